Context: an optimization exercise on an open-source flow, tuned for small area, a short achievable clock period and few clock cycles per item. The choices shown serve that exercise and are no tape-out recipe.
In this exercise RTL edits were held to simulation tests only and were not proved equivalent to the original.
Runs are listed by start time; runs that overlapped did not see each other's results, and the first one shown may already differ from the original design.
Some runs may be left out. An edit can pass the tests and still lose a function that they never use.
Power is estimated from default activity; no workload was simulated.

==> flow/design.v <==
`timescale 1ns / 1ps
module Flopr
#(parameter WIDTH = 8)
(	
	input 			  clk,reset,
	input [WIDTH-1:0] d,
	output reg [WIDTH-1:0] q
);
always@(posedge clk or posedge reset)
begin
	if (reset)
		q <= 0;
	else
		q <= d;
end	
endmodule
`timescale 1ns / 1ps
module Floprc 
#(parameter WIDTH = 8)
(
	input                  clk, reset, clear,
	input      [WIDTH-1:0] d, 
	output reg [WIDTH-1:0] q
);
always @(posedge clk, posedge reset)
    if (reset)      q <= 0;
    else if (clear) q <= 0;
    else            q <= d;
endmodule
`timescale 1ns / 1ps
module Flopenr
#(parameter WIDTH = 8)
(	
	input 			  clk,reset,en,
	input 	   [WIDTH-1:0] d,
	output reg [WIDTH-1:0] q
);
always@(posedge clk or posedge reset)
begin
	if (reset)
		q <= 0;
	else if(en)
		q <= d;
end	
endmodule
`timescale 1ns / 1ps
module Flopenrc 
#(parameter WIDTH = 8)
(
	input                  clk, reset,
	input                  en, clear,
	input      [WIDTH-1:0] d, 
	output reg [WIDTH-1:0] q
);
always @(posedge clk, posedge reset)
    if      (reset) q <= 0;
    else if (clear) q <= 0;
    else if (en)    q <= d;
endmodule
`timescale 1ns / 1ps
module Mux2
#(parameter WIDTH = 8)
(
	input [WIDTH-1:0] d0,d1,
	input 			  sel,
	output[WIDTH-1:0] out
);
assign out = sel ? d1 : d0;
endmodule
`timescale 1ns / 1ps
module Mux3
#(parameter WIDTH = 8)
(
	input [WIDTH-1:0] d0,d1,d2,
	input [1:0]		  sel,
	output[WIDTH-1:0] out
);
assign out = sel[1] ? d2 : (sel[0] ? d1 : d0);
endmodule
`timescale 1ns / 1ps
module Adder(
	input [31:0] a,b,
	output[31:0] out
);
assign out = a + b;
endmodule
`timescale 1ns / 1ps
module ALU(
	input [31:0] A,B,
	input [2:0]  ALUControl,
	output		 Zero,
	output reg [31:0] Result
);
wire [31:0] temp1,Sum;
wire		V,slt;  
assign temp1 = ALUControl[0] ? ~B:B;
assign Sum   = A + temp1 + ALUControl[0];
assign V	 = ((~ALUControl[1]) & (A[31]^Sum[31]) & (~ALUControl[0]^A[31]^B[31]));
assign slt	 = V^Sum[31];
always@(*)
  case(ALUControl)
	3'b000: Result = Sum;  
	3'b001: Result = Sum;  
	3'b010: Result = A&B;  
	3'b011: Result = A|B;  
	3'b101: Result = {31'b0,slt};  
	default:Result = Sum;
  endcase
assign Zero = (Result == 32'b0)? 1'b1:1'b0;
endmodule
`timescale 1ns / 1ps
module Extend(
	input [31:7] instr,
	input [2:0]  immsrc,
	output reg [31:0] immext
);
always@(*)
	case(immsrc)		
		3'b000: immext = {{20{instr[31]}},instr[31:20]}; 
		3'b001: immext = {{20{instr[31]}},instr[31:25],instr[11:7]}; 
		3'b010: immext = {{20{instr[31]}},instr[7],instr[30:25],instr[11:8],1'b0}; 
		3'b011: immext = {{12{instr[31]}},instr[19:12],instr[20],instr[30:21],1'b0}; 
		3'b100: immext = {instr[31:12],12'd0};  
		default: immext = 32'd0;  
	endcase
endmodule
`timescale 1ns / 1ps
module Regfile(
	input 		 clk,reset,
	input 		 we3,
	input [4:0]  ra1,ra2,wa3,
	input [31:0] wd3,
	output[31:0] rd1,rd2
);
reg [31:0] rf[31:0];
integer i;
always@(posedge clk)
begin
	if (reset) begin
        for (i = 0; i < 32; i = i + 1) begin
            rf[i] <= 32'b0;
        end
	end
	else if(we3)
		rf[wa3] <= wd3;
end
assign rd1 = (ra1 == 0) ? 32'b0 : (we3 && (wa3 == ra1)) ? wd3 : rf[ra1];
assign rd2 = (ra2 == 0) ? 32'b0 : (we3 && (wa3 == ra2)) ? wd3 : rf[ra2];
endmodule
`timescale 1ns / 1ps
module Maindec(
	input [6:0] op,
	output[1:0] ResultSrc,
	output		MemWrite,
	output		Branch,ALUSrc,
	output		RegWrite,Jump,
	output[2:0] ImmSrc,
	output[1:0] ALUop
);
reg [11:0] controls;
always@(*)
	case(op)
	  7'b0000000: controls = 12'b0_000_0_0_00_0_00_0;
	  7'b0000011: controls = 12'b1_000_1_0_01_0_00_0; 
	  7'b0100011: controls = 12'b0_001_1_1_00_0_00_0; 
	  7'b0110011: controls = 12'b1_000_0_0_00_0_10_0; 
	  7'b1100011: controls = 12'b0_010_0_0_00_1_01_0; 
	  7'b0010011: controls = 12'b1_000_1_0_00_0_10_0; 
	  7'b1101111: controls = 12'b1_011_0_0_10_0_00_1; 
	  7'b0110111: controls = 12'b1_100_1_0_00_0_00_0; 
	  default:    controls = 12'b0_000_0_0_00_0_00_0; 
    endcase
assign {RegWrite,ImmSrc,ALUSrc,MemWrite,
		ResultSrc,Branch,ALUop,Jump} = controls;	
endmodule
`timescale 1ns / 1ps
module ALUdec(
	input 		opb5,
	input [2:0] funct3,
	input 		funct7b5,
	input [1:0] ALUOp,
	output reg [2:0] ALUControl
);
wire RtypeSub;
assign RtypeSub = funct7b5 & opb5;  
always@(*)
begin
	case(ALUOp)
	  2'b00:			  ALUControl = 3'b000;  
	  2'b01:			  ALUControl = 3'b001;  
	  default:case(funct3) 
				3'b000: if(RtypeSub)
						  ALUControl = 3'b001;  
						else
						  ALUControl = 3'b000;  
				3'b010:   ALUControl = 3'b101;  
				3'b110:   ALUControl = 3'b011;  
				3'b111:   ALUControl = 3'b010;  
				default:  ALUControl = 3'b000;  
			endcase
	endcase
end
endmodule
`timescale 1ns / 1ps
module Hazard
(
	input  	   [4:0] Rs1D, Rs2D, Rs1E, Rs2E, RdM, RdW, RdE, 
	input  	         RegwriteM, RegwriteW,PCSrcE,
	input  	   [1:0] ResultSrcE,
	output reg [1:0] forwardAE, forwardBE,
	output       	 stallF, stallD, flushD, flushE
);
  wire lwstallD;
  always @(*)
    begin
      forwardAE = 2'b00; forwardBE = 2'b00;
      if (Rs1E != 0)
        if ((Rs1E == RdM) & RegwriteM) 
			forwardAE = 2'b10;
        else if ((Rs1E == RdW) & RegwriteW) 
			forwardAE = 2'b01;
		else
			forwardAE = 2'b00;
      if (Rs2E != 0)
        if ((Rs2E == RdM) & RegwriteM) 
			forwardBE = 2'b10;
        else if ((Rs2E == RdW) & RegwriteW) 
			forwardBE = 2'b01;
		else
			forwardBE = 2'b00;
    end
  assign lwstallD = ResultSrcE[0] & ((Rs1D == RdE) | (Rs2D == RdE));
  assign stallD = lwstallD;
  assign stallF = lwstallD;  
  assign flushD = PCSrcE;
  assign flushE = lwstallD | PCSrcE;  
endmodule
`timescale 1ns / 1ps
module IFU(
input 		 clk,reset,
input 		 PCSrcE,
input  [31:0] PCtargetE,
input stallF,
output [31:0] PCF,
output [31:0] PCplus4F
);
wire [31:0] PCnextF;
Mux2 #(32) PCmux(
	.d0(PCplus4F),
	.d1(PCtargetE),
	.sel(PCSrcE),
	.out(PCnextF)
);
Flopenr #(32) PCreg(
	.clk(clk),
	.reset(reset),
	.en(~stallF),
	.d(PCnextF),
	.q(PCF)
);
Adder PCadd4(
	.a(PCF),
	.b(32'd4),
	.out(PCplus4F)
);
endmodule
`timescale 1ns / 1ps
module IDU(
input 		 clk,reset,
input [31:0] PCplus4F,PCF,InstrF,
input 		 flushD,stallD,
input [2:0]  ImmSrcD,
input        RegWriteW,
input [31:0] ResultW,
input [4:0]  RdW,
output [31:0] InstrD,PCplus4D,ImmExtD,
output [31:0] PCD,RD1D,RD2D
);
Flopenr #(32) r1D(
	.clk(clk), 
	.reset(reset), 
	.en(~stallD), 
	.d(PCplus4F), 
	.q(PCplus4D)
);
Flopenrc #(32) r2D(
	.clk(clk), 
	.reset(reset), 
	.en(~stallD), 
	.clear(flushD), 
	.d(InstrF),
	.q(InstrD)
);
Flopenrc #(32) r3D(
	.clk(clk), 
	.reset(reset), 
	.en(~stallD), 
	.clear(flushD), 
	.d(PCF),
	.q(PCD)
);
Regfile rf(
	.clk(clk),
	.reset(reset),
	.we3(RegWriteW),
    .ra1((InstrD[6:0] == 7'b0110111) ? 5'd0 : InstrD[19:15]),  
	.ra2(InstrD[24:20]),
	.wa3(RdW),
    .wd3(ResultW),
    .rd1(RD1D),
    .rd2(RD2D)
);
Extend ext(
	.instr(InstrD[31:7]),
	.immsrc(ImmSrcD),
    .immext(ImmExtD)
);
endmodule
`timescale 1ns / 1ps
module EXU(
input 		 clk,reset,
input [4:0]  Rs1D,Rs2D,RdD,
input [31:0] RD1D,RD2D,
input [31:0] PCD,PCplus4D,ImmExtD,
input		 flushE,ALUSrcE,
input [1:0]  forwardAE, forwardBE,
input [2:0]  ALUControlE,
input [31:0] ResultW,ALUResultM,
output 		  ZeroE,
output [4:0] RdE,Rs1E,Rs2E,
output [31:0]PCplus4E,
output [31:0]PCtargetE,ALUResultE,WriteDataE
);
wire [31:0] ImmExtE;
wire [31:0] RD1E,RD2E;
wire [31:0] PCE;
wire [31:0] SrcAE,SrcBE;
Floprc #(32) r1E(
	.clk(clk), 
	.reset(reset),  
	.clear(flushE), 
	.d(RD1D),
	.q(RD1E)
);
Floprc #(32) r2E(
	.clk(clk), 
	.reset(reset),  
	.clear(flushE), 
	.d(RD2D),
	.q(RD2E)
);
Floprc #(32) r3E(
	.clk(clk), 
	.reset(reset),  
	.clear(flushE), 
	.d(PCD),
	.q(PCE)
);
Floprc #(5) r4E(
	.clk(clk), 
	.reset(reset),  
	.clear(flushE), 
	.d(Rs1D),
	.q(Rs1E)
);
Floprc #(5) r5E(
	.clk(clk), 
	.reset(reset),  
	.clear(flushE), 
	.d(Rs2D),
	.q(Rs2E)
);
Floprc #(5) r6E(
	.clk(clk), 
	.reset(reset),  
	.clear(flushE), 
	.d(RdD),
	.q(RdE)
);
Floprc #(32) r7E(
	.clk(clk), 
	.reset(reset),  
	.clear(flushE), 
	.d(ImmExtD),
	.q(ImmExtE)
);
Floprc #(32) r8E(
	.clk(clk), 
	.reset(reset),  
	.clear(flushE), 
	.d(PCplus4D),
	.q(PCplus4E)
);
Mux3 #(32) SrcAmux(
	.d0(RD1E),
	.d1(ResultW),
	.d2(ALUResultM),
    .sel(forwardAE),
    .out(SrcAE)
);
Mux3 #(32) SrcBmux(
	.d0(RD2E),
	.d1(ResultW),
	.d2(ALUResultM),
    .sel(forwardBE),
    .out(WriteDataE)
);
Adder PCaddBranch(
	.a(PCE),
	.b(ImmExtE),
	.out(PCtargetE)
);
Mux2 #(32) Srcmux(
	.d0(WriteDataE),
	.d1(ImmExtE),
	.sel(ALUSrcE),
	.out(SrcBE)
);
ALU alu(
	.A(SrcAE),
	.B(SrcBE),
    .ALUControl(ALUControlE),
    .Zero(ZeroE),
    .Result(ALUResultE)
);
endmodule
`timescale 1ns / 1ps
module MEMS(
input 		 clk,reset,
input [31:0] ALUResultE,WriteDataE,PCplus4E,
input [4:0] RdE,
output [31:0] ALUResultM,WriteDataM,PCplus4M,
output [4:0] RdM
);
Flopr #(32) r1M(
	.clk(clk), 
	.reset(reset), 
	.d(ALUResultE), 
	.q(ALUResultM)
);
Flopr #(32) r2M(
	.clk(clk), 
	.reset(reset), 
	.d(WriteDataE), 
	.q(WriteDataM)
);
Flopr #(5) r3M(
	.clk(clk), 
	.reset(reset), 
	.d(RdE), 
	.q(RdM)
);
Flopr #(32) r4M(
	.clk(clk), 
	.reset(reset), 
	.d(PCplus4E), 
	.q(PCplus4M)
);
endmodule
`timescale 1ns / 1ps
module WBU(
input 		 clk,reset,
input [4:0]  RdM,
input [31:0] ALUResultM,
input [31:0] ReadDataM,PCplus4M,
input [1:0]  ResultSrcW,
output [4:0] RdW,
output [31:0] ResultW
);
wire [31:0] ALUResultW,ReadDataW,PCplus4W;	
Flopr #(32) r1W(
	.clk(clk), 
	.reset(reset), 
	.d(ALUResultM), 
	.q(ALUResultW)
);
Flopr #(32) r2W(
	.clk(clk), 
	.reset(reset), 
	.d(ReadDataM), 
	.q(ReadDataW)
);
Flopr #(5) r3W(
	.clk(clk), 
	.reset(reset), 
	.d(RdM), 
	.q(RdW)
);
Flopr #(32) r4W(
	.clk(clk), 
	.reset(reset), 
	.d(PCplus4M), 
	.q(PCplus4W)
);
Mux3 #(32) resultmux(
	.d0(ALUResultW),
	.d1(ReadDataW),
	.d2(PCplus4W),
    .sel(ResultSrcW),
    .out(ResultW)
);	
endmodule
`timescale 1ns / 1ps
module Datapath(
	input 		 clk,reset,
	input [1:0]  ResultSrcW,
	input 		 PCSrcE,ALUSrcE,
	input 		 RegWriteM,RegWriteW,
	input [2:0]  ImmSrcD,
	input [2:0]  ALUControlE,
	input [31:0] InstrF,
	input [31:0] ReadDataM,
	input [1:0]  ResultSrcE,
	output 		  ZeroE,
	output [31:0] InstrD,
	output		  flushE,
	output [31:0] PCF,
	output [31:0] ALUResultM,WriteDataM
);
wire [1:0]  forwardAE, forwardBE;
wire 		stallD,stallF;
wire [4:0]  Rs1D, Rs2D, Rs1E, Rs2E, RdM, RdW, RdE,RdD;
wire 		flushD;
wire [31:0] PCplus4F,PCplus4D,PCplus4E,PCplus4M,PCplus4W;
wire [31:0] PCD,PCE;
wire [31:0] PCtargetE;
wire [31:0] RD1D,RD2D,RD1E,RD2E;
wire [31:0] ImmExtD,ImmExtE;
wire [31:0] SrcAE,SrcBE;
wire [31:0] ALUResultE,ALUResultW,WriteDataE,ReadDataW;
wire [31:0] ResultW;
IFU u_IFU(
	.clk(clk),
	.reset(reset),
	.PCSrcE(PCSrcE),
	.PCtargetE(PCtargetE),
	.stallF(stallF),
	.PCF(PCF),
	.PCplus4F(PCplus4F)
);
IDU u_IDU(
	.clk(clk),
	.reset(reset),
	.PCF(PCF),
	.PCplus4F(PCplus4F),
	.InstrF(InstrF),
	.flushD(flushD),
	.ImmSrcD(ImmSrcD),
	.RdW(RdW),
	.stallD(stallD),
	.RegWriteW(RegWriteW),
	.ResultW(ResultW),
	.InstrD(InstrD),
	.PCplus4D(PCplus4D),
	.ImmExtD(ImmExtD),
	.PCD(PCD),
	.RD1D(RD1D),
	.RD2D(RD2D)
);
assign Rs1D = (InstrD[6:0] == 7'b0110111) ? 5'd0 : InstrD[19:15];  
assign Rs2D = InstrD[24:20];
assign RdD = InstrD[11:7];
EXU u_EXU(
	.clk(clk),
	.reset(reset),
	.Rs1D(Rs1D),
	.Rs2D(Rs2D),
	.RdD(RdD),
	.RD1D(RD1D),
	.RD2D(RD2D),
	.PCD(PCD),
	.PCplus4D(PCplus4D),
	.ImmExtD(ImmExtD),
	.flushE(flushE),
	.ALUSrcE(ALUSrcE),
	.forwardAE(forwardAE),
	.forwardBE(forwardBE),
	.ALUControlE(ALUControlE),
	.ResultW(ResultW),
	.ALUResultM(ALUResultM),
	.ZeroE(ZeroE),
	.RdE(RdE),
	.Rs1E(Rs1E),
	.Rs2E(Rs2E),
	.PCplus4E(PCplus4E),
	.PCtargetE(PCtargetE),
	.WriteDataE(WriteDataE),
	.ALUResultE(ALUResultE)
);
MEMS u_MEMS(
	.clk(clk),
	.reset(reset),
	.ALUResultE(ALUResultE),
	.WriteDataE(WriteDataE),
	.PCplus4E(PCplus4E),
	.RdE(RdE),
	.ALUResultM(ALUResultM),
	.WriteDataM(WriteDataM),
	.PCplus4M(PCplus4M),
	.RdM(RdM)
);
WBU u_WBU(
	.clk(clk),
	.reset(reset),
	.RdM(RdM),
	.ALUResultM(ALUResultM),
	.ReadDataM(ReadDataM),
	.PCplus4M(PCplus4M),
	.ResultSrcW(ResultSrcW),
	.RdW(RdW),
	.ResultW(ResultW)
);
Hazard H(
	.Rs1D(Rs1D), 
	.Rs2D(Rs2D), 
	.Rs1E(Rs1E), 
	.Rs2E(Rs2E), 
	.RdM(RdM), 
	.RdW(RdW), 
	.RdE(RdE),
	.RegwriteM(RegWriteM), 
	.RegwriteW(RegWriteW),
	.ResultSrcE(ResultSrcE),
	.PCSrcE(PCSrcE),
	.forwardAE(forwardAE), 
	.forwardBE(forwardBE),
	.stallF(stallF), 
	.stallD(stallD), 
	.flushD(flushD), 
	.flushE(flushE)	
);
endmodule
`timescale 1ns / 1ps
module Controller(
	input		clk,reset,
	input [6:0] opD,
	input [2:0] funct3D,
	input  		funct7b5D,
	input  		ZeroE,
	input		flushE,
	output[1:0] ResultSrcE,ResultSrcW,
	output 		MemWriteM,
	output 		PCSrcE,ALUSrcE,
	output 		RegWriteM,RegWriteW,JumpE,
	output[2:0] ImmSrcD,
	output[2:0] ALUControlE
);
  wire [1:0] ALUopD;
  wire		 MemWriteD,BranchD,ALUSrcD,RegWriteD,JumpD;
  wire 		 BranchE;
  wire 		 RegWriteE,MemWriteE;
  wire [1:0] ResultSrcD,ResultSrcM;
  wire [2:0] ALUControlD;
Maindec u_decode(
  	.op(opD),
    .ResultSrc(ResultSrcD),
    .MemWrite(MemWriteD),
    .Branch(BranchD),
  	.ALUSrc(ALUSrcD),
    .RegWrite(RegWriteD),
  	.Jump(JumpD),
    .ImmSrc(ImmSrcD),
    .ALUop(ALUopD)
  );
  ALUdec u_ALUdecode(
  	.opb5(opD[5]),
    .funct3(funct3D),
    .funct7b5(funct7b5D),
    .ALUOp(ALUopD),
    .ALUControl(ALUControlD)
  );
  assign PCSrcE = (BranchE & ZeroE )|JumpE;
Floprc #(10) regE(
	.clk(clk), 
	.reset(reset), 
	.clear(flushE),
	.d({RegWriteD,ResultSrcD,MemWriteD,JumpD,BranchD,ALUControlD,ALUSrcD}), 
	.q({RegWriteE,ResultSrcE,MemWriteE,JumpE,BranchE,ALUControlE,ALUSrcE})
);
Flopr #(4) regM(
	.clk(clk), 
	.reset(reset), 
	.d({RegWriteE,ResultSrcE,MemWriteE}), 
	.q({RegWriteM,ResultSrcM,MemWriteM})
);
Flopr #(3) regW(
	.clk(clk), 
	.reset(reset), 
	.d({RegWriteM,ResultSrcM}), 
	.q({RegWriteW,ResultSrcW})
);
endmodule
`timescale 1ns / 1ps
module miniRISCVpipe(
	input 		 clk,reset,
	input [31:0] InstrF,
	input [31:0] ReadDataM,
	output[31:0] PCF,
	output		 MemWriteM,
	output[31:0] ALUResultM,WriteDataM
);
wire 	   ALUSrcE,RegWriteW,JumpE,ZeroE,PCSrcE;
wire   	   flushE,RegWriteM;
wire [1:0] ResultSrcE,ResultSrcW;
wire [2:0] ALUControlE,ImmSrcD;
wire [31:0]InstrD;
Controller u_control(
	.clk(clk),
	.reset(reset),
	.opD(InstrD[6:0]),
    .funct3D(InstrD[14:12]),
    .funct7b5D(InstrD[30]),
    .ZeroE(ZeroE),
	.flushE(flushE),
    .ResultSrcE(ResultSrcE),
	.ResultSrcW(ResultSrcW),
    .MemWriteM(MemWriteM),
    .PCSrcE(PCSrcE),
	.ALUSrcE(ALUSrcE),
	.RegWriteM(RegWriteM),
    .RegWriteW(RegWriteW),
	.JumpE(JumpE),
    .ImmSrcD(ImmSrcD),
    .ALUControlE(ALUControlE)
);
Datapath u_dp(
	.clk(clk),
	.reset(reset),
    .ResultSrcW(ResultSrcW),
    .PCSrcE(PCSrcE),
	.ALUSrcE(ALUSrcE),
	.RegWriteM(RegWriteM),
    .RegWriteW(RegWriteW),
    .ImmSrcD(ImmSrcD),
    .ALUControlE(ALUControlE),
    .InstrF(InstrF),
    .ReadDataM(ReadDataM),
	.ResultSrcE(ResultSrcE),
	.ZeroE(ZeroE),
	.InstrD(InstrD),
	.flushE(flushE),
	.PCF(PCF),
	.ALUResultM(ALUResultM),
	.WriteDataM(WriteDataM)
);	
endmodule
==> flow/run.sh <==
#!/bin/bash
# synth_recipe.tcl (not shown) runs the flow's synth.tcl, then flattens the netlist and writes it again
# the make line also repeats each setting of config.mk as NAME=value (left out here)
make -C /OpenROAD-flow-scripts/flow DESIGN_CONFIG=/design/flow/config.mk WORK_HOME=/design/flow/orfs CLKGATE_MAP_FILE= SYNTH_SCRIPT=/design/flow/synth_recipe.tcl finish
==> flow/config.mk <==
export PLATFORM = sky130hd
export DESIGN_NAME = miniRISCVpipe
export DESIGN_NICKNAME = miniRISCVpipe
export VERILOG_FILES = /design/flow/design.v
export SDC_FILE = /design/flow/constraint.sdc
export NUM_CORES = 4
export LEC_CHECK = 0
export CAP_MARGIN = 20
export CORE_MARGIN = 2
export CORE_UTILIZATION = 40
export SLEW_MARGIN = 20
==> flow/constraint.sdc <==
create_clock -name core_clock -period 10.0 [get_ports {clk}]
set_input_delay 2.0000 -clock core_clock [delete_from_list [all_inputs] [get_ports {clk}]]
set_output_delay 2.0000 -clock core_clock [all_outputs]
set_load 0.01 [all_outputs]
==> flow_summary.ini, run 1 <==
[run_status]
status = finished clean

[cts]
cts_tree = built
cts_root_buf = clkbuf_16
cts_sinks = 1545
worstSkewPairLatency_ns = 0.85
cts_buffers = 170
post_cts_buffers = 0
hold_buffers = 0
path_clk_slew_ns = 0.06
clk_path_buf_depth = 3
cts_resized = 0
htree_levels = 4

[detailed_routing]
antenna_left = 0
routedWlPerCell_um = 32.84
vias = 58930
drtPass1Iterations = 6
vias_per_cell = 6.369
drtIter0Drc = 8741
drc = 0
wl_mm = 303.8

[timing]
slew_headroom_pct = 6.410
tightest_slew_ns = 1.395
setup_ws_ns = 1.714
clock.fmax_ghz = 0.1207
skew_ns = 0.05469
tns_ns = 0
slew_viol_final = 0
period_minus_slack_ns = 8.286
rsz0062_at_grt = false
period_share_pct = 82.86
setup_viol = 0
hold_viol = 0

[layout]
final_area_mm2 = 0.08827
area_growth_pct = 12.91
drive_above_1_share_pct = 15.62
fin_nets = 6690

[floorplanning]
die_w_um = 446.1
die_h_um = 446.1
die_area_mm2 = 0.1990
core_mm2 = 0.1946
start_util_pct = 40.18
pin_count = 163
core.rowCount = 162

[worst_setup_path]
setup.worst_path.class = reg2reg
cp_cell_sequence = mux2i_1 -> o21a_2 -> a22o_1 -> o21ai_0 -> mux2i_1 -> fa_1 -> nor2b_1 -> o31ai_1 -> a21oi_1 -> a21oi_1 -> a31oi_1 -> nand4b_1 -> nand4b_1 -> nand2_1 -> a221oi_1 -> nor4_2 -> and3_1 -> nand4_1 -> buf_12 -> o2111ai_4 -> a211oi_1
cp_max_fo = 83
required_ns = 10.67
critPathBufInv = 1
crit_arrival_ns = 8.96
cp_slowest_cell = dfrtp_2
cp_top_family = compound AO/OA/AOI/OAI gates
start_kind = register
crit_path_end_kind = register
slowest_delay_ns = 1.06

[logic_synthesis]
synth_edf_count = 1024
synth_fp_nets = 6811
ys_ff_latch = 1545
synth_flop_cell = edfxtp_1
netlist-cell-type-count = 92
ys_seq_area_share_pct = 56.01
synthTopCellsByArea = edfxtp_1 39%, dfrtp_1 17%, mux4_2 11%
yosys_warnings = 15
yosysTopAreaCell = edfxtp_1
synth_async_sr_flop_share_pct = 33.72
syn_avg_cell_area_um2 = 11.70
syn_area_mm2 = 0.07818
synth_top_area_share_pct = 39.33
synth_cells = 6681

[grt]
gr-usage-all-layers_pct = 30.12
grt_pass1_vias = 56220
antenna_found_initial = 12
gr-total-overflow = 0
grt_max_degree = 171
grt_first_pass_wirelength_mm = 426.5

[placed_design]
hpwl_mm = 191.2
globalplace.congestion = 1.001
io_buffer_count = 162
dpl_cell_area_mm2 = 0.08265
place_ws_ns = 1.922

[min_path]
hp-class = reg2reg

[power]
powerDensity_mw_per_mm2 = 209.9
p_leak_nw = 33.09
vdd_drop_max_mv = 0.1808

[flow_run]
cap_violations = 0
[per-stage QoR]
| step | power, mW | utilization [%] | instances | hold WS (ns) |
|---|---|---|---|---|
| 6_report | 18.53 | 45.36 | 9253 | 0.3445 |
| 5_1_grt | 19.03 | 45.36 | 9252 | 0.3540 |
| 4_1_cts | 18.44 | 45.32 | 9242 | 0.3418 |
| 3_5_place_dp | 12.16 | 42.47 | 8928 | 0.3347 |
| 3_3_place_gp | 12.12 | 42.44 | 8926 | 0.3328 |
| 2_1_floorplan | 10.09 | - | 6681 | 0.3312 |
[where the power goes]
group / total, mW / switching (mW) / internal [mW]
Sequential: 8.03 / 0.624 / 7.41
Combinational: 4.16 / 2.88 / 1.29
Clock: 6.33 / 2.75 / 3.58
[worst paths after layout]
path                                  startpoint                    to  slack (ns)  cells after the start
max                          u_control.regW.q[0]   u_dp.u_EXU.r1E.q[3]        1.71                     21
max in group asynchronous                  reset   u_control.regW.q[1]        5.97                      4
min                        u_dp.u_MEMS.r4M.q[30]  u_dp.u_WBU.r4W.q[30]        0.34                      0
min in group asynchronous                  reset   u_dp.u_EXU.r4E.q[0]        1.84                      2
max reg2reg                  u_control.regW.q[0]   u_dp.u_EXU.r1E.q[3]        1.71                     21
min reg2reg                u_dp.u_MEMS.r4M.q[30]  u_dp.u_WBU.r4W.q[30]        0.34                      0
[synthesized netlist by cell type (38+ instances only)]
| library cell | number |
|---|---|
| nor2_1 | 1209 |
| edfxtp_1 | 1024 |
| nand2_1 | 651 |
| clkbuf_1 | 531 |
| dfrtp_1 | 521 |
| mux4_2 | 378 |
| a211oi_1 | 358 |
| a21oi_1 | 355 |
| mux2i_1 | 134 |
| o21ai_0 | 127 |
| and2_1 | 112 |
| and3_1 | 104 |
| xnor2_1 | 97 |
| a311oi_1 | 96 |
| mux2_2 | 87 |
| nor3_1 | 77 |
| buf_1 | 67 |
| ha_1 | 62 |
| inv_1 | 62 |
| nor2b_1 | 62 |
| nand3_1 | 48 |
| o221ai_1 | 39 |
| nand2b_1 | 38 |
[final cells by class]
class | instances | area, µm²
Inverter | 64 | 247.7
Clock buffer | 225 | 4661
Antenna cell | 9 | 22.52
Sequential cell | 1545 | 43820
Tap cell | 2542 | 3181
Timing Repair Buffer | 334 | 3138
Fill cell | 17700 | 106300
Clock inverter | 89 | 868.3
Multi-Input combinational cell | 4445 | 32340
[routing by layer]
layer / vias to the layer above / track usage, % / part of all wire, %
met2: 3837 / 44.72 / 44
met3: 684 / 8.262 / 12
met4: 6 / 17.97 / 6.8
li1: 24390 / - / -
met5: - / 0 / 0.013
met1: 30020 / 39.43 / 37
[sequential cells by signal, summed over array words and instances, names as in the netlist, 32 cells and up]
signal,flops
u_dp.u_EXU.r2E.q,32
u_dp.u_WBU.r4W.q,32
u_dp.u_MEMS.r2M.q,32
u_dp.u_EXU.r7E.q,32
u_dp.u_MEMS.r1M.q,32
u_dp.u_EXU.r3E.q,32
u_dp.u_WBU.r2W.q,32
u_dp.u_EXU.r8E.q,32
u_dp.u_MEMS.r4M.q,32
u_dp.u_IDU.r1D.q,32
u_dp.u_IFU.PCreg.q,32
u_dp.u_IDU.r2D.q,32
u_dp.u_IDU.r3D.q,32
u_dp.u_IDU.rf.rf,1024
u_dp.u_WBU.r1W.q,32
u_dp.u_EXU.r1E.q,32
[cells in the final DEF, fill, tap and decap left out, types with 36 or more instances in the layout]
master              n
nor2_1           1207
edfxtp_1         1024
nand2_1           613
dfrtp_1           512
mux4_2            378
a211oi_1          347
a21oi_1           325
clkbuf_16         175
clkdlybuf4s50_1   162
buf_4             153
mux2i_1           134
o21ai_0           127
and2_1            109
and3_1            102
xnor2_1            97
a311oi_1           96
mux2_2             87
nor3_1             77
ha_1               62
inv_1              61
nor2b_1            61
nand3_1            48
clkbuf_1           40
o221ai_1           39
nand2b_1           38
xor2_1             36
[kinds of logic after synthesis]
kind of cell / after synthesis / synth area share, %
simple gates: 2416 / 13.29
flops: 1545 / 56.01
compound gates: 1218 / 10.74
buf+inv: 691 / 3.374
mux: 599 / 13.86
xor+xnor: 133 / 1.490
fa+ha+maj: 79 / 1.237
Testbench counts, summed over its fixed seeds: cycles 34,966, instret 23,956.
==> inputs of run 2 (changes only) <==
==> flow/design.v (replaced) <==
`timescale 1ns / 1ps
module miniRISCVpipe(
	input 		 clk,reset,
	input [31:0] InstrF,
	input [31:0] ReadDataM,
	output[31:0] PCF,
	output		 MemWriteM,
	output[31:0] ALUResultM,WriteDataM
);
reg [31:0] pc;
reg [31:0] aluM, wdM;
reg        memwM, regwM, loadM;
reg [4:0]  rdM;
reg [31:0] rf [1:31];
assign PCF        = pc;
assign ALUResultM = aluM;
assign WriteDataM = wdM;
assign MemWriteM  = memwM;
wire [31:0] I  = InstrF;
wire [6:0]  op = I[6:0];
wire [2:0]  f3 = I[14:12];
wire [4:0]  rs1 = I[19:15];
wire [4:0]  rs2 = I[24:20];
wire [4:0]  rd  = I[11:7];
wire isR   = (op == 7'b0110011);
wire isI   = (op == 7'b0010011);
wire isLW  = (op == 7'b0000011);
wire isSW  = (op == 7'b0100011);
wire isBEQ = (op == 7'b1100011);
wire isJAL = (op == 7'b1101111);
wire isLUI = (op == 7'b0110111);
wire isOp   = isR | isI;
wire opLog  = isOp & f3[2];                  
wire opSlt  = isOp & ~f3[2] & f3[1];         
wire opSub  = opSlt | (isR & ~f3[2] & ~f3[1] & I[30]);
wire selSum = ~(opLog | opSlt | isLUI | isJAL);
wire [31:0] immI = {{20{I[31]}}, I[31:20]};
wire [31:0] immS = {{20{I[31]}}, I[31:25], I[11:7]};
wire [31:0] immB = {{20{I[31]}}, I[7], I[30:25], I[11:8], 1'b0};
wire [31:0] immJ = {{12{I[31]}}, I[19:12], I[20], I[30:21], 1'b0};
wire [31:0] immU = {I[31:12], 12'd0};
wire [31:0] resM = loadM ? ReadDataM : aluM;
reg [31:0] rd1, rd2;
integer k;
always @(*) begin
	rd1 = 32'd0;
	rd2 = 32'd0;
	for (k = 1; k < 32; k = k + 1) begin
		rd1 = rd1 | ({32{rs1 == k}} & rf[k]);
		rd2 = rd2 | ({32{rs2 == k}} & rf[k]);
	end
end
wire fwdA = regwM & (rdM == rs1);
wire fwdB = regwM & (rdM == rs2);
wire [31:0] A   = fwdA ? resM : rd1;
wire [31:0] R2  = fwdB ? resM : rd2;
wire [31:0] B    = isR ? R2 : (isSW ? immS : immI);
wire [31:0] sum  = A + (opSub ? ~B : B) + {31'd0, opSub};
wire        slt  = (A[31] ^ B[31]) ? A[31] : sum[31];
wire [31:0] pc4  = pc + 32'd4;
wire [31:0] logv = f3[0] ? (A & B) : (A | B);
wire [31:0] res = ({32{selSum}} & sum)
                | ({32{opLog}}  & logv)
                | ({32{opSlt}}  & {31'd0, slt})
                | ({32{isLUI}}  & immU)
                | ({32{isJAL}}  & pc4);
wire [31:0] target = pc + (op[2] ? immJ : immB);
wire        taken  = isJAL | (isBEQ & (A == R2));
wire [31:0] pcnext = taken ? target : pc4;
wire regw = (isOp | isLW | isJAL | isLUI) & (rd != 5'd0);
always @(posedge clk or posedge reset) begin
	if (reset) begin
		pc    <= 32'd0;
		memwM <= 1'b0;
		regwM <= 1'b0;
	end else begin
		pc    <= pcnext;
		memwM <= isSW;
		regwM <= regw;
	end
end
always @(posedge clk) begin
	aluM  <= res;
	wdM   <= R2;
	rdM   <= rd;
	loadM <= isLW;
end
genvar g;
generate
	for (g = 1; g < 32; g = g + 1) begin : regs
		always @(posedge clk) begin
			if (reset)
				rf[g] <= 32'd0;
			else if (regwM && rdM == g)
				rf[g] <= resM;
		end
	end
endgenerate
endmodule
==> run 2 against run 1 <==
Against the previous run: global-route usage increased by 12 points; register-to-register slack improved by 2.0 ns; total power decreased by 42%; design area decreased by 29%; utilization increased by 1.1 points; critical path depth increased by 7; non-clock buffer count increased by 76; area after synthesis decreased by 30%; sequential power decreased by 43%; worst hold slack improved by 0.17 ns; critical endpoint is now aluM[28]; largest cell class is now multi-input gates; largest power group is now clock.
==> flow_summary.ini, run 2 <==
[logic_synthesis]
ys_seq_area_share_pct = 40.63
synth_edf_count = 0
syn_area_mm2 = 0.05436
synth_fp_nets = 6568
synthAdderAreaFrac_pct = 2.058
synth_xor_area_share_pct = 2.417
synth_cells = 6437
synth-simple-area-share_pct = 15.96
netlist-cell-type-count = 93
synth_top_area_share_pct = 39.11
synth_flop_cell = dfxtp_1
ys_ff_latch = 1095
yosys_warnings = 2
synth_async_sr_flop_share_pct = 3.014
yosysTopAreaCell = dfxtp_1
syn_avg_cell_area_um2 = 8.445
synth_most_common_cell = nor2_1
synthMuxAreaShare_pct = 2.419
netlist_top_cells_count = 1185 x nor2_1, 1062 x dfxtp_1, 998 x a211oi_1, 761 x a22oi_1, 525 x clkbuf_1
synth_top_family_by_area = compound AO/OA/AOI/OAI gates
synthTopCellsByArea = dfxtp_1 39%, a211oi_1 14%, a22oi_1 11%
synth_compound_area_share_pct = 31.04

[flow_run]
cap_violations = 0

[worst_setup_path]
cp_slowest_cell = clkdlybuf4s50_1
required_ns = 10.68
slowest_delay_ns = 0.88
cp_max_fo = 31
crit_path_end_kind = register
crit_arrival_ns = 9.25
start_kind = primary input
worstReg2RegStart = rdM[4]
r2r_slack_ns = 3.76
r2r-end = aluM[29]
setup.worst_path.class = in2reg
r2r_cells = 18

[placed_design]
hpwl_mm = 192.8
io_buffer_count = 161
globalplace.congestion = 1.034

[timing]
hold_viol = 0
slew_viol_final = 0
rsz0062_at_grt = false
setup_viol = 0
tightest_slew_ns = 1.256
period_minus_slack_ns = 8.566
skew_ns = 0.03874
tns_ns = 0
clock.fmax_ghz = 0.1167
slew_headroom_pct = 15.50
period_share_pct = 85.66

[grt]
antenna_found_initial = 25
grt-busiest-layer = met2
grt_pass1_vias = 52410
gr-usage-met1_pct = 53.90
gr-total-overflow = 0
grt_use_met2_pct = 59.86
grt_first_pass_wirelength_mm = 418.8
use_met3_pct = 14.30
gr-usage-all-layers_pct = 41.78
grt_max_degree = 214

[layout]
register_area_mm2 = 0.02209
largest_reg_flops = 992
nFillCells = 13190
regMostFlops = rf
area_growth_pct = 15.37
top_regs = rf (992), aluM (32), wdM (32)
final_common_cell = nor2_1
fin_nets = 6424
final_cell_mix = 1097 x nor2_1, 1061 x dfxtp_1, 998 x a211oi_1, 761 x a22oi_1, 255 x nand2_1
fin_util_pct = 46.41
multiInputGateArea_mm2 = 0.03041
drive_above_1_share_pct = 9.887

[cts]
cts_buffers = 118
worstSkewPairLatency_ns = 0.78
cts_sinks = 1095
post_cts_buffers = 0
path_clk_slew_ns = 0.07
hold_buffers = 0
cts_root_buf = clkbuf_16
htree_levels = 3
cts_resized = 0
cts_tree = built
clk_path_buf_depth = 3

[power]
switching_share_pct = 28.61
switchingPower_mw = 3.063
clockPowerShare_pct = 43.9
pwr-share-comb_pct = 13.4
p_leak_nw = 20.24
intPower_mw = 7.642
vdd_drop_max_mv = 0.1336
power_frac_seq_pct = 42.7
powerDensity_mw_per_mm2 = 170.7

[detailed_routing]
drtPass1Iterations = 14
routedWlPerCell_um = 37.12
antenna_left = 0
wl_mm = 303.8
vias_per_cell = 7.086
drtIter0Drc = 11490
vias = 58000
drc = 0

[floorplanning]
pin_count = 163
core_mm2 = 0.1351
start_util_pct = 40.23
die_area_mm2 = 0.1389
core.rowCount = 135
die_h_um = 372.7
die_w_um = 372.7

[min_path]
hold_start = rf[8][22]
hold_end = rf[8][22]
hold_path_depth = 2
hp-class = reg2reg

[run_status]
status = finished clean
## run 2: worst max path at each step
stage	from	to	slack (ns)	cells past startpoint
after floorplan	InstrF[24]	aluM[28]	3.21	28
after global placement	InstrF[20]	aluM[28]	1.0	28
after detailed placement	InstrF[20]	aluM[28]	0.98	28
after CTS	InstrF[20]	aluM[28]	1.79	28
after global routing	InstrF[20]	aluM[28]	1.11	28
final	InstrF[20]	aluM[28]	1.43	28
## run 2: kinds of logic after synthesis
kind of cell    count (synthesis)
compound gates               2247
xor+xnor                      150
fa+ha+maj                      94
buf+inv                       736
flops                        1095
mux                           128
other cells                     1
simple gates                 1986
## run 2: power groups by stage
stage	Combinational, mW	Sequential, mW	Clock [mW]
2_1_floorplan	0.807	4.65	0
3_3_place_gp	1.37	4.67	0
3_5_place_dp	1.38	4.67	0
4_1_cts	1.39	4.57	4.69
5_1_grt	1.50	4.58	4.87
6_report	1.44	4.57	4.69
## run 2: per-stage QoR
stage | cells | setup slack (ns) | hold WS [ns] | total power [mW] | area (µm²)
finish | 8185 | 1.434 | 0.5163 | 10.70 | 62720
global route | 8174 | 1.110 | 0.5343 | 10.95 | 62690
CTS | 8169 | 1.788 | 0.5138 | 10.65 | 62580
detailed placement | 7950 | 0.9850 | 0.5054 | 6.050 | 58500
global placement | 7949 | 0.9973 | 0.4978 | 6.035 | 58480
floorplan | 6437 | 3.215 | 0.4814 | 5.458 | 54360
## run 2: layout make-up
class                           instances  share of cell area (%)
Multi-Input combinational cell       4606                   48.48
Tap cell                             1781                   3.553
Timing Repair Buffer                  410                   5.825
Sequential cell                      1095                   35.22
Clock inverter                         48                  0.9735
Antenna cell                           12                 0.04788
Clock buffer                          171                   5.524
Inverter                               62                  0.3711
## run 2: critical path: cells and delay by family
kind	cells	cell delay (ns)
xor gates and xnor gates	1	0.11
adders and majority gates	1	0.37
and+or+nand+nor	7	1.46
AOI/OAI and AO/OA	14	3.04
buffers and inverters	5	2.16
## run 2: routing by layer
layer  vias to the layer above  wire length (µm)
met5                         -               132
met3                      1445             43320
met2                      5175            122100
li1                      24010                 -
met1                     27350            115600
met4                        20             22670
Testbench counts for the RTL of run 2, summed over its fixed seeds: cycles 23,964, instret 23,956.
==> inputs of run 3 (changes only) <==
==> flow/design.v (replaced) <==
`timescale 1ns / 1ps
module miniRISCVpipe(
	input 		 clk,reset,
	input [31:0] InstrF,
	input [31:0] ReadDataM,
	output[31:0] PCF,
	output		 MemWriteM,
	output[31:0] ALUResultM,WriteDataM
);
reg [31:0] pc;
reg [31:0] aE, bE, sE;         
reg        regwE, memwE, loadE, beqE;
reg        subE, sltE, logE, andE;
reg        fAE, fBE, fSE;       
reg [4:0]  rdE;
reg [31:0] aluM, wdM;
reg        memwM, regwM, loadM;
reg [4:0]  rdM;
reg [31:0] rf [1:31];
assign PCF        = pc;
assign ALUResultM = aluM;
assign WriteDataM = wdM;
assign MemWriteM  = memwM;
wire [31:0] I  = InstrF;
wire [6:0]  op = I[6:0];
wire [2:0]  f3 = I[14:12];
wire [4:0]  rs1 = I[19:15];
wire [4:0]  rs2 = I[24:20];
wire [4:0]  rd  = I[11:7];
wire isR   = (op == 7'b0110011);
wire isI   = (op == 7'b0010011);
wire isLW  = (op == 7'b0000011);
wire isSW  = (op == 7'b0100011);
wire isBEQ = (op == 7'b1100011);
wire isJAL = (op == 7'b1101111);
wire isLUI = (op == 7'b0110111);
wire isOp  = isR | isI;
wire opLog = isOp & f3[2];                   
wire opSlt = isOp & ~f3[2] & f3[1];          
wire opSub = opSlt | (isR & ~f3[2] & ~f3[1] & I[30]);
wire useA  = isOp | isLW | isSW | isBEQ;
wire useS  = isR | isSW | isBEQ;
wire [31:0] immI = {{20{I[31]}}, I[31:20]};
wire [31:0] immS = {{20{I[31]}}, I[31:25], I[11:7]};
wire [31:0] immB = {{20{I[31]}}, I[7], I[30:25], I[11:8], 1'b0};
wire [31:0] immJ = {{12{I[31]}}, I[19:12], I[20], I[30:21], 1'b0};
wire [31:0] immU = {I[31:12], 12'd0};
wire [31:0] resM = loadM ? ReadDataM : aluM;
reg [31:0] rd1, rd2;
integer k;
always @(*) begin
	rd1 = 32'd0;
	rd2 = 32'd0;
	for (k = 1; k < 32; k = k + 1) begin
		rd1 = rd1 | ({32{rs1 == k}} & rf[k]);
		rd2 = rd2 | ({32{rs2 == k}} & rf[k]);
	end
end
wire [31:0] r1 = (regwM & (rdM == rs1)) ? resM : rd1;
wire [31:0] r2 = (regwM & (rdM == rs2)) ? resM : rd2;
wire [31:0] pc4    = pc + 32'd4;
wire [31:0] target = pc + (op[2] ? immJ : immB);
wire hitA  = regwE & (rdE == rs1) & useA;
wire hitS  = regwE & (rdE == rs2) & useS;
wire stall = loadE & (hitA | hitS);
wire [31:0] A = fAE ? aluM : aE;
wire [31:0] B = fBE ? aluM : bE;
wire [31:0] S = fSE ? aluM : sE;
wire [31:0] sum  = A + (subE ? ~B : B) + {31'd0, subE};
wire        slt  = (A[31] ^ B[31]) ? A[31] : sum[31];
wire [31:0] logv = andE ? (A & B) : (A | B);
wire [31:0] res  = logE ? logv : sltE ? {31'd0, slt} : sum;
wire taken = beqE & (A == S);      
wire kill = taken | stall;         
always @(posedge clk or posedge reset) begin
	if (reset) begin
		pc    <= 32'd0;
		regwE <= 1'b0;
		memwE <= 1'b0;
		loadE <= 1'b0;
		beqE  <= 1'b0;
		memwM <= 1'b0;
		regwM <= 1'b0;
	end else begin
		pc    <= taken ? bE : stall ? pc : isJAL ? target : pc4;
		regwE <= ~kill & (isOp | isLW | isJAL | isLUI) & (rd != 5'd0);
		memwE <= ~kill & isSW;
		loadE <= ~kill & isLW;
		beqE  <= ~kill & isBEQ;
		memwM <= memwE;
		regwM <= regwE;
	end
end
always @(posedge clk) begin
	aE   <= isJAL ? pc4 : isLUI ? 32'd0 : r1;
	bE   <= isR ? r2 : isSW ? immS : isLUI ? immU : isJAL ? 32'd0 : isBEQ ? target : immI;
	sE   <= r2;
	subE <= opSub;
	sltE <= opSlt;
	logE <= opLog;
	andE <= f3[0];
	fAE  <= hitA;
	fBE  <= hitS & isR;
	fSE  <= hitS;
	rdE  <= rd;
	aluM  <= res;
	wdM   <= S;
	rdM   <= rdE;
	loadM <= loadE;
end
genvar g;
generate
	for (g = 1; g < 32; g = g + 1) begin : regs
		always @(posedge clk) begin
			if (reset | (regwM && rdM == g))
				rf[g] <= reset ? 32'd0 : resM;
		end
	end
endgenerate
endmodule
==> run 3 against run 2 <==
Against the previous run: still clean on timing, DRC and antenna; register-to-register slack better by 1.0 ns; synthesized cell count down 25%; worst setup slack better by 2.1 ns; utilization up 0.26 points; count of clock-buffer cells in the layout down 13; critical endpoint is now bE[13]; largest power group is now sequential cells; highest routed layer unchanged.
==> flow_summary.ini, run 3 <==
[min_path]
hold_end = memwM
hp-class = reg2reg
hold_start = memwE
hold_path_depth = 0

[cts]
clk_path_buf_depth = 3
cts_root_buf = clkbuf_16
htree_levels = 4
cts_resized = 0
post_cts_buffers = 0
cts_buffers = 132
cts_tree = built
cts_sinks = 1208
worstSkewPairLatency_ns = 0.83
path_clk_slew_ns = 0.06
hold_buffers = 0

[floorplanning]
core_mm2 = 0.1414
pin_count = 163
die_area_mm2 = 0.1454
core.rowCount = 138
start_util_pct = 40.28
die_w_um = 381.4
die_h_um = 381.4

[timing]
slew_headroom_pct = 11.75
rsz0062_at_grt = false
hold_viol = 0
tns_ns = 0
period_minus_slack_ns = 6.509
skew_ns = 0.03848
slew_viol_final = 0
setup_viol = 0
tightest_slew_ns = 1.310
period_share_pct = 65.09
clock.fmax_ghz = 0.1536

[worst_setup_path]
r2r_cells = 13
cp_max_fo = 20
r2r_slack_ns = 4.76
required_ns = 10.71
worstReg2RegStart = fAE
r2r-end = aluM[29]
start_kind = primary input
setup.worst_path.class = in2reg
crit_path_end_kind = register
crit_arrival_ns = 7.22

[grt]
antenna_found_initial = 13
grt_pass1_vias = 47750
grt_first_pass_wirelength_mm = 395.3
gr-usage-all-layers_pct = 39.48
gr-total-overflow = 0
grt_max_degree = 61

[run_status]
status = finished clean

[logic_synthesis]
netlist-cell-type-count = 94
synthTopCellsByArea = edfxtp_1 52%, a22oi_1 11%, dfxtp_1 6.3%
ys_seq_area_share_pct = 60.22
synth_top_area_share_pct = 52.30
synth_async_sr_flop_share_pct = 3.146
synth_most_common_cell = edfxtp_1
yosys_warnings = 2
synth_edf_count = 992
synth_flop_cell = edfxtp_1
synth_fp_nets = 4951
netlist_top_cells_count = 992 x edfxtp_1, 838 x a22oi_1, 503 x nand2_1, 253 x clkbuf_1, 249 x nor2_1
ys_ff_latch = 1208
syn_area_mm2 = 0.05696
syn_avg_cell_area_um2 = 11.82
yosysTopAreaCell = edfxtp_1
synth_cells = 4820

[layout]
regMostFlops = rf
fin_nets = 5090
final_area_mm2 = 0.06600
largest_reg_flops = 992
multiInputGateArea_mm2 = 0.02152
final_common_cell = edfxtp_1
final_cell_mix = 992 x edfxtp_1, 838 x a22oi_1, 494 x nand2_1, 206 x nor2_1, 176 x buf_4
nFillCells = 12430
instances_no_fill = 6967
register_area_mm2 = 0.03431
drive_above_1_share_pct = 11.21
area_growth_pct = 15.87

[power]
power_frac_seq_pct = 47.6
p_leak_nw = 24.20
p_total_mw = 16.18
powerDensity_mw_per_mm2 = 245.1
clockPowerShare_pct = 31.4
switchingPower_mw = 5.386
vdd_drop_max_mv = 0.2282
pwr-share-comb_pct = 21.0
switching_share_pct = 33.29
intPower_mw = 10.79

[placed_design]
hpwl_mm = 172.5
globalplace.congestion = 1.015
dpl_cell_area_mm2 = 0.06149
dp_cells = 6713
io_buffer_count = 162

[detailed_routing]
drtPass1Iterations = 17
vias = 51360
vias_per_cell = 7.371
routedWlPerCell_um = 42.75
antenna_left = 0
drtIter0Drc = 12770
drc = 0
wl_mm = 297.9

[flow_run]
cap_violations = 0
[run 3: changes by cell type after synthesis, moves of 36 or more]
cell | before | now
a22oi_1 | 761 | 838
nor2_1 | 1185 | 249
edfxtp_1 | 0 | 992
nand2_1 | 255 | 503
buf_2 | 104 | 52
a211oi_1 | 998 | 20
o21ai_0 | 53 | 145
nand3_1 | 139 | 90
clkbuf_1 | 525 | 253
dfxtp_1 | 1062 | 178
a21oi_1 | 112 | 166
xnor2_1 | 72 | 108
[run 3: logic make-up (layout without fill, tap and decap cells)]
kind of cell | Yosys count | after routing | share of synthesized area (%)
AO/OA/AOI/OAI | 1549 | 1549 | 19.59
XOR/XNOR | 161 | 161 | 2.476
adder cells (fa/ha/maj) | 82 | 82 | 1.753
AND/OR/NAND/NOR | 1240 | 1240 | 10.20
multiplexers | 148 | 148 | 2.693
flip-flops | 1208 | 1208 | 60.22
buffers and inverters | 432 | 678 | 3.069
other | 0 | 11 | 0
[run 3: how the worst max path moves through the flow]
| stage | from | endpoint | cells past startpoint |
|---|---|---|---|
| 2_1_floorplan | reset | rf[10][0] | 4 |
| 3_3_place_gp | InstrF[2] | pc[25] | 12 |
| 3_5_place_dp | InstrF[2] | pc[25] | 12 |
| 4_1_cts | InstrF[2] | pc[25] | 12 |
| 5_1_grt | InstrF[22] | bE[13] | 10 |
| 6_report | InstrF[22] | bE[13] | 10 |
[run 3: critical path, cell delays in order]
cell and delay [ns]:
clkdlybuf4s50_1 1.10, nor3b_2 0.70, and2_2 0.66, buf_4 0.65, a22oi_1 0.14, nand4_1 0.13, nor3_1 0.06, a31oi_1 0.89
nor2_1 0.57, a21oi_1 0.26
[run 3: power groups by stage]
stage,clock [mW],sequential (mW),combinational [mW]
floorplan,0,7.35,1.63
global placement,0,7.73,3.18
detailed placement,0,7.71,3.19
CTS,5.05,7.62,3.21
global route,5.25,7.72,3.49
finish,5.09,7.69,3.40
[run 3: cell type report]
cell class | count | share of cell area [%]
multi-input combinational | 3180 | 32.61
timing repair buffer | 340 | 4.504
antenna | 11 | 0.04171
clock buffer | 158 | 5.312
tap | 1890 | 3.583
clock inverter | 83 | 1.403
inverter | 97 | 0.5555
sequential | 1208 | 51.99
[run 3: layer usage]
layer | routed length [µm] | part of all wire, % | track usage (%) | up-vias
met2 | 120300 | 40 | 56.38 | 5675
met5 | 279 | 0.094 | 0.9590 | -
li1 | - | - | - | 19300
met1 | 94950 | 32 | 45.77 | 24530
met3 | 51060 | 17 | 18.06 | 1832
met4 | 31330 | 11 | 30.73 | 22
[run 3: through the flow]
step	hold WS (ns)	util, %	worst slack (ns)
3_5_place_dp	0.3458	43.48	3.147
6_report	0.3577	46.67	3.491
2_1_floorplan	0.3312	-	4.769
3_3_place_gp	0.3384	43.48	3.105
5_1_grt	0.3592	46.65	3.622
4_1_cts	0.3602	46.62	3.912
Testbench counts for the RTL of run 3, summed over its fixed seeds: cycles 27,749, instret 23,956.
==> inputs of run 4 (changes only) <==
--- a/flow/design.v
+++ b/flow/design.v
@@ -1 +1,32 @@
+`timescale 1ns / 1ps
+module Adder #(parameter W = 32, parameter L = 5)    
+(
+	input  [W-1:0] a, b,
+	input          cin,
+	output [W-1:0] s,
+	output         cout
+);
+wire [W-1:0] p0 = a ^ b;
+wire [W-1:0] g  [0:L];
+wire [W-1:0] p  [0:L];
+assign g[0] = (a & b) | {{(W-1){1'b0}}, p0[0] & cin};
+assign p[0] = p0;
+genvar k, i;
+generate
+	for (k = 0; k < L; k = k + 1) begin : lvl
+		for (i = 0; i < W; i = i + 1) begin : bit_
+			if (i >= (1 << k)) begin : comb
+				assign g[k+1][i] = g[k][i] | (p[k][i] & g[k][i - (1 << k)]);
+				assign p[k+1][i] = p[k][i] & p[k][i - (1 << k)];
+			end else begin : pass
+				assign g[k+1][i] = g[k][i];
+				assign p[k+1][i] = p[k][i];
+			end
+		end
+	end
+endgenerate
+wire [W:0] c = {g[L], cin};
+assign s    = p0 ^ c[W-1:0];
+assign cout = c[W];
+endmodule
 `timescale 1ns / 1ps
@@ -60,4 +91,19 @@
 wire [31:0] r2 = (regwM & (rdM == rs2)) ? resM : rd2;
-wire [31:0] pc4    = pc + 32'd4;
-wire [31:0] target = pc + (op[2] ? immJ : immB);
+wire [19:0] hi  = pc[31:12];
+wire [19:0] hiP = hi + 20'd1;
+wire [19:0] hiM = hi - 20'd1;
+wire [12:0] lo4 = {1'b0, pc[11:0]} + 13'd4;
+wire [31:0] pc4 = {lo4[12] ? hiP : hi, lo4[11:0]};
+wire [12:0] loB = {1'b0, pc[11:0]} + {1'b0, immB[11:0]};
+wire [19:0] hiB = (I[31] == loB[12]) ? hi : (loB[12] ? hiP : hiM);
+wire [31:0] tgtB = {hiB, loB[11:0]};
+wire [12:0] loJ  = {1'b0, pc[11:0]} + {1'b0, immJ[11:0]};
+wire [8:0]  midJ0 = {1'b0, hi[7:0]} + {1'b0, I[19:12]};
+wire [8:0]  midJ1 = {1'b0, hi[7:0]} + {1'b0, I[19:12]} + 9'd1;
+wire [8:0]  midJ  = loJ[12] ? midJ1 : midJ0;
+wire [11:0] top   = hi[19:8];
+wire [11:0] topP  = top + 12'd1;
+wire [11:0] topM  = top - 12'd1;
+wire [11:0] topJ  = (I[31] == midJ[8]) ? top : (midJ[8] ? topP : topM);
+wire [31:0] tgtJ  = {topJ, midJ[7:0], loJ[11:0]};
 wire hitA  = regwE & (rdE == rs1) & useA;
@@ -68,3 +114,4 @@
 wire [31:0] S = fSE ? aluM : sE;
-wire [31:0] sum  = A + (subE ? ~B : B) + {31'd0, subE};
+wire [31:0] sum;
+Adder #(32, 5) alu_add(.a(A), .b(B ^ {32{subE}}), .cin(subE), .s(sum), .cout());
 wire        slt  = (A[31] ^ B[31]) ? A[31] : sum[31];
@@ -84,3 +131,3 @@
 	end else begin
-		pc    <= taken ? bE : stall ? pc : isJAL ? target : pc4;
+		pc    <= taken ? bE : stall ? pc : isJAL ? tgtJ : pc4;
 		regwE <= ~kill & (isOp | isLW | isJAL | isLUI) & (rd != 5'd0);
@@ -95,3 +142,3 @@
 	aE   <= isJAL ? pc4 : isLUI ? 32'd0 : r1;
-	bE   <= isR ? r2 : isSW ? immS : isLUI ? immU : isJAL ? 32'd0 : isBEQ ? target : immI;
+	bE   <= isR ? r2 : isSW ? immS : isLUI ? immU : isJAL ? 32'd0 : isBEQ ? tgtB : immI;
 	sE   <= r2;
--- a/flow/config.mk
+++ b/flow/config.mk
@@ -10,2 +10,3 @@
 export CORE_UTILIZATION = 40
+export SETUP_SLACK_MARGIN = 5
 export SLEW_MARGIN = 20
==> run 4 against run 3 <==
Against the previous run: critical path type unchanged; critical path depth grew 11; first-iteration DRC count decreased by 4.6%; register-to-register slack gained 0.42 ns; maximum frequency up 23%; synthesized cell count fell by 8.2%; largest power group unchanged; still clean; area after synthesis shrank 1.6%; largest cell class unchanged; via count decreased by 2.5%.
==> flow_summary.ini, run 4 <==
[run_status]
status = finished clean

[layout]
fin_nets = 4801
area_growth_pct = 18.45
final_cell_mix = 992 x edfxtp_1, 396 x a221oi_1, 366 x a22o_1, 270 x buf_4
regMostFlops = rf
fin_util_pct = 47.65
largest_reg_flops = 992
drive_above_1_share_pct = 15.32
final_common_cell = edfxtp_1

[cts]
clk_path_buf_depth = 3
path_clk_slew_ns = 0.06
htree_levels = 3
worstSkewPairLatency_ns = 0.79
hold_buffers = 0
cts_sinks = 1208
cts_buffers = 120
cts_root_buf = clkbuf_16
cts_tree = built

[floorplanning]
die_w_um = 378.4
core.rowCount = 137
start_util_pct = 40.23
core_mm2 = 0.1394
pin_count = 163
die_h_um = 378.4
die_area_mm2 = 0.1432

[logic_synthesis]
synth_most_common_cell = edfxtp_1
yosys_warnings = 3
yosysTopAreaCell = edfxtp_1
syn_avg_cell_area_um2 = 12.67
synth_cells = 4424
ys_seq_area_share_pct = 61.19
synthTopCellsByArea = edfxtp_1 53%, a221oi_1 6.4%, dfxtp_1 6.4%
synth_flop_cell = edfxtp_1
synth_fp_nets = 4565
ys_ff_latch = 1208
synth_edf_count = 992
netlist-cell-type-count = 79
syn_area_mm2 = 0.05606
netlist_top_cells_count = 992 x edfxtp_1, 408 x a221oi_1, 366 x a22o_1, 251 x clkbuf_1, 245 x nor2_1
synth_async_sr_flop_share_pct = 3.146
synth_top_area_share_pct = 53.14

[worst_setup_path]
start_kind = primary input
required_ns = 10.67
crit_path_end_kind = register
r2r_cells = 10
setup.worst_path.class = in2reg
crit_arrival_ns = 5.98
worstReg2RegStart = fAE
cp-startpoint = InstrF[26]
r2r-end = beqE
cp_max_fo = 8
r2r_slack_ns = 5.18

[min_path]
hold_end = memwM
hold_start = memwE
hp-class = reg2reg
hold_path_depth = 0

[timing]
setup_viol = 0
setup_ws_ns = 4.690
clock.fmax_ghz = 0.1883
period_minus_slack_ns = 5.310
tightest_slew_ns = 1.299
tns_ns = 0
period_share_pct = 53.10
skew_ns = 0.04990
rsz0062_at_grt = true
slew_headroom_pct = 12.74
hold_viol = 0
slew_viol_final = 0

[grt]
grt_first_pass_wirelength_mm = 385.3
antenna_found_initial = 21
grt_pass1_vias = 46480
gr-usage-all-layers_pct = 39.17
grt_max_degree = 58
gr-total-overflow = 0

[placed_design]
hpwl_mm = 167.3
place_ws_ns = 2.830
io_buffer_count = 162
globalplace.congestion = 1.007

[detailed_routing]
routedWlPerCell_um = 43.28
antenna_left = 0
vias_per_cell = 7.518
drtPass1Iterations = 11
wl_mm = 288.1
vias = 50050
drc = 0
drtIter0Drc = 12180

[power]
powerDensity_mw_per_mm2 = 244.6
vdd_drop_max_mv = 0.1537
p_leak_nw = 23.03
p_total_mw = 16.24

[flow_run]
cap_violations = 0
## run 4: changes by cell type after synthesis, moves of 38 or more
| cell | previous run | this run |
|---|---|---|
| a221oi_1 | 43 | 408 |
| nor4_1 | 67 | 17 |
| nand2_1 | 503 | 183 |
| a22oi_1 | 838 | 180 |
| nand4_1 | 72 | 110 |
| a22o_1 | 31 | 366 |
## run 4: layout make-up
type / instances / area [µm²]
Antenna cell: 15 / 37.54
Clock buffer: 146 / 3256
Clock inverter: 82 / 789.5
Fill cell: 12320 / 72960
Inverter: 84 / 322.8
Multi-Input combinational cell: 2801 / 21500
Sequential cell: 1208 / 34310
Tap cell: 1876 / 2347
Timing Repair Buffer: 445 / 3839
## run 4: per-layer routing
metal,track usage [%],part of all wire (%)
met3,19.18,17
met1,44.57,32
met4,31.69,11
met2,55.35,40
met5,1.475,0.16
## run 4: worst max path at each step
stage / to / slack (ns) / cells past startpoint
final: pc[31] / 4.69 / 21
after global routing: pc[31] / 4.50 / 20
after CTS: pc[30] / 4.74 / 22
after detailed placement: pc[31] / 2.83 / 20
after global placement: pc[31] / 2.80 / 19
after floorplan: pc[31] / 4.40 / 20
## run 4: logic make-up after synthesis
family	after synthesis	share of synthesized area, %
compound gates	1514	21.00
xor+xnor	197	3.078
fa+ha+maj	92	2.044
buf+inv	415	2.877
flops	1208	61.19
mux	128	2.352
simple gates	870	7.459
## run 4: through the flow
step,cell area (µm²),cells,hold WS [ns]
floorplan,56180,4424,0.3312
global placement,61100,6330,0.3365
detailed placement,61110,6330,0.3397
CTS,65930,6613,0.3541
global route,66380,6647,0.3551
finish,66400,6657,0.3531
## run 4: where the power goes
part           switching [mW]  internal, mW
sequential              0.923          6.75
combinational            2.43          1.45
clock                    2.07          2.62
## run 4: what timing repair did
item | 4_1_cts | 5_1_grt
pin swaps | 40 | 28
buffers inserted | 55 | 26
resized for setup | 135 | 35
setup endpoints to repair | 105 | 41
## run 4: worst max-delay path, stage by stage
cell and delay [ns]:
clkdlybuf4s15_1 0.26, ha_4 0.32, nand4_1 0.18, nor2_2 0.23, a2111oi_4 0.11, and4b_1 0.31
nand4_1 0.13, buf_6 0.16, xnor2_4 0.22, clkinv_4 0.19, ha_4 0.27, a211oi_4 0.26
o21ai_2 0.09, nand2_1 0.09, o21ai_2 0.06, o21ai_1 0.18, nand2b_1 0.11, a21oi_2 0.16
xnor2_1 0.16, mux2_4 0.33, a31oi_1 0.15
Testbench counts for the RTL of run 4, summed over its fixed seeds: cycles 27,749, instret 23,956.
==> inputs of run 5 (changes only) <==
--- a/flow/design.v
+++ b/flow/design.v
@@ -44,3 +44,3 @@
 reg        subE, sltE, logE, andE;
-reg        fAE, fBE, fSE;       
+reg        fAlE, fAaE, fArE, fBlE, fBaE, fBrE, fSlE, fSaE, fSrE;
 reg [4:0]  rdE;
@@ -94,11 +94,14 @@
 wire [19:0] hiM = hi - 20'd1;
-wire [12:0] lo4 = {1'b0, pc[11:0]} + 13'd4;
+wire [12:0] lo4;
+Adder #(12, 4) add_lo4(.a(pc[11:0]), .b(12'd4), .cin(1'b0), .s(lo4[11:0]), .cout(lo4[12]));
 wire [31:0] pc4 = {lo4[12] ? hiP : hi, lo4[11:0]};
-wire [12:0] loB = {1'b0, pc[11:0]} + {1'b0, immB[11:0]};
+wire [12:0] loB;
+Adder #(12, 4) add_loB(.a(pc[11:0]), .b(immB[11:0]), .cin(1'b0), .s(loB[11:0]), .cout(loB[12]));
 wire [19:0] hiB = (I[31] == loB[12]) ? hi : (loB[12] ? hiP : hiM);
 wire [31:0] tgtB = {hiB, loB[11:0]};
-wire [12:0] loJ  = {1'b0, pc[11:0]} + {1'b0, immJ[11:0]};
-wire [8:0]  midJ0 = {1'b0, hi[7:0]} + {1'b0, I[19:12]};
-wire [8:0]  midJ1 = {1'b0, hi[7:0]} + {1'b0, I[19:12]} + 9'd1;
-wire [8:0]  midJ  = loJ[12] ? midJ1 : midJ0;
+wire [12:0] loJ;
+Adder #(12, 4) add_loJ(.a(pc[11:0]), .b(immJ[11:0]), .cin(1'b0), .s(loJ[11:0]), .cout(loJ[12]));
+wire [8:0]  midJ0, midJ1;
+Adder #(8, 3) add_mJ0(.a(hi[7:0]), .b(I[19:12]), .cin(1'b0), .s(midJ0[7:0]), .cout(midJ0[8]));
+Adder #(8, 3) add_mJ1(.a(hi[7:0]), .b(I[19:12]), .cin(1'b1), .s(midJ1[7:0]), .cout(midJ1[8]));
 wire [11:0] top   = hi[19:8];
@@ -106,10 +109,12 @@
 wire [11:0] topM  = top - 12'd1;
-wire [11:0] topJ  = (I[31] == midJ[8]) ? top : (midJ[8] ? topP : topM);
-wire [31:0] tgtJ  = {topJ, midJ[7:0], loJ[11:0]};
+wire [11:0] topJ0 = (I[31] == midJ0[8]) ? top : (midJ0[8] ? topP : topM);
+wire [11:0] topJ1 = (I[31] == midJ1[8]) ? top : (midJ1[8] ? topP : topM);
+wire [19:0] hiJ0  = {topJ0, midJ0[7:0]};    
+wire [19:0] hiJ1  = {topJ1, midJ1[7:0]};
+wire [31:0] tgtJ  = {loJ[12] ? hiJ1 : hiJ0, loJ[11:0]};
 wire hitA  = regwE & (rdE == rs1) & useA;
 wire hitS  = regwE & (rdE == rs2) & useS;
-wire stall = loadE & (hitA | hitS);
-wire [31:0] A = fAE ? aluM : aE;
-wire [31:0] B = fBE ? aluM : bE;
-wire [31:0] S = fSE ? aluM : sE;
+wire [31:0] A = ({32{fAlE}} & ReadDataM) | ({32{fAaE}} & aluM) | ({32{fArE}} & aE);
+wire [31:0] B = ({32{fBlE}} & ReadDataM) | ({32{fBaE}} & aluM) | ({32{fBrE}} & bE);
+wire [31:0] S = ({32{fSlE}} & ReadDataM) | ({32{fSaE}} & aluM) | ({32{fSrE}} & sE);
 wire [31:0] sum;
@@ -120,3 +125,3 @@
 wire taken = beqE & (A == S);      
-wire kill = taken | stall;         
+wire kill = taken;                 
 always @(posedge clk or posedge reset) begin
@@ -131,3 +136,3 @@
 	end else begin
-		pc    <= taken ? bE : stall ? pc : isJAL ? tgtJ : pc4;
+		pc    <= taken ? bE : isJAL ? tgtJ : pc4;
 		regwE <= ~kill & (isOp | isLW | isJAL | isLUI) & (rd != 5'd0);
@@ -148,5 +153,11 @@
 	andE <= f3[0];
-	fAE  <= hitA;
-	fBE  <= hitS & isR;
-	fSE  <= hitS;
+	fAlE <= hitA & loadE;
+	fAaE <= hitA & ~loadE;
+	fArE <= ~hitA;
+	fBlE <= hitS & isR & loadE;
+	fBaE <= hitS & isR & ~loadE;
+	fBrE <= ~(hitS & isR);
+	fSlE <= hitS & loadE;
+	fSaE <= hitS & ~loadE;
+	fSrE <= ~hitS;
 	rdE  <= rd;
==> flow/flow/run.sh (new file) <==
#!/bin/bash
# The standard layout (standard.sh: the ORFS flow with its standard synthesis), with
# two changes to how it is made:
#  - timing repair aims for 6 ns of setup slack (a 4 ns target) instead of 0, so the
#    resizer sizes and buffers the critical paths; the clock and constraints are the standard flow's;
#  - the ports are buffered with buf_4 cells.
# make's full output goes to flow_make.log here; ORFS keeps each step's log under orfs/logs.
set -euo pipefail
bash standard.sh SETUP_SLACK_MARGIN=6 "BUFFER_PORTS_ARGS=-buffer_cell sky130_fd_sc_hd__buf_4" finish > flow_make.log 2>&1
==> flow/standard.sh (new file) <==
#!/bin/bash
# synth_recipe.tcl (not shown) runs the flow's synth.tcl, then flattens the netlist and writes it again
# the make line also repeats each setting of config.mk as NAME=value (left out here)
make -C /OpenROAD-flow-scripts/flow DESIGN_CONFIG=/design/flow/config.mk WORK_HOME=/design/flow/orfs CLKGATE_MAP_FILE= SYNTH_SCRIPT=/design/flow/synth_recipe.tcl "${@:-finish}"
--- a/flow/config.mk
+++ b/flow/config.mk
@@ -9,4 +9,4 @@
 export CORE_MARGIN = 2
-export CORE_UTILIZATION = 40
-export SETUP_SLACK_MARGIN = 5
+export CORE_UTILIZATION = 35
+export CTS_BUF_LIST = sky130_fd_sc_hd__clkbuf_8
 export SLEW_MARGIN = 20
removed: flow/run.sh
==> run 5 against run 4 <==
Against the previous run: total power down 2.1%; combinational power down 7.5%; still clean; die area up 14%; critical path depth down 10; critical endpoint is now bE[12]; area after synthesis down 0.29%.
==> flow_summary.ini, run 5 <==
[logic_synthesis]
synthTopCellsByArea = edfxtp_1 53%, a22oi_1 8.1%, dfxtp_1 6.6%
synth_async_sr_flop_share_pct = 3.130
synth_fp_nets = 4636
synth_cells = 4505
synth_edf_count = 992
synth_most_common_cell = edfxtp_1
netlist-cell-type-count = 81
yosysTopAreaCell = edfxtp_1
ys_ff_latch = 1214
syn_avg_cell_area_um2 = 12.41
yosys_warnings = 5
syn_area_mm2 = 0.05590
netlist_top_cells_count = 992 x edfxtp_1, 603 x a22oi_1, 279 x nor2_1, 267 x clkbuf_1, 266 x nand2_1
synth_flop_cell = edfxtp_1
synth_top_area_share_pct = 53.29
ys_seq_area_share_pct = 61.58

[timing]
hold_viol = 0
period_minus_slack_ns = 4.211
rsz0062_at_grt = true
tns_ns = 0
setup_viol = 0
skew_ns = 0.06480
slew_headroom_pct = 11.98
clock.fmax_ghz = 0.2375
tightest_slew_ns = 1.316
period_share_pct = 42.11
slew_viol_final = 0

[cts]
worstSkewPairLatency_ns = 1.03
cts_sinks = 1214
clk_path_buf_depth = 3
cts_buffers = 197
cts_root_buf = clkbuf_8
hold_buffers = 0
path_clk_slew_ns = 0.06
htree_levels = 4
cts_tree = built

[detailed_routing]
antenna_left = 0
drt-met1-wl_mm = 93.39
wl_met2_mm = 113.6
wl_mm = 292.8
routedWlPerCell_um = 41.38
vias = 51670
wl_met3_mm = 54.80
drtIter0Drc = 13500
drtPass1Iterations = 15
top_layer = met5
drc = 0
vias_per_cell = 7.301

[grt]
grt_max_degree = 67
antenna_found_initial = 18
gr-total-overflow = 0
grt_pass1_vias = 47330
grt_first_pass_wirelength_mm = 388.8
gr-usage-all-layers_pct = 34.51

[layout]
instances_no_fill = 7076
largest_reg_flops = 992
final_cell_mix = 992 x edfxtp_1, 603 x a22oi_1, 407 x buf_4, 255 x nand2_1, 224 x clkbuf_8
nFillCells = 14630
drive_above_1_share_pct = 20.21
regMostFlops = rf
fin_nets = 4956
final_common_cell = edfxtp_1
area_growth_pct = 19.28

[worst_setup_path]
cp_max_fo = 32
setup.worst_path.class = in2reg
required_ns = 10.91
crit_arrival_ns = 5.12
start_kind = primary input
crit_path_end_kind = register

[floorplanning]
core.rowCount = 146
die_h_um = 403.6
die_w_um = 403.6
core_mm2 = 0.1586
die_area_mm2 = 0.1629
start_util_pct = 35.26
pin_count = 163

[power]
powerDensity_mw_per_mm2 = 238.4
vdd_drop_max_mv = 0.1247
p_leak_nw = 24.31

[flow_run]
cap_violations = 0

[run_status]
status = finished clean

[placed_design]
globalplace.congestion = 0.9740
dp_cells = 6555
hpwl_mm = 158.4
io_buffer_count = 162

[min_path]
hp-class = reg2reg
## run 5: cell families after synthesis
kind of cell,share of synthesized area (%)
muxes,0.9468
adders and majority gates,2.014
AOI/OAI and AO/OA,20.91
xor gates and xnor gates,2.961
and+or+nand+nor,8.539
buffers and inverters,3.055
DFF,61.58
## run 5: per-stage QoR
stage | util [%] | setup slack, ns | hold WS (ns) | power, mW | instance area [µm²]
floorplan | - | 5.036 | 0.3312 | 9.080 | 56400
CTS | 41.57 | 5.934 | 0.3524 | 15.48 | 65920
detailed placement | 38.24 | 4.337 | 0.3379 | 10.78 | 60640
global route | 42.04 | 5.761 | 0.3555 | 16.22 | 66660
finish | 42.05 | 5.789 | 0.3513 | 15.90 | 66680
global placement | 38.24 | 4.405 | 0.3346 | 10.75 | 60630
## run 5: cell type report
type,count,area (µm²),area share [%]
diodes,11,27.53,0.04128
clock buffers,222,3055,4.582
clock inverters,145,1174,1.760
inverters,94,355.3,0.5329
multi-input cells,2856,21290,31.92
flip-flops and latches,1214,34430,51.64
well taps,2072,2592,3.888
repair buffers,462,3756,5.633
## run 5: worst max-delay path, cell delays in order
cell	delay, ns
buf_4	0.21
or3b_2	0.61
nor2_4	0.13
buf_6	0.57
a22oi_1	0.15
nand2_1	0.14
nor4_1	0.06
and3_1	0.18
a32oi_1	0.55
nor2_1	0.24
a31oi_1	0.18
## run 5: where the power goes
part | total, mW | leakage (nW) | switching (mW) | internal, mW
combinational | 3.58 | 9.87 | 2.37 | 1.21
clock | 4.69 | 2.35 | 2.20 | 2.49
sequential | 7.62 | 12.1 | 0.848 | 6.78
total | 15.9 | 24.3 | 5.42 | 10.5
## run 5: worst paths after layout
check	startpoint	to	slack (ns)	depth (start not counted)
worst max-delay path	InstrF[20]	bE[12]	5.79	11
worst min-delay path	memwE	memwM	0.35	0
worst max register to register	fBlE	aluM[28]	6.26	14
worst min register to register	memwE	memwM	0.35	0
max in group asynchronous	reset	pc[2]	6.97	3
min in group asynchronous	reset	memwE	2.32	3
## run 5: timing repair
action | CTS | global route
setup buffers | 91 | 49
resized for setup | 74 | 72
gates cloned | 0 | 1
endpoints found under the setup margin | 334 | 81
pin swaps | 64 | 55
## run 5: layer usage
metal	GRT usage [%]	vias to the layer above
li1	-	19010
met1	39.98	24560
met2	47.55	6073
met3	19.16	1967
met4	24.73	58
met5	2.319	-
Testbench counts for the RTL of run 5, summed over its fixed seeds: cycles 25,821, instret 23,956.
==> inputs of run 6 (changes only) <==
==> flow/run.sh (new file) <==
#!/bin/bash
# synth_recipe.tcl (not shown) runs the flow's synth.tcl, then flattens the netlist and writes it again
# the make line also repeats each setting of config.mk as NAME=value (left out here)
make -C /OpenROAD-flow-scripts/flow DESIGN_CONFIG=/design/flow/config.mk WORK_HOME=/design/flow/orfs CLKGATE_MAP_FILE= SYNTH_SCRIPT=/design/flow/synth_recipe.tcl finish
--- a/flow/config.mk
+++ b/flow/config.mk
@@ -11,2 +11,3 @@
 export CTS_BUF_LIST = sky130_fd_sc_hd__clkbuf_8
+export SETUP_SLACK_MARGIN = 5
 export SLEW_MARGIN = 20
removed: flow/flow/run.sh
removed: flow/standard.sh
==> run 6 against run 5 <==
Against the previous run: synthesized cell count is the same; cell count shrank 0.49%; worst hold slack lost 0.0039 ns; maximum frequency shrank 20%; count of clock-buffer cells in the layout shrank 12; utilization shrank 0.64 points; via count is essentially flat; critical path depth is the same; clock power shrank 8.7%; design area shrank 1.5%; largest cell class unchanged.
==> flow_summary.ini, run 6 <==
[detailed_routing]
wl_mm = 295.2
drc = 0
vias_per_cell = 7.336
drtIter0Drc = 13400
antenna_left = 0
drtPass1Iterations = 15
routedWlPerCell_um = 41.93
vias = 51650

[worst_setup_path]
crit_arrival_ns = 6.13
r2r_cells = 9
worstReg2RegStart = pc[2]
r2r-end = bE[23]
setup.worst_path.class = in2reg
cp_max_fo = 16
crit_path_end_kind = register
cp-startpoint = InstrF[24]
r2r_slack_ns = 5.79
slowest_delay_ns = 0.88
required_ns = 10.87
cp_cell_sequence = clkdlybuf4s50_1 -> nand2_2 -> nor2_4 -> buf_4 -> a22oi_1 -> nand2_1 -> nor4_1 -> and3_1 -> a32oi_1 -> nor2_1 -> a31oi_1
start_kind = primary input
crit_path_end = bE[12]
cp_slowest_cell = clkdlybuf4s50_1

[layout]
regMostFlops = rf
final_cell_mix = 992 x edfxtp_1, 603 x a22oi_1, 255 x nand2_1, 248 x buf_4, 217 x nor2_1
final_area_mm2 = 0.06567
area_growth_pct = 17.47
fin_util_pct = 41.42
largest_reg_flops = 992
nFillCells = 14720
fin_nets = 4921
instances_no_fill = 7041
final_common_cell = edfxtp_1
drive_above_1_share_pct = 14.40

[flow_run]
cap_violations = 0

[timing]
rsz0062_at_grt = true
slew_headroom_pct = 17.15
skew_ns = 0.07424
slew_viol_final = 0
period_share_pct = 52.56
hold_viol = 0
tns_ns = 0
setup_viol = 0
period_minus_slack_ns = 5.256
tightest_slew_ns = 1.243
clock.fmax_ghz = 0.1902

[cts]
cts_tree = built
path_clk_slew_ns = 0.07
cts_buffers = 194
cts_root_buf = clkbuf_8
hold_buffers = 0
clk_path_buf_depth = 3
htree_levels = 4
cts_sinks = 1214
worstSkewPairLatency_ns = 0.99

[run_status]
status = finished clean

[grt]
grt_pass1_vias = 47450
gr-usage-met1_pct = 40.55
grt_max_degree = 62
gr-total-overflow = 0
grt_first_pass_wirelength_mm = 392.2
use_met3_pct = 19.46
grt-busiest-layer = met2
grt_use_met2_pct = 47.36
gr-usage-all-layers_pct = 34.83
antenna_found_initial = 19

[power]
vdd_drop_max_mv = 0.1187
p_leak_nw = 23.69
powerDensity_mw_per_mm2 = 233.2

[placed_design]
dp_cells = 6579
io_buffer_count = 162
hpwl_mm = 166.1
globalplace.congestion = 0.9931
dpl_cell_area_mm2 = 0.06089

[logic_synthesis]
ys_seq_area_share_pct = 61.58
synth_most_common_cell = edfxtp_1
synthTopCellsByArea = edfxtp_1 53%, a22oi_1 8.1%, dfxtp_1 6.6%
netlist-cell-type-count = 81
synth_top_family_by_area = compound AO/OA/AOI/OAI gates
synth_xor_area_share_pct = 2.961
synth_cells = 4505
synth_compound_area_share_pct = 20.91
yosys_warnings = 5
ys_ff_latch = 1214
synth_fp_nets = 4636
synth-simple-area-share_pct = 8.539
yosysTopAreaCell = edfxtp_1
synth_edf_count = 992
synthAdderAreaFrac_pct = 2.014
synthMuxAreaShare_pct = 0.9468
netlist_top_cells_count = 992 x edfxtp_1, 603 x a22oi_1, 279 x nor2_1, 267 x clkbuf_1, 266 x nand2_1
syn_avg_cell_area_um2 = 12.41
synth_top_area_share_pct = 53.29
synth_flop_cell = edfxtp_1
synth_async_sr_flop_share_pct = 3.130
syn_area_mm2 = 0.05590

[floorplanning]
start_util_pct = 35.26
core_mm2 = 0.1586
core.rowCount = 146
pin_count = 163
die_area_mm2 = 0.1629
die_h_um = 403.6
die_w_um = 403.6

[min_path]
hp-class = reg2reg
-- run 6: report_power, final --
part / internal (mW) / switching, mW
registers: 6.78 / 0.858
clock network: 2.12 / 2.16
logic: 1.13 / 2.27
total: 10.0 / 5.29
-- run 6: how the worst min path moves through the flow --
stage	endpoint	depth (start not counted)	slack [ns]	from
after floorplan	memwM	0	0.33	memwE
after global placement	memwM	0	0.34	memwE
after detailed placement	memwM	0	0.34	memwE
after CTS	memwM	0	0.35	memwE
after global routing	memwM	0	0.38	memwE
final	memwM	0	0.35	memwE
-- run 6: final cells by class --
cell class	count	area (µm²)	share of cell area (%)
inverter	94	355.3	0.5411
clock inverter	154	914.6	1.393
tap	2072	2592	3.948
antenna	11	27.53	0.04192
multi-input combinational	2855	20650	31.44
timing repair buffer	431	3815	5.809
clock buffer	210	2890	4.401
sequential	1214	34430	52.42
-- run 6: logic make-up (layout without fill, tap and decap cells) --
logic type      count (synthesis)  count (layout)
flops                        1214            1214
other cells                     0              11
compound gates               1518            1518
buf+inv                       436             889
fa+ha+maj                      94              94
mux                            49              49
simple gates                 1005            1005
xor+xnor                      189             189
-- run 6: worst max-delay path, delay by kind of cell --
family          cells  cell delay (ns)
buf+inv             2             1.45
simple gates        6             1.61
compound gates      3             1.01
-- run 6: per-layer routing --
layer	part of all wire, %	vias up
met4	10	26
met5	0.093	-
met1	32	24540
met3	19	1991
li1	-	18920
met2	39	6180
-- run 6: what timing repair did --
action | 4_1_cts | 5_1_grt
gates resized for setup | 11 | 28
buffers inserted | 57 | 29
setup endpoints to repair | 89 | 63
pin swaps | 35 | 18
-- run 6: metrics by stage --
stage | power, mW | hold slack, ns | setup slack, ns
6_report | 15.32 | 0.3474 | 4.744
5_1_grt | 15.64 | 0.3804 | 4.898
4_1_cts | 14.98 | 0.3507 | 4.773
3_5_place_dp | 10.79 | 0.3395 | 3.748
3_3_place_gp | 10.78 | 0.3386 | 3.771
2_1_floorplan | 8.987 | 0.3312 | 5.013
==> inputs of run 7 (changes only) <==
--- a/flow/design.v
+++ b/flow/design.v
@@ -116,8 +116,9 @@
 wire hitS  = regwE & (rdE == rs2) & useS;
+wire stall = loadE & hitS & isR & opSub;
 wire [31:0] A = ({32{fAlE}} & ReadDataM) | ({32{fAaE}} & aluM) | ({32{fArE}} & aE);
-wire [31:0] B = ({32{fBlE}} & ReadDataM) | ({32{fBaE}} & aluM) | ({32{fBrE}} & bE);
+wire [31:0] B = ({32{fBlE}} & ReadDataM) | ({32{fBaE}} & (aluM ^ {32{subE}})) | ({32{fBrE}} & bE);
 wire [31:0] S = ({32{fSlE}} & ReadDataM) | ({32{fSaE}} & aluM) | ({32{fSrE}} & sE);
 wire [31:0] sum;
-Adder #(32, 5) alu_add(.a(A), .b(B ^ {32{subE}}), .cin(subE), .s(sum), .cout());
-wire        slt  = (A[31] ^ B[31]) ? A[31] : sum[31];
+Adder #(32, 5) alu_add(.a(A), .b(B), .cin(subE), .s(sum), .cout());
+wire        slt  = (A[31] ^ B[31] ^ subE) ? A[31] : sum[31];
 wire [31:0] logv = andE ? (A & B) : (A | B);
@@ -125,3 +126,3 @@
 wire taken = beqE & (A == S);      
-wire kill = taken;                 
+wire kill = taken | stall;         
 always @(posedge clk or posedge reset) begin
@@ -136,3 +137,3 @@
 	end else begin
-		pc    <= taken ? bE : isJAL ? tgtJ : pc4;
+		pc    <= taken ? bE : stall ? pc : isJAL ? tgtJ : pc4;
 		regwE <= ~kill & (isOp | isLW | isJAL | isLUI) & (rd != 5'd0);
@@ -147,3 +148,3 @@
 	aE   <= isJAL ? pc4 : isLUI ? 32'd0 : r1;
-	bE   <= isR ? r2 : isSW ? immS : isLUI ? immU : isJAL ? 32'd0 : isBEQ ? tgtB : immI;
+	bE   <= (isR ? r2 : isSW ? immS : isLUI ? immU : isJAL ? 32'd0 : isBEQ ? tgtB : immI) ^ {32{opSub}};
 	sE   <= r2;
==> flow/flow/run.sh (new file) <==
#!/bin/bash
# The standard layout (standard.sh: the ORFS flow with its standard synthesis), with
# two changes to how it is made:
#  - timing repair aims for 6 ns of setup slack (a 4 ns target) instead of 0, so the
#    resizer sizes and buffers the critical paths; the clock and constraints are the standard flow's;
#  - the ports are buffered with buf_4 cells.
# make's full output goes to flow_make.log here; ORFS keeps each step's log under orfs/logs.
set -euo pipefail
bash standard.sh SETUP_SLACK_MARGIN=6 "BUFFER_PORTS_ARGS=-buffer_cell sky130_fd_sc_hd__buf_4" finish > flow_make.log 2>&1
==> flow/standard.sh (new file) <==
#!/bin/bash
# synth_recipe.tcl (not shown) runs the flow's synth.tcl, then flattens the netlist and writes it again
# the make line also repeats each setting of config.mk as NAME=value (left out here)
make -C /OpenROAD-flow-scripts/flow DESIGN_CONFIG=/design/flow/config.mk WORK_HOME=/design/flow/orfs CLKGATE_MAP_FILE= SYNTH_SCRIPT=/design/flow/synth_recipe.tcl "${@:-finish}"
--- a/flow/config.mk
+++ b/flow/config.mk
@@ -11,3 +11,2 @@
 export CTS_BUF_LIST = sky130_fd_sc_hd__clkbuf_8
-export SETUP_SLACK_MARGIN = 5
 export SLEW_MARGIN = 20
removed: flow/run.sh
==> run 7 against run 6 <==
Against the previous run: die area rose by 2.0%; synthesized cell count rose by 3.9%; critical endpoint is now aluM[16]; highest routed layer unchanged; largest power group unchanged; worst setup slack improved by 1.0 ns; sequential share of layout area fell by 2.2 points.
==> flow_summary.ini, run 7 <==
[timing]
setup_viol = 0
skew_ns = 0.08222
slew_headroom_pct = 9.017
hold_viol = 0
period_share_pct = 42.15
clock.fmax_ghz = 0.2373
whs_ns = 0.3497
setup_ws_ns = 5.785
rsz0062_at_grt = true
period_minus_slack_ns = 4.215
tightest_slew_ns = 1.327
tns_ns = 0
slew_viol_final = 0

[worst_setup_path]
start_kind = primary input
crit_path_end_kind = register
required_ns = 10.83
cp_max_fo = 3
crit_arrival_ns = 5.04
setup.worst_path.class = in2reg

[placed_design]
io_buffer_count = 162
dpl_cell_area_mm2 = 0.06218
place_ws_ns = 4.227
dp_cells = 6844
hpwl_mm = 166.8
globalplace.congestion = 0.9800

[logic_synthesis]
ys_seq_area_share_pct = 60.38
synth_edf_count = 992
netlist-cell-type-count = 85
netlist_top_cells_count = 992 x edfxtp_1, 592 x a22oi_1, 318 x nand2_1, 300 x clkbuf_1, 248 x nor2_1
yosys_warnings = 5
syn_area_mm2 = 0.05701
synthTopCellsByArea = edfxtp_1 52%, a22oi_1 7.8%, dfxtp_1 6.5%
yosysTopAreaCell = edfxtp_1
synth_top_area_share_pct = 52.26
syn_avg_cell_area_um2 = 12.18
synth_cells = 4680
ys_ff_latch = 1214
synth_fp_nets = 4844
synth_async_sr_flop_share_pct = 3.130
synth_most_common_cell = edfxtp_1
synth_flop_cell = edfxtp_1

[power]
p_total_mw = 15.93
vdd_drop_max_mv = 0.1018
intPower_mw = 10.31
switching_share_pct = 35.30
power_frac_seq_pct = 48.3
clockPowerShare_pct = 27.3
switchingPower_mw = 5.625
pwr-share-comb_pct = 24.4
p_leak_nw = 24.90
powerDensity_mw_per_mm2 = 232.2

[grt]
grt_first_pass_wirelength_mm = 402.3
gr-usage-all-layers_pct = 34.61
gr-total-overflow = 0
antenna_found_initial = 19
grt_max_degree = 65
grt_pass1_vias = 49100

[cts]
worstSkewPairLatency_ns = 0.99
cts_tree = built
clk_path_buf_depth = 3
path_clk_slew_ns = 0.06
htree_levels = 4
cts_buffers = 193
cts_root_buf = clkbuf_8
cts_sinks = 1214

[layout]
regMostFlops = rf
final_common_cell = edfxtp_1
drive_above_1_share_pct = 20.52
area_growth_pct = 20.35
final_area_mm2 = 0.06861
instances_no_fill = 7395
fin_nets = 5199
fin_util_pct = 42.29
largest_reg_flops = 992
final_cell_mix = 992 x edfxtp_1, 592 x a22oi_1, 437 x buf_4, 302 x nand2_1, 201 x clkbuf_8

[floorplanning]
die_h_um = 407.6
start_util_pct = 35.14
pin_count = 163
core.rowCount = 148
die_w_um = 407.6
core_mm2 = 0.1622
die_area_mm2 = 0.1661

[detailed_routing]
drtPass1Iterations = 12
drc = 0
antenna_left = 0
routedWlPerCell_um = 40.64
vias_per_cell = 7.202
vias = 53260
drtIter0Drc = 12860
wl_mm = 300.6

[run_status]
status = finished clean

[min_path]
hp-class = reg2reg

[flow_run]
cap_violations = 0
run 7: final timing paths:
check                        startpoint  cells after the start       end  slack, ns
max                        ReadDataM[0]                     16  aluM[16]       5.79
min                               memwE                      0     memwM       0.35
max reg2reg                        subE                     16  aluM[26]       5.92
min reg2reg                       memwE                      0     memwM       0.35
max in group asynchronous         reset                      3     pc[2]       7.21
min in group asynchronous         reset                      3    pc[12]       2.28
run 7: repair_timing:
action,CTS,global route
resized for setup,125,113
pin swaps,85,50
hold buffers,0,0
gates cloned,3,2
endpoints found under the setup margin,134,84
setup buffers,119,47
run 7: logic make-up after synthesis:
family | after synthesis | share of synthesized area, %
AOI/OAI and AO/OA | 1560 | 21.02
xor gates and xnor gates | 211 | 3.242
adders and majority gates | 98 | 2.204
buffers and inverters | 484 | 3.301
DFF | 1214 | 60.38
muxes | 64 | 1.130
and+or+nand+nor | 1049 | 8.722
run 7: layout make-up:
class                   count  area, µm²
multi-input cells        2985      22710
fillers                 15060      93610
inverters                 129      490.5
repair buffers            512       4344
clock inverters           160       1104
flip-flops and latches   1214      34430
clock buffers             200       2753
well taps                2175       2721
diodes                     20      50.05
run 7: worst max-delay path, stage by stage:
cell      delay [ns]
buf_8           0.10
a222oi_1        0.43
buf_4           0.21
fa_2            0.28
fa_2            0.26
nor2b_2         0.05
o21a_1          0.20
o21ai_2         0.15
buf_4           0.14
a211oi_1        0.06
o21ai_1         0.24
a21oi_2         0.08
or4_1           0.42
a31oi_1         0.19
xor2_1          0.17
o21ai_1         0.07
run 7: metal layers:
layer / share of wire [%] / wire (µm) / vias to the layer above / track usage [%]
met5: 0.18 / 532 / - / 0.6609
met4: 9.6 / 28980 / 28 / 24.75
met3: 18 / 55260 / 1937 / 18.21
met2: 40 / 119500 / 6260 / 48.59
met1: 32 / 96260 / 25430 / 40.15
li1: - / - / 19610 / -
run 7: power groups by stage:
| stage | logic, mW | clock network (mW) | registers [mW] |
|---|---|---|---|
| 6_report | 3.88 | 4.35 | 7.69 |
| 3_5_place_dp | 3.34 | 0 | 7.70 |
| 2_1_floorplan | 1.92 | 0 | 7.35 |
| 5_1_grt | 4.00 | 4.56 | 7.72 |
| 3_3_place_gp | 3.30 | 0 | 7.71 |
| 4_1_cts | 3.53 | 4.35 | 7.61 |
Testbench counts for the RTL of run 7, summed over its fixed seeds: cycles 25,821, instret 23,956.

==> re-timing with driven ports <==
The flow's constraints put no driver on any port. The routed layouts listed below were extracted and timed again, unchanged, in two steps.
Step 1 assumes that a clkbuf_16 drives the clock port and a buf_2 every other input.
Step 2 moves the port delays by t, midway between the first and last clock arrival at a register: inputs arrive t later, outputs are due t later. That takes back most of the time a late clock gives input paths.
Three values: ideal, step 1, step 2; two values: the first two.
| run | shift t [ns] | setup WS [ns] | worst setup path after step 2 | cell pins on the clock port's net |
|---|---|---|---|---|
| run 1 | 0.912 | 1.714 / 1.714 / 1.714 | register to register | 1 |
| run 2 | 0.839 | 1.434 / 1.476 / 0.638 | input to register | 1 |
| run 3 | 0.883 | 3.491 / 3.462 / 2.578 | input to register | 1 |
| run 4 | 0.847 | 4.690 / 4.740 / 3.893 | input to register | 1 |
| run 5 | 1.075 | 5.789 / 5.815 / 4.740 | input to register | 1 |
| run 6 | 1.010 | 4.744 / 4.785 / 3.775 | input to register | 1 |
| run 7 | 1.029 | 5.785 / 5.800 / 4.771 | input to register | 1 |
After both steps setup and hold are still met in every run listed. For run 5, which loses most, drivers alone change the setup slack by +0.026 ns; drivers and shift together by -1.049 ns.
